Source: an optimization exercise on an open RTL-to-GDS flow (aim: small area). Production flows keep margins and buffers that such runs may drop.
Function was checked by simulation only, so behaviour that the tests miss may differ from the original.
Runs are listed by start time; runs that overlapped did not see each other's results, and the first one shown may already differ from the original design.
The series may have gaps, and a smaller design here may also do less where the tests do not look.
No driver is modelled on the clock port, so clocking that relies on it looks cheaper here than on a real chip.
No activity file was given, so power comes from the tool's default toggle rates.

### flow/config.mk
export PLATFORM = sky130hd
export DESIGN_NAME = stopwatch
export DESIGN_NICKNAME = stopwatch
export VERILOG_FILES = /design/flow/design.v
export SDC_FILE = /design/flow/constraint.sdc
export NUM_CORES = 4
export LEC_CHECK = 0
export CAP_MARGIN = 20
export CORE_MARGIN = 2
export CORE_UTILIZATION = 40
export SLEW_MARGIN = 20
### flow/constraint.sdc
create_clock -name core_clock -period 12.0 [get_ports {clk}]
set_input_delay 2.4000 -clock core_clock [delete_from_list [all_inputs] [get_ports {clk}]]
set_output_delay 2.4000 -clock core_clock [all_outputs]
set_load 0.01 [all_outputs]
### flow/design.v
`timescale 1ns / 1ps
module clock_divider(
    input wire clk,
    input wire rst,
    output wire twohz_clk,
    output wire onehz_clk,
    output wire blink_clk,
    output wire much_faster_clk
);
reg twohz_clk_register;
reg onehz_clk_register;
reg blink_clk_register;
reg much_faster_clk_register;
reg [11:0] counter_2;
reg [12:0] counter_1;
reg [9:0] counter_blink;
reg [3:0] counter_much_faster;
localparam twohz_divisor = 2500;
localparam onehz_divisor=5000;
localparam blink_divisor = 625;
localparam faster_divisor=10;
always @(posedge clk)
begin
    if(rst) begin
        twohz_clk_register<=0;
        counter_2<=12'b0;
    end
    else if(counter_2 == twohz_divisor-1) begin
        twohz_clk_register<= ~twohz_clk_register;
        counter_2<=12'b0;
    end
    else begin
        counter_2<=counter_2+12'b1;
    end
end
always @(posedge clk)
begin
    if(rst) begin
        onehz_clk_register<=0;
        counter_1<=13'b0;
    end
    else if(counter_1 == onehz_divisor-1) begin
        onehz_clk_register<= ~onehz_clk_register;
        counter_1<=13'b0;
    end
    else begin
        counter_1<=counter_1+13'b1;
    end
end
always @(posedge clk)
begin
    if(rst) begin
        blink_clk_register<=0;
        counter_blink<=10'b0;
    end
    else if(counter_blink == blink_divisor-1) begin
        blink_clk_register<= ~blink_clk_register;
        counter_blink<=10'b0;
    end
    else begin
        counter_blink<=counter_blink+10'b1;
    end
end
always @(posedge clk)
begin
    if(rst) begin
        much_faster_clk_register<=0;
        counter_much_faster<=4'b0;
    end
    else if(counter_much_faster == faster_divisor-1) begin
        much_faster_clk_register<= ~much_faster_clk_register;
        counter_much_faster<=4'b0;
    end
    else begin
        counter_much_faster<=counter_much_faster+4'b1;
    end
end
assign twohz_clk=twohz_clk_register;
assign onehz_clk=onehz_clk_register;
assign blink_clk=blink_clk_register;
assign much_faster_clk=much_faster_clk_register;
endmodule
`timescale 1ns / 1ps
module debouncer(
    input clk_sys,
    input rst,
    input button,
    output button_output
);
localparam DIV_BITS = 5;
reg [4:0] count;
reg button_output_reg;
wire [3:0] count_sum;
reg [DIV_BITS-1:0] clk_divider;
always @(posedge clk_sys) begin
    if (rst)
        clk_divider <= 0;
    else
        clk_divider <= clk_divider+1;
end
wire clk_en = (clk_divider == {1'b0, {(DIV_BITS-1){1'b1}}});
always @(posedge clk_sys) begin
    if (rst)
        count <= 5'b00000;
    else if (clk_en) begin
        if(button==0)
            count<=(count << 1);
        else
            count<=(count<<1)|1;
    end
end
always @(posedge clk_sys) begin
    if (rst)
        button_output_reg <= 0;
    else if (clk_en) begin
        if(count_sum<=1) begin
            button_output_reg<=0;
        end else if (count_sum>=3)
        begin
            button_output_reg<=1;
        end
    end
end
    assign count_sum= count[4]+count[3]+count[2]+count[1]+count[0];
    assign button_output=button_output_reg;
endmodule
`timescale 1ns / 1ps
module stopwatch(
    input clk,
    input reset,
	 input btnd,
	 input btnr,
	 input [7:0] sw,
	 output [7:0] seg,
	 output [3:0] an
    );
wire twohz_clk;
wire onehz_clk;
wire blink_clk;
wire much_faster_clk;
wire rst;
debouncer RstDebouncer(.clk_sys(clk), .rst(reset), .button(btnd), .button_output(rst));
wire pause;
debouncer PauseDebouncer(.clk_sys(clk), .rst(reset), .button(btnr), .button_output(pause));
reg pause_prev;
reg twohz_prev;
reg faster_prev;
always @(posedge clk) begin
	if (reset) begin
		pause_prev <= 0;
		twohz_prev <= 0;
		faster_prev <= 0;
	end else begin
		pause_prev <= pause;
		twohz_prev <= twohz_clk;
		faster_prev <= much_faster_clk;
	end
end
wire pause_rise = pause & ~pause_prev;
wire twohz_rise = twohz_clk & ~twohz_prev;
wire faster_rise = much_faster_clk & ~faster_prev;
reg pause_reg;
always @(posedge clk) begin
	if (reset)
		pause_reg <= 0;
	else if (pause_rise)
		pause_reg <= ~pause_reg;
end
reg [12:0] sec_counter;
wire [6:0] minutes;
wire [5:0] seconds;
reg [7:0] sw_deb;
always @(posedge clk) begin
	if (reset)
		sw_deb <= 0;
	else if (faster_rise)
		sw_deb <= sw;
end
assign minutes = sec_counter/60;
assign seconds = sec_counter%60;
reg onehz_div;
reg [3:0] blink_which;
always @(posedge clk) begin
if (reset || rst) begin
	sec_counter <= 0;
	onehz_div <= 0;
	blink_which <= 0;
end
else if (twohz_rise) begin
if (!pause_reg && !sw_deb[0]) begin  
		sec_counter <= (sec_counter+(onehz_div))%3600;
		onehz_div <= ~onehz_div;
		blink_which <= 0;
end
else if (!pause_reg && sw_deb[0])  
begin
	if(sw[1]==0) begin
		blink_which <= 4'b1100;
		sec_counter<= (sec_counter+60) % 3600;
		end
	if(sw[1]==1)begin
		blink_which <= 4'b0011;
		if (seconds == 59)
			sec_counter <= (sec_counter - 59) % 3600;
		else
			sec_counter <= (sec_counter + 1) % 3600;
	end
end
end
end
clock_divider ClockDivider(.clk(clk), .rst(reset),
.twohz_clk(twohz_clk), .onehz_clk(onehz_clk), .blink_clk(blink_clk),
.much_faster_clk(much_faster_clk));
fourdig_7seg FourDigSevenSeg(.clk(clk), .rst(reset), .en(faster_rise), .blink_clk(blink_clk), .blink_which(blink_which),
.minutes(minutes), .seconds({1'b0, seconds}), .seg(seg), .an(an));
endmodule
module fourdig_7seg(
	input clk,
	input rst,
	input en,
	input blink_clk,
	input [3:0] blink_which,  
	input [6:0] minutes,
	input [6:0] seconds,
	output [7:0] seg,
	output [3:0] an);
reg [1:0] ctr;
reg [3:0] dig;
reg [3:0] an_fast;
assign an = an_fast | (blink_which * blink_clk);
to_7seg To_7Seg(.dig(dig), .seg(seg));
always @(posedge clk) begin
if (rst) begin
	ctr <= 0;
	dig <= 0;
	an_fast <= 4'b1111;
end else if (en) begin
ctr <= ctr+1;
if (ctr == 0) begin
	dig <= seconds % 10;
	an_fast <= 4'b1110;
end else if (ctr == 1) begin
	an_fast <= 4'b1101;
	dig <= seconds / 10;
end else if (ctr == 2) begin
	dig <= minutes % 10;
	an_fast <= 4'b1011;
end else begin
	an_fast <= 4'b0111;
	dig <= minutes / 10;
end
end
end
endmodule
module to_7seg(input [3:0] dig, output reg [7:0] seg);
always @(*) begin
if (dig == 0)
	seg = 8'b11000000;
else if (dig == 1)
	seg = 8'b11111001;  
	else if (dig == 2)
	seg = 8'b10100100;  
	else if (dig == 3)
	seg = 8'b10110000;  
	else if (dig == 4)
	seg = 8'b10011001;  
	else if (dig == 5)
	seg = 8'b10010010;  
	else if (dig == 6)
	seg = 8'b10000010;  
	else if (dig == 7)
	seg = 8'b11111000;  
	else if (dig == 8)
	seg = 8'b10000000;  
	else if (dig == 9)
	seg = 8'b10010000;  
	else
	seg = 8'b11111111;  
end
endmodule
### flow/run.sh
#!/bin/bash
# synth_recipe.tcl (not shown) runs the flow's synth.tcl, then flattens the netlist and writes it again
# the make line also repeats each setting of config.mk as NAME=value (left out here)
make -C /OpenROAD-flow-scripts/flow DESIGN_CONFIG=/design/flow/config.mk WORK_HOME=/design/flow/orfs CLKGATE_MAP_FILE= SYNTH_SCRIPT=/design/flow/synth_recipe.tcl finish
==> run notes, run 1 <==
outcome finished clean; asr flop ratio synth 0%; Syn-to-layout area delta 15.5%; max_slew headroom 46.2%; CP endpoint kind flop; largest family of logic cells by synthesized area compound AO/OA/AOI/OAI gates; initial drt markers 577; CP required 12.27 ns; max frequency 88.7 MHz; Die X-Extent 155 um; Synth area leader dfxtp_1; Crit-path slowest cell or4b_4; DRC 0; worst-skew pair later-pin latency 0.34 ns; post-DP HPWL 18.6 mm; Initial Util 40.6%; Yosys cell types 113; CTS Hold Bufs 0; Synth Area in Compound Gates 32.0%; final core utilization 46.9%; GP Congestion 0.916; share of layout cells above drive strength 1 15.4%; Synth Area in XOR/XNOR 7.81%; DRT Pass-1 Iters 5; syn_area_per_cell 7.34 um2; clock root cell clkbuf_16; first-pass GRT wire length 41.2 mm; EDFF count, synth 0; Top FF cell, synth dfxtp_1; reg-to-reg slack, setup 0.73 ns; register area share after synthesis 17.9%; core area 22,600 um2; CTS sink count 82; Slew Limit Fails 0; Layout Skew 0.00588 ns; fin crit share 93.9%; Setup CP Type reg2reg; Max FO, Critical Path 10; hold slack 0.443 ns; clock tree buffer depth 2; Rows 55; HP Start PauseDebouncer.clk_divider[0]$_SDFF_PP0_; largest register by flop count sec_counter; Synth area leaders dfxtp_1 18%, nor2_1 5.8%, ha_1 5.5%, nand2_1 5.4%, xnor2_1 4.9%; IO Count 24; maximum capacitance violations 0; Slew @ Worst Pin 0.807 ns; Synth Cell Area 9170 um2; grt total ovfl 0; DR WL/cell 15.3 um; Syn. warnings 5; antenna cell count 0; crit path launch type flop; CTS tree built; Total Routing Usage GR 19.9%; worst endpoint data arrival time 11.54 ns; CP max stage delay 0.57 ns; mux share of post-synthesis cell area 3.92%; Cells after Synth 1,249; DIE HEIGHT 155 um; Largest register FFs 13; Min-Delay Path Class reg2reg; hold path cells 1; R2R depth 46; Final Setup Violations 0; final wirelength 24.4 mm; Num CTS Buffers 9; Yosys reg bits 82; Final Hold Viols 0; Top Registers sec_counter x13, ClockDivider.counter_2 x12, ClockDivider.counter_blink x10; I/O Buffers 16; Worst R2R End sec_counter[8]$_SDFFE_PP0P_; adder-cell share of the synthesized area 6.33%; net count after synthesis 1,305; vias in the first global route 8,644; number of nets in the layout 1,365; H-Tree Depth 3; Via Count 9,424; area of the die 24,100 um2; largest net degree at the start of global routing 48; simple-gate area share of the yosys netlist 27.1%; RR Startpoint sec_counter[2]$_SDFFE_PP0P_; antenna-violating nets left 0; CTS clk-pin slew, worst paths 0.07 ns; top cell type's share of synthesized area 17.9%; Final min period 11.27 ns; via-per-instance ratio 5.89; worst min-delay path endpoint PauseDebouncer.clk_divider[0]$_SDFF_PP0_; initial antenna violation count 0
## worst max-delay path: cells and delay by family (launching register included)
kind	cells	cell delay, ns
and+or+nand+nor	19	4.15
AOI/OAI and AO/OA	17	4.26
DFF	1	0.32
muxes	3	1.14
adders and majority gates	3	0.84
buffers and inverters	4	0.50
## stage by stage
stage | cells | area [um2] | setup slack [ns] | TNS, ns
global placement | 1576 | 10000 | 0.506 | 0
CTS | 1592 | 10300 | 0.366 | 0
detailed placement | 1576 | 10000 | 0.427 | 0
finish | 1599 | 10600 | 0.727 | 0
floorplan | 1249 | 9170 | 0.729 | 0
global route | 1599 | 10600 | -0.0569 | -0.162
## metal layers
layer | track usage (%) | up-vias | share of wire (%)
met5 | 0 | - | 0
met4 | 4.59 | 0 | 0.98
met3 | 1.75 | 29 | 3.2
li1 | - | 4722 | -
met1 | 28.1 | 4472 | 49
met2 | 33.0 | 201 | 47
## kinds of logic (layout without fill, tap and decap cells)
kind of cell | count (synthesis) | count (layout)
flops | 82 | 82
other cells | 1 | 1
compound gates | 400 | 400
xor+xnor | 80 | 80
mux | 31 | 31
fa+ha+maj | 44 | 44
simple gates | 503 | 503
buf+inv | 108 | 173
## area by class of cell
class	count	area (um2)
Sequential cell	82	1640
Clock buffer	9	225
Inverter	54	205
Tap cell	285	357
Multi-Input combinational cell	1059	7270
Timing Repair Buffer	103	808
Fill cell	2310	12000
Clock inverter	7	81.3
## how the worst max path moves through the flow
stage,endpoint,startpoint,cells after the start
2_1_floorplan,sec_counter[7]$_SDFFE_PP0P_,sec_counter[2]$_SDFFE_PP0P_,49
3_3_place_gp,sec_counter[8]$_SDFFE_PP0P_,sec_counter[2]$_SDFFE_PP0P_,46
3_5_place_dp,sec_counter[8]$_SDFFE_PP0P_,sec_counter[2]$_SDFFE_PP0P_,46
4_1_cts,sec_counter[8]$_SDFFE_PP0P_,sec_counter[2]$_SDFFE_PP0P_,46
5_1_grt,sec_counter[4]$_SDFFE_PP0P_,sec_counter[2]$_SDFFE_PP0P_,52
6_report,sec_counter[8]$_SDFFE_PP0P_,sec_counter[2]$_SDFFE_PP0P_,46
## Yosys cell counts (all sizes together), types with 14 or more instances
| master | count |
|---|---|
| xnor2 | 52 |
| nor3 | 28 |
| dfxtp | 82 |
| or3 | 17 |
| nand2 | 133 |
| or2 | 14 |
| nand3 | 56 |
| a21o | 20 |
| buf | 14 |
| and2 | 17 |
| o21ai | 79 |
| inv | 52 |
| o211ai | 25 |
| nor2 | 144 |
| o21a | 15 |
| and3 | 16 |
| a21oi | 89 |
| a211oi | 22 |
| ha | 40 |
| a31oi | 28 |
| clkbuf | 40 |
| mux2i | 21 |
| xor2 | 28 |
## repair_timing
action / 4_1_cts / 5_1_grt
setup buffers: 0 / 7
endpoints found under the setup margin: 0 / 8
resized for setup: 0 / 38
## layout by cell type, fill, tap and decap left out, drive strengths merged, types with 5 or more instances in the layout
| cell type | n |
|---|---|
| a2111oi | 10 |
| a211o | 10 |
| a211oi | 22 |
| a21boi | 10 |
| a21o | 20 |
| a21oi | 89 |
| a2bb2oi | 5 |
| a31oi | 28 |
| a41o | 5 |
| and2 | 17 |
| and3 | 16 |
| buf | 88 |
| clkbuf | 9 |
| clkdlybuf4s50 | 15 |
| dfxtp | 82 |
| ha | 40 |
| inv | 57 |
| mux2 | 10 |
| mux2i | 21 |
| nand2 | 133 |
| nand2b | 13 |
| nand3 | 56 |
| nand4 | 12 |
| nor2 | 144 |
| nor2b | 13 |
| nor3 | 28 |
| nor4 | 12 |
| o2111ai | 7 |
| o211ai | 25 |
| o21a | 15 |
| o21ai | 79 |
| o22ai | 10 |
| o31a | 5 |
| o31ai | 9 |
| or2 | 14 |
| or3 | 17 |
| xnor2 | 52 |
| xor2 | 28 |
Power of run 1 is not shown: the default activity estimate is doubtful for this run.
==> run 2, diff against run 1 <==
==> flow/design.v (replaced) <==
`timescale 1ns / 1ps
module clock_divider(
    input wire clk,
    input wire rst,
    output wire tick,
    output wire scan,
    output wire sample,
    output wire blink
);
reg [4:0] k32;
reg [2:0] a;
reg [6:0] b;
wire a_wrap = (a[2]);           
always @(posedge clk) begin
    if (rst) begin
        k32 <= 5'd0;
        a <= 3'd0;
        b <= 7'd0;
    end else begin
        k32 <= k32 + 5'd1;
        a <= a_wrap ? 3'd0 : a + 3'd1;
        if (a_wrap)
            b <= (b == 7'd124) ? 7'd0 : b + 7'd1;
    end
end
wire a0 = (a == 3'd0);
assign tick   = a0 && (b == 7'd0) && (k32[2:0] == 3'd4);
assign scan   = a0 && (k32[1:0] == 2'd2);
assign sample = (k32 == 5'd15);
assign blink  = k32[0] ^ a[0] ^ b[0];
endmodule
`timescale 1ns / 1ps
module debouncer(
    input clk_sys,
    input rst,
    input en,
    input button,
    output button_output,
    output rise
);
reg [4:0] count;
reg out;
wire [4:0] c = count;
wire ge2 = (c[0] & (c[1] | c[2] | c[3] | c[4])) | (c[1] & (c[2] | c[3] | c[4]))
         | (c[2] & (c[3] | c[4])) | (c[3] & c[4]);
wire ge3 = (c[0] & c[1] & (c[2] | c[3] | c[4])) | (c[0] & c[2] & (c[3] | c[4]))
         | (c[0] & c[3] & c[4]) | (c[1] & c[2] & (c[3] | c[4])) | (c[1] & c[3] & c[4])
         | (c[2] & c[3] & c[4]);
wire hi = ge3;
wire lo = ~ge2;
always @(posedge clk_sys) begin
    if (rst) begin
        count <= 5'b0;
        out <= 1'b0;
    end else if (en) begin
        count <= {count[3:0], button};
        out <= hi | (out & ~lo);
    end
end
assign button_output = out;
assign rise = en & hi & ~out;
endmodule
`timescale 1ns / 1ps
module stopwatch(
    input clk,
    input reset,
    input btnd,
    input btnr,
    input [7:0] sw,
    output [7:0] seg,
    output [3:0] an
    );
wire tick, scan, sample, blink;
clock_divider ClockDivider(.clk(clk), .rst(reset), .tick(tick), .scan(scan),
    .sample(sample), .blink(blink));
wire clr;
wire clr_rise_unused;
debouncer RstDebouncer(.clk_sys(clk), .rst(reset), .en(sample), .button(btnd),
    .button_output(clr), .rise(clr_rise_unused));
wire pause_out_unused;
wire pause_rise;
debouncer PauseDebouncer(.clk_sys(clk), .rst(reset), .en(sample), .button(btnr),
    .button_output(pause_out_unused), .rise(pause_rise));
reg paused;
always @(posedge clk) begin
    if (reset)
        paused <= 1'b0;
    else if (pause_rise)
        paused <= ~paused;
end
reg adj;     
always @(posedge clk) begin
    if (reset)
        adj <= 1'b0;
    else if (scan)
        adj <= sw[0];
end
reg [3:0] s0;    
reg [2:0] s1;    
reg [3:0] m0;    
reg [2:0] m1;    
reg half;        
reg blink_m, blink_s;
wire run = tick & ~paused;
wire s0_9 = s0[3] & s0[0];
wire s1_5 = s1[2] & s1[0];
wire m0_9 = m0[3] & m0[0];
wire m1_5 = m1[2] & m1[0];
wire inc_s = run & (adj ? sw[1] : half);
wire inc_m = run & (adj ? ~sw[1] : (half & s0_9 & s1_5));
always @(posedge clk) begin
    if (reset || clr) begin
        s0 <= 4'd0;
        s1 <= 3'd0;
        m0 <= 4'd0;
        m1 <= 3'd0;
        half <= 1'b0;
        blink_m <= 1'b0;
        blink_s <= 1'b0;
    end else begin
        if (inc_s) begin
            s0 <= s0_9 ? 4'd0 : s0 + 4'd1;
            if (s0_9)
                s1 <= s1_5 ? 3'd0 : s1 + 3'd1;
        end
        if (inc_m) begin
            m0 <= m0_9 ? 4'd0 : m0 + 4'd1;
            if (m0_9)
                m1 <= m1_5 ? 3'd0 : m1 + 3'd1;
        end
        if (run) begin
            if (!adj)
                half <= ~half;
            blink_m <= adj & ~sw[1];
            blink_s <= adj & sw[1];
        end
    end
end
reg [1:0] pos;
reg on;
reg [3:0] dig;
always @(posedge clk) begin
    if (reset) begin
        pos <= 2'd3;
        on <= 1'b0;
        dig <= 4'd0;
    end else if (scan) begin
        pos <= pos + 2'd1;
        on <= 1'b1;
        case (pos)
            2'd3: dig <= s0;
            2'd0: dig <= {1'b0, s1};
            2'd1: dig <= m0;
            default: dig <= {1'b0, m1};
        endcase
    end
end
assign an[0] = ~(on & (pos == 2'd0)) | (blink_s & blink);
assign an[1] = ~(on & (pos == 2'd1)) | (blink_s & blink);
assign an[2] = ~(on & (pos == 2'd2)) | (blink_m & blink);
assign an[3] = ~(on & (pos == 2'd3)) | (blink_m & blink);
wire [3:0] d = dig;
wire [6:0] segs;
assign segs[0] = ~d[3] & ~d[1] & (d[2] ^ d[0]);
assign segs[1] = d[2] & (d[1] ^ d[0]);
assign segs[2] = ~d[2] & d[1] & ~d[0];
assign segs[3] = (d[2] & ~d[1] & ~d[0]) | (~d[2] & ~d[1] & d[0] & ~d[3]) | (d[2] & d[1] & d[0]);
assign segs[4] = d[0] | (d[2] & ~d[1]);
assign segs[5] = (~d[3] & ~d[2] & d[0]) | (~d[2] & d[1]) | (d[1] & d[0]);
assign segs[6] = (~d[3] & ~d[2] & ~d[1]) | (d[2] & d[1] & d[0]);
assign seg = {1'b1, segs};
endmodule
==> run notes, run 2 <==
outcome finished clean; Yosys reg bits 53 (-35%); critical-path cell list xnor2_1 > xnor2_1 > a21oi_1 > nand2_1 > clkdlybuf4s50_1; clock root cell clkbuf_8; max frequency 236 MHz (+170%); R2R depth 5 (-89%); number of nets in the layout 339 (-75%); final std cells w/o fill 389 (-76%); commonest non-fill, non-tap cells in the layout 53 x dfxtp_1, 32 x nor2_1, 24 x nand2_1; EDFF count, synth 0 (unchanged); grt total ovfl 0 (unchanged); Critical Path Most Common Cell xnor2_1; Total Routing Usage GR 14.0% (-6.0 points); core area 6680 um2 (-70%); antenna-violating nets left 0 (unchanged); top post-synthesis cells by count 53 x dfxtp_1, 32 x nor2_1, 24 x nand2_1; metal3 WL 145 um (-81%); Crit-path slowest cell clkdlybuf4s50_1; Cells after Synth 298 (-76%); wire length on met1 2.34 mm (-80%); DRT Pass-1 Iters 4 (-1); DIE HEIGHT 86.5 um (-44%); CTS tree built; vias in the first global route 1,856 (-79%); Yosys cell types 57 (-50%); largest net degree at the start of global routing 37 (-23%); maximum vdd ir drop 0.0625 mV; leakage 1.12 nW; H-Tree Depth 2 (-1); initial antenna violation count 0 (unchanged); CTS Hold Bufs 0 (unchanged); Setup CP Type reg2out; CTS clk-pin slew, worst paths 0.09 ns (+0.02 ns); DRC 0 (unchanged); hold slack 0.469 ns (+0.0258 ns); area of the die 7490 um2 (-69%); Initial Util 40.8% (+0.15 points); top cell type's share of synthesized area 39.0% (+21 points); Syn-to-layout area delta 11.5%; maximum capacitance violations 0 (unchanged); Layout Skew 0.00745 ns (+0.00157 ns); Syn. warnings 3 (-2); net count after synthesis 328 (-75%); via-per-instance ratio 5.25 (-11%); Slew @ Worst Pin 0.926 ns (+0.119 ns); postcts setup bufs 0 (unchanged); setup ws final 7.76 ns (+7.04 ns); fin crit share 35.3% (-59 points); largest register by flop count ClockDivider.b; antenna cell count 0 (unchanged); asr flop ratio synth 0% (unchanged); Synth area leaders dfxtp_1 39%, ha_1 8.3%, mux2i_1 7.0%, nor2_1 4.4%, nand2_1 3.3%; GP Congestion 0.769 (-16%); top-count cell post-synth dfxtp_1; post-DP HPWL 3.41 mm (-82%); Via Count 2,041 (-78%); RR Startpoint ClockDivider.k32[0]$_SDFF_PP0_; CP required 9.60 ns (-2.67 ns); CP endpoint kind primary output; clock tree buffer depth 2 (unchanged); Largest register FFs 7 (-6); crit path from ClockDivider.k32[0]$_SDFF_PP0_; commonest non-fill, non-tap cell in the layout dfxtp_1; I/O Buffers 16 (unchanged); Max Used Layer met4; DR WL/cell 12.4 um (-19%); Rows 30 (-45%); Fin Setup TNS 0 ns (unchanged); Final Hold Viols 0 (unchanged); worst slack, placed 7.73 ns (+7.30 ns); FILL cells 640 (-72%); crit path launch type flop; Placed Instances 382 (-76%); CP max stage delay 0.48 ns (-0.09 ns); Min-Delay Path Class reg2reg; final wirelength 4.82 mm (-80%); worst endpoint data arrival time 1.84 ns (-9.70 ns); Synth Cell Area 2720 um2 (-70%); Num CTS Buffers 5 (-4); Top FF cell, synth dfxtp_1; RSZ-0062 raised after global routing false; Power Dens Cells 106 nW/um2; Die X-Extent 86.5 um (-44%); Slew Limit Fails 0 (unchanged); share of layout cells above drive strength 1 7.44% (-8.0 points); register area share after synthesis 39.0% (+21 points); Worst R2R End paused$_SDFFE_PP0P_; Synth area leader dfxtp_1; Final min period 4.24 ns (-7.04 ns); syn_area_per_cell 9.14 um2 (+25%); IO Count 24 (unchanged); Final Setup Violations 0 (unchanged); post-cts sizing count 0 (unchanged); reg-to-reg slack, setup 9.80 ns (+9.07 ns); first-pass GRT wire length 8.47 mm (-79%); met2 WL post-DR 2.31 mm (-80%); Max FO, Critical Path 5 (-5); initial drt markers 106 (-82%); CP endpoint an[0]; CTS sink count 53 (-35%); max_slew headroom 38.0% (-8.2 points); worst-skew pair later-pin latency 0.30 ns (-0.04 ns)
==> run 2: changes by cell type in the layout (fill, tap and decap cells not counted), moves of 26 or more <==
cell     before  now
a31oi_1      26    0
dfxtp_1      82   53
xnor2_1      48    7
nor2_1      140   32
nand3_1      55    4
nand2_1     133   24
a21oi_1      86   15
o21ai_0      61   11
buf_4        87    1
inv_1        51   15
==> run 2: critical path: cells and delay by family, from the launching register on <==
kind,cells,cell delay (ns)
DFF,1,0.42
buffers and inverters,1,0.48
AOI/OAI and AO/OA,1,0.26
xor gates and xnor gates,2,0.26
and+or+nand+nor,1,0.11
==> run 2: kinds of logic (layout without fill, tap and decap cells) <==
group,after synthesis,after routing,synth area share [%]
other,1,1,0.138
buffers and inverters,28,39,4.36
adder cells (fa/ha/maj),20,20,9.00
AO/OA/AOI/OAI,53,53,13.4
multiplexers,21,21,7.81
XOR/XNOR,12,12,3.86
AND/OR/NAND/NOR,110,110,22.5
flip-flops,53,53,39.0
==> run 2: layout make-up <==
class	instances	area [um2]	share of cell area [%]
Clock inverter	2	38.8	1.28
Tap cell	80	100	3.30
Inverter	15	56.3	1.85
Multi-Input combinational cell	217	1540	50.8
Timing Repair Buffer	17	168	5.52
Clock buffer	5	68.8	2.27
Sequential cell	53	1060	34.9
==> run 2: layer usage <==
layer	global-route usage, %	vias up
met1	18.5	944
met4	3.13	0
met3	3.90	2
met2	22.7	26
met5	0	-
li1	-	1069
==> run 2: where the power goes <==
| group | total [mW] | internal (mW) | leakage, nW | switching [mW] |
|---|---|---|---|---|
| Sequential | 0.182 | 0.179 | 0.428 | 0.00296 |
| Clock | 0.118 | 0.0618 | 0.0546 | 0.0565 |
| Combinational | 0.0217 | 0.00920 | 0.642 | 0.0125 |
==> run 2: worst min path at each step <==
stage                                    start                   end  slack, ns  cells past startpoint
after floorplan           blink_s$_SDFFE_PP0P_  blink_s$_SDFFE_PP0P_       0.43                      2
after global placement    blink_s$_SDFFE_PP0P_  blink_s$_SDFFE_PP0P_       0.44                      2
after detailed placement  blink_s$_SDFFE_PP0P_  blink_s$_SDFFE_PP0P_       0.45                      2
after CTS                 blink_s$_SDFFE_PP0P_  blink_s$_SDFFE_PP0P_       0.47                      2
after global routing      blink_s$_SDFFE_PP0P_  blink_s$_SDFFE_PP0P_       0.49                      2
final                     blink_s$_SDFFE_PP0P_  blink_s$_SDFFE_PP0P_       0.47                      2
==> run 2: through the flow <==
stage	util [%]	power [mW]	cell area [um2]
6_report	45.4	0.321	3040
5_1_grt	45.4	0.338	3040
4_1_cts	45.4	0.327	3040
3_5_place_dp	43.8	0.208	2930
3_3_place_gp	43.8	0.207	2930
2_1_floorplan	-	0.202	2720
==> run 3, diff against run 2 <==
--- a/flow/design.v
+++ b/flow/design.v
@@ -8,26 +8,27 @@
     output wire blink
 );
 reg [4:0] k32;
-reg [2:0] a;
-reg [6:0] b;
-wire a_wrap = (a[2]);           
+reg [2:0] a;    
+reg [6:0] b;    
+reg bl;
+wire a_wrap = a[2] & ~a[1];
+wire a0 = ~a[2] & ~a[0];
+wire fb = b[6] ^ (b[5] | ~b[4]);
+wire b_last = (b == 7'h40);   
 always @(posedge clk) begin
     if (rst) begin
-        k32 <= 5'd0;
-        a <= 3'd0;
-        b <= 7'd0;
+        k32 <= 5'd0; a <= 3'd0; b <= 7'd0; bl <= 1'b0;
     end else begin
         k32 <= k32 + 5'd1;
-        a <= a_wrap ? 3'd0 : a + 3'd1;
-        if (a_wrap)
-            b <= (b == 7'd124) ? 7'd0 : b + 7'd1;
+        a <= {a[1:0], ~(a[1] | a[2])};
+        if (a_wrap) b <= {b[5:0], fb};
+        if (a_wrap && b_last) bl <= ~bl;
     end
 end
-wire a0 = (a == 3'd0);
 assign tick   = a0 && (b == 7'd0) && (k32[2:0] == 3'd4);
 assign scan   = a0 && (k32[1:0] == 2'd2);
 assign sample = (k32 == 5'd15);
-assign blink  = k32[0] ^ a[0] ^ b[0];
+assign blink  = bl;
 endmodule
 `timescale 1ns / 1ps
 module debouncer(
@@ -108,8 +109,17 @@
 wire m1_5 = m1[2] & m1[0];
 wire inc_s = run & (adj ? sw[1] : half);
 wire inc_m = run & (adj ? ~sw[1] : (half & s0_9 & s1_5));
+wire clear = reset | clr;
+wire [3:0] t_s0 = {inc_s & s0[0] & (s0[3] | (s0[2] & s0[1])), inc_s & s0[0] & s0[1],
+                   inc_s & s0[0] & ~s0[3], inc_s};
+wire inc_s1 = inc_s & s0_9;
+wire [2:0] t_s1 = {inc_s1 & s1[0] & (s1[1] | s1[2]), inc_s1 & s1[0] & ~s1[2], inc_s1};
+wire [3:0] t_m0 = {inc_m & m0[0] & (m0[3] | (m0[2] & m0[1])), inc_m & m0[0] & m0[1],
+                   inc_m & m0[0] & ~m0[3], inc_m};
+wire inc_m1 = inc_m & m0_9;
+wire [2:0] t_m1 = {inc_m1 & m1[0] & (m1[1] | m1[2]), inc_m1 & m1[0] & ~m1[2], inc_m1};
 always @(posedge clk) begin
-    if (reset || clr) begin
+    if (clear) begin
         s0 <= 4'd0;
         s1 <= 3'd0;
         m0 <= 4'd0;
@@ -118,16 +128,10 @@
         blink_m <= 1'b0;
         blink_s <= 1'b0;
     end else begin
-        if (inc_s) begin
-            s0 <= s0_9 ? 4'd0 : s0 + 4'd1;
-            if (s0_9)
-                s1 <= s1_5 ? 3'd0 : s1 + 3'd1;
-        end
-        if (inc_m) begin
-            m0 <= m0_9 ? 4'd0 : m0 + 4'd1;
-            if (m0_9)
-                m1 <= m1_5 ? 3'd0 : m1 + 3'd1;
-        end
+        s0 <= s0 ^ t_s0;
+        s1 <= s1 ^ t_s1;
+        m0 <= m0 ^ t_m0;
+        m1 <= m1 ^ t_m1;
         if (run) begin
             if (!adj)
                 half <= ~half;
==> flow/flow/run.sh (new file) <==
#!/bin/bash
# Own layout flow: the standard synthesis, then an area re-mapping of the
# combinational logic (flip-flops untouched), then the standard layout with
# smaller port buffers and a clock tree without dummy loads.
set -euo pipefail
W=$(pwd)
F=$W/flow
PLAT=${FLOW_PLATFORM:-sky130hd}
R=$W/orfs/results/$PLAT/stopwatch/base
YOSYS=$FLOW_HOME/../tools/install/yosys/bin/yosys
[ -x "$YOSYS" ] || YOSYS=yosys
LIB=$FLOW_HOME/platforms/$PLAT/lib/sky130_fd_sc_hd__tt_025C_1v80.lib

bash standard.sh synth > $W/log_1_synth.txt 2>&1

cp $R/1_2_yosys.v $W/standard_synth.v
python3 $F/mkmodels.py $W/standard_synth.v $LIB > $W/cell_models.v
REMAP_LIB=$LIB REMAP_MODELS=$W/cell_models.v REMAP_IN=$W/standard_synth.v \
REMAP_OUT=$W/remapped.v REMAP_STAT=$W/remap_stat.txt REMAP_ABC=$F/remap.abc \
REMAP_DONT_USE="$(cat $F/dont_use.txt)" \
  $YOSYS -c $F/remap.tcl > $W/log_2_remap.txt 2>&1

cp $W/remapped.v $R/1_2_yosys.v
rm -f $R/1_synth.odb $R/1_synth.sdc

bash standard.sh \
  "BUFFER_PORTS_ARGS=-buffer_cell sky130_fd_sc_hd__buf_1" \
  "CTS_ARGS=$(cat $F/cts_args.txt)" \
  finish > $W/log_3_layout.txt 2>&1
==> flow/flow/cts_args.txt (new file) <==
-sink_clustering_enable -repair_clock_nets -buf_list sky130_fd_sc_hd__clkbuf_8 -dont_use_dummy_load
==> flow/flow/dont_use.txt (new file) <==
sky130_fd_sc_hd__lpflow_bleeder_1 sky130_fd_sc_hd__lpflow_clkbufkapwr_1 sky130_fd_sc_hd__lpflow_clkbufkapwr_16 sky130_fd_sc_hd__lpflow_clkbufkapwr_2 sky130_fd_sc_hd__lpflow_clkbufkapwr_4 sky130_fd_sc_hd__lpflow_clkbufkapwr_8 sky130_fd_sc_hd__lpflow_clkinvkapwr_1 sky130_fd_sc_hd__lpflow_clkinvkapwr_16 sky130_fd_sc_hd__lpflow_clkinvkapwr_2 sky130_fd_sc_hd__lpflow_clkinvkapwr_4 sky130_fd_sc_hd__lpflow_clkinvkapwr_8 sky130_fd_sc_hd__lpflow_decapkapwr_12 sky130_fd_sc_hd__lpflow_decapkapwr_3 sky130_fd_sc_hd__lpflow_decapkapwr_4 sky130_fd_sc_hd__lpflow_decapkapwr_6 sky130_fd_sc_hd__lpflow_decapkapwr_8 sky130_fd_sc_hd__lpflow_inputiso0n_1 sky130_fd_sc_hd__lpflow_inputiso0p_1 sky130_fd_sc_hd__lpflow_inputiso1n_1 sky130_fd_sc_hd__lpflow_inputiso1p_1 sky130_fd_sc_hd__lpflow_inputisolatch_1 sky130_fd_sc_hd__lpflow_isobufsrc_1 sky130_fd_sc_hd__lpflow_isobufsrc_16 sky130_fd_sc_hd__lpflow_isobufsrc_2 sky130_fd_sc_hd__lpflow_isobufsrc_4 sky130_fd_sc_hd__lpflow_isobufsrc_8 sky130_fd_sc_hd__lpflow_isobufsrckapwr_16 sky130_fd_sc_hd__lpflow_lsbuf_lh_hl_isowell_tap_1 sky130_fd_sc_hd__lpflow_lsbuf_lh_hl_isowell_tap_2 sky130_fd_sc_hd__lpflow_lsbuf_lh_hl_isowell_tap_4 sky130_fd_sc_hd__lpflow_lsbuf_lh_isowell_4 sky130_fd_sc_hd__lpflow_lsbuf_lh_isowell_tap_1 sky130_fd_sc_hd__lpflow_lsbuf_lh_isowell_tap_2 sky130_fd_sc_hd__lpflow_lsbuf_lh_isowell_tap_4 sky130_fd_sc_hd__probe_p_8 sky130_fd_sc_hd__probec_p_8 
==> flow/flow/mkmodels.py (new file) <==
# Writes Verilog models of the combinational standard cells a netlist uses,
# from the functions in the Liberty file: mkmodels.py NETLIST LIBERTY
import re,sys
lib=open(sys.argv[2]).read()
used=set(re.findall(r'(sky130_fd_sc_hd__\w+)\s',open(sys.argv[1]).read()))
out=[]
for m in re.finditer(r'\n\s*cell\s*\(\s*"?(\w+)"?\s*\)\s*\{',lib):
    name=m.group(1)
    if name not in used: continue
    # find block end
    i=m.end(); depth=1
    while depth:
        c=lib[i]
        if c=='{': depth+=1
        elif c=='}': depth-=1
        i+=1
    body=lib[m.end():i]
    if re.search(r'\bff\s*\(|\blatch\s*\(',body): continue
    pins=re.findall(r'\n\s*pin\s*\(\s*"?(\w+)"?\s*\)\s*\{(.*?)\n\s*\}',body,re.S)
    ins=[];outs=[]
    for p,pb in pins:
        d=re.search(r'direction\s*:\s*"?(\w+)',pb)
        if not d: continue
        if d.group(1)=='input': ins.append(p)
        elif d.group(1)=='output':
            f=re.search(r'function\s*:\s*"([^"]*)"',pb)
            outs.append((p,f.group(1) if f else None))
    if any(f is None for _,f in outs): continue
    def conv(f):
        f=f.replace('!','~').replace('*','&').replace('+','|')
        f=re.sub(r'(\w+)\s+(?=[\w(~])',r'\1 & ',f)  # implicit AND by space
        return f
    ports=ins+[o for o,_ in outs]
    out.append(f"module {name}({', '.join(ports)});")
    for p in ins: out.append(f"  input {p};")
    for o,f in outs: out.append(f"  output {o};\n  assign {o} = {conv(f)};")
    out.append("endmodule")
print('\n'.join(out))
==> flow/flow/remap.abc (new file) <==
strash
&get -n
&deepsyn -T 60
&put
dch -f
map -a
topo
==> flow/flow/remap.tcl (new file) <==
# Re-maps the combinational logic of the standard synthesis netlist for area.
# The flip-flops stay as they are (same instances, names and cells); every
# combinational cell is replaced by its function and mapped again by ABC.
yosys -import
set lib $::env(REMAP_LIB)
read_verilog $::env(REMAP_MODELS)
read_liberty -lib -ignore_redef $lib
read_verilog $::env(REMAP_IN)
hierarchy -top $::env(FLOW_TOP)
flatten
hierarchy -top $::env(FLOW_TOP)
read_liberty -lib -ignore_redef $lib
techmap
opt -purge
set dont_use {}
foreach c $::env(REMAP_DONT_USE) { lappend dont_use -dont_use $c }
abc -script $::env(REMAP_ABC) -liberty $lib {*}$dont_use
setundef -zero
splitnets
opt_clean -purge
hilomap -singleton -hicell sky130_fd_sc_hd__conb_1 HI -locell sky130_fd_sc_hd__conb_1 LO
insbuf -buf sky130_fd_sc_hd__buf_4 A X
opt_clean -purge
tee -o $::env(REMAP_STAT) stat -liberty $lib
check -assert
write_verilog -noattr -nohex -nodec $::env(REMAP_OUT)
==> flow/standard.sh (new file) <==
#!/bin/bash
# synth_recipe.tcl (not shown) runs the flow's synth.tcl, then flattens the netlist and writes it again
# the make line also repeats each setting of config.mk as NAME=value (left out here)
make -C /OpenROAD-flow-scripts/flow DESIGN_CONFIG=/design/flow/config.mk WORK_HOME=/design/flow/orfs CLKGATE_MAP_FILE= SYNTH_SCRIPT=/design/flow/synth_recipe.tcl "${@:-finish}"
removed: flow/run.sh
==> run notes, run 3 <==
maximum vdd ir drop 0.0550 mV (-12%); worst endpoint data arrival time 1.90 ns (+0.06 ns); Via Count 1,846 (-9.6%); final std cells w/o fill 374 (-3.9%); grt total ovfl 0 (unchanged); Largest delay share family, worst path compound AO/OA/AOI/OAI gates; Synth Cell Area 2240 um2 (-18%); clock tree buffer depth 2 (unchanged); Fin Setup TNS 0 ns (unchanged); Final Setup Violations 0 (unchanged); Final min period 4.30 ns (+0.0625 ns); GP Congestion 0.778 (+1.2%); DR WL/cell 11.2 um (-9.9%); commonest non-fill, non-tap cell in the layout dfxtp_1; Gate power share 3.6% (-3.1 points); P_int 0.222 mW (-11%); DRC 0 (unchanged); CTS clk-pin slew, worst paths 0.11 ns (+0.02 ns); hold slack 0.426 ns (-0.0437 ns); leakage 0.791 nW (-30%); CP max stage delay 0.39 ns (-0.09 ns); initial antenna violation count 0 (unchanged); switching share of power 21.8% (-0.58 points); crit path launch type flop; hold path cells 1 (-1); antenna cell count 0 (unchanged); H-Tree Depth 2 (unchanged); IO Count 24 (unchanged); Total Routing Usage GR 14.3% (+0.36 points); core area 5440 um2 (-19%); syn_area_per_cell 7.64 um2 (-16%); maximum capacitance violations 0 (unchanged); Num CTS Buffers 5 (unchanged); first-pass GRT wire length 7.05 mm (-17%); Die X-Extent 78.8 um (-8.9%); power share of the clock group 31.8% (-5.0 points); CP required 9.60 ns (about the same); reg-to-reg slack, setup 9.19 ns (-0.61 ns); Slew @ Worst Pin 0.543 ns (-0.383 ns); Initial Util 41.2% (+0.39 points); Seq pwr share 64.6% (+8.1 points); Power Total 0.284 mW (-12%); post-DP HPWL 3.11 mm (-8.9%); vias in the first global route 1,646 (-11%); clock root cell clkbuf_8; largest register by flop count ClockDivider.b; Crit path buffers/inverters 3 (+2); Rows 27 (-10%); postcts setup bufs 0 (unchanged); critical-path cell list clkinv_1 > o21ai_0 > nand2_1 > a21oi_1 > clkinv_1 > a21oi_1 > buf_1; cell count along the critical path 7 (+2); RR Startpoint ClockDivider.b[5]$_SDFFE_PP0P_; CTS sink count 54 (+1.9%); outcome finished clean; area of the die 6210 um2 (-17%); Cells after Synth 293 (-1.7%); share of layout cells above drive strength 1 2.98% (-4.5 points); post-cts sizing count 0 (unchanged); Worst R2R End s1[2]$_SDFF_PP0_; CP endpoint kind primary output; max_slew headroom 63.8% (+26 points); HP Start ClockDivider.a[1]$_SDFF_PP0_; Min-Delay Path Class reg2reg; CTS tree built; net count after synthesis 305 (-7.0%); final core utilization 43.5% (-1.9 points); Largest register FFs 7 (unchanged); Placed Instances 369 (-3.4%); commonest non-fill, non-tap cells in the layout 54 x dfxtp_1, 53 x clkinv_1, 42 x nor2_1; Crit-path slowest cell dfxtp_1; initial drt markers 52 (-51%); DIE HEIGHT 78.8 um (-8.9%); via-per-instance ratio 4.94 (-5.9%); CTS Hold Bufs 0 (unchanged); Layout Skew 0.0325 ns (+0.0251 ns); R2R depth 15 (+10); DRT Pass-1 Iters 4 (unchanged); Slew Limit Fails 0 (unchanged); final wirelength 4.17 mm (-13%); Syn-to-layout area delta 5.76%; Net Sw Power 0.0619 mW (-14%); antenna-violating nets left 0 (unchanged); number of nets in the layout 316 (-6.8%); largest net degree at the start of global routing 19 (-49%); Max FO, Critical Path 4 (-1); Final Hold Viols 0 (unchanged); max frequency 233 MHz (-1.5%); RSZ-0062 raised after global routing false; fin crit share 35.8% (+0.52 points); Setup CP Type reg2out; worst-skew pair later-pin latency 0.31 ns (about the same); Syn. warnings 3 (unchanged); worst min-delay path endpoint ClockDivider.a[0]$_SDFF_PP0_; Power Dens Cells 120 nW/um2 (+13%); I/O Buffers 16 (unchanged)
run 3: final cells by class:
class | count | area (um2)
clock buffer | 5 | 68.8
tap | 72 | 90.1
fill | 565 | 3070
inverter | 53 | 199
sequential | 54 | 1080
multi-input combinational | 174 | 868
timing repair buffer | 16 | 60.1
run 3: layer usage:
metal  global-route usage (%)  wire (um)
met2                     22.3       1780
met4                     6.84         53
met5                        0          0
met3                     3.75        164
met1                     18.4       2180
run 3: how the worst max path moves through the flow:
stage	from	end	slack, ns
6_report	dig[2]$_SDFFE_PP0P_	seg[6]	7.70
2_1_floorplan	sw[1]	s1[2]$_SDFF_PP0_	8.16
3_5_place_dp	sw[1]	s1[2]$_SDFF_PP0_	7.80
3_3_place_gp	sw[1]	s1[2]$_SDFF_PP0_	7.81
4_1_cts	dig[2]$_SDFFE_PP0P_	seg[6]	7.74
5_1_grt	dig[2]$_SDFFE_PP0P_	seg[5]	7.57
run 3: power groups by stage:
stage / Combinational, mW / Clock [mW] / Sequential [mW]
after floorplan: 0.00768 / 0 / 0.187
after global placement: 0.0103 / 0 / 0.188
after detailed placement: 0.0104 / 0 / 0.188
after CTS: 0.0104 / 0.0951 / 0.183
after global routing: 0.0118 / 0.0993 / 0.184
final: 0.0102 / 0.0904 / 0.183
run 3: per-stage QoR:
step / setup WS (ns) / area, um2
finish: 7.70 / 2370
floorplan: 8.16 / 2240
detailed placement: 7.80 / 2300
global route: 7.57 / 2370
CTS: 7.74 / 2370
global placement: 7.81 / 2300
==> run 4, diff against run 3 <==
--- a/flow/design.v
+++ b/flow/design.v
@@ -91,9 +91,7 @@
 end
 reg adj;     
 always @(posedge clk) begin
-    if (reset)
-        adj <= 1'b0;
-    else if (scan)
+    if (scan)
         adj <= sw[0];
 end
 reg [3:0] s0;    
@@ -102,14 +100,37 @@
 reg [2:0] m1;    
 reg half;        
 reg blink_m, blink_s;
+reg P;
+wire clear = reset | clr;
 wire run = tick & ~paused;
+always @(posedge clk) begin
+    if (clear) begin
+        half <= 1'b0;
+        blink_m <= 1'b0;
+        blink_s <= 1'b0;
+    end else if (run) begin
+        if (!adj)
+            half <= ~half;
+        blink_m <= adj & ~sw[1];
+        blink_s <= adj & sw[1];
+    end
+end
+always @(posedge clk) begin
+    if (reset) begin
+        P <= 1'b0;
+    end else begin
+        if (scan)
+            P <= 1'b0;
+        else if (run & ~clr)
+            P <= 1'b1;
+    end
+end
 wire s0_9 = s0[3] & s0[0];
 wire s1_5 = s1[2] & s1[0];
 wire m0_9 = m0[3] & m0[0];
 wire m1_5 = m1[2] & m1[0];
-wire inc_s = run & (adj ? sw[1] : half);
-wire inc_m = run & (adj ? ~sw[1] : (half & s0_9 & s1_5));
-wire clear = reset | clr;
+wire inc_s = P & (adj ? blink_s : ~half);
+wire inc_m = P & (adj ? blink_m : (~half & s0_9 & s1_5));
 wire [3:0] t_s0 = {inc_s & s0[0] & (s0[3] | (s0[2] & s0[1])), inc_s & s0[0] & s0[1],
                    inc_s & s0[0] & ~s0[3], inc_s};
 wire inc_s1 = inc_s & s0_9;
@@ -119,45 +140,37 @@
 wire inc_m1 = inc_m & m0_9;
 wire [2:0] t_m1 = {inc_m1 & m1[0] & (m1[1] | m1[2]), inc_m1 & m1[0] & ~m1[2], inc_m1};
 always @(posedge clk) begin
-    if (clear) begin
+    if (reset || (scan && clr)) begin
         s0 <= 4'd0;
         s1 <= 3'd0;
         m0 <= 4'd0;
         m1 <= 3'd0;
-        half <= 1'b0;
-        blink_m <= 1'b0;
-        blink_s <= 1'b0;
-    end else begin
+    end else if (scan) begin
         s0 <= s0 ^ t_s0;
         s1 <= s1 ^ t_s1;
         m0 <= m0 ^ t_m0;
         m1 <= m1 ^ t_m1;
-        if (run) begin
-            if (!adj)
-                half <= ~half;
-            blink_m <= adj & ~sw[1];
-            blink_s <= adj & sw[1];
-        end
     end
 end
 reg [1:0] pos;
 reg on;
-reg [3:0] dig;
 always @(posedge clk) begin
     if (reset) begin
         pos <= 2'd3;
         on <= 1'b0;
-        dig <= 4'd0;
     end else if (scan) begin
-        pos <= pos + 2'd1;
+        pos <= {pos[1] ^ pos[0], ~pos[0]};
         on <= 1'b1;
-        case (pos)
-            2'd3: dig <= s0;
-            2'd0: dig <= {1'b0, s1};
-            2'd1: dig <= m0;
-            default: dig <= {1'b0, m1};
-        endcase
     end
+end
+reg [3:0] dig;
+always @(*) begin
+    case (pos)
+        2'd0: dig = s0;
+        2'd1: dig = {1'b0, s1};
+        2'd2: dig = m0;
+        default: dig = {1'b0, m1};
+    endcase
 end
 assign an[0] = ~(on & (pos == 2'd0)) | (blink_s & blink);
 assign an[1] = ~(on & (pos == 2'd1)) | (blink_s & blink);
==> flow/flow/run.sh (replaced) <==
#!/bin/bash
# Own layout flow: the standard synthesis, then an area re-mapping of the
# combinational logic (flip-flops untouched: same instances, names and cells),
# then the standard layout with smaller port buffers and a clock tree
# without dummy loads. Each tool writes its full output to a log_* file here.
set -euo pipefail
W=$(pwd)
F=$W/flow
PLAT=${FLOW_PLATFORM:-sky130hd}
R=$W/orfs/results/$PLAT/stopwatch/base
YOSYS=$FLOW_HOME/../tools/install/yosys/bin/yosys
[ -x "$YOSYS" ] || YOSYS=yosys
LIB=$FLOW_HOME/platforms/$PLAT/lib/sky130_fd_sc_hd__tt_025C_1v80.lib

bash standard.sh synth > $W/log_1_synth.txt 2>&1

cp $R/1_2_yosys.v $W/standard_synth.v
python3 $F/mkmodels.py $W/standard_synth.v $LIB > $W/cell_models.v

# map with ABC under several random seeds, four at a time, and keep the smallest
SEEDS="1 2 3 4 5 6 7 8"
for S in $SEEDS; do
  sed "s/@SEED@/$S/" $F/remap.abc > $W/remap_$S.abc
  REMAP_LIB=$LIB REMAP_MODELS=$W/cell_models.v REMAP_IN=$W/standard_synth.v \
  REMAP_OUT=$W/remapped_$S.v REMAP_STAT=$W/remap_stat_$S.txt REMAP_ABC=$W/remap_$S.abc \
  REMAP_DONT_USE="$(cat $F/dont_use.txt)" \
    $YOSYS -c $F/remap.tcl > $W/log_2_remap_$S.txt 2>&1 &
  if [ $((S % 4)) -eq 0 ]; then wait; fi
done
wait
best=""; bestarea=""
for S in $SEEDS; do
  a=$(grep "Chip area" $W/remap_stat_$S.txt | awk '{print $NF}') || continue
  [ -n "$a" ] || continue
  if [ -z "$best" ] || awk "BEGIN{exit !($a < $bestarea)}"; then best=$S; bestarea=$a; fi
done
echo "remap: chose $best with area $bestarea" > $W/log_2_remap_choice.txt
cp $W/remapped_$best.v $R/1_2_yosys.v
rm -f $R/1_synth.odb $R/1_synth.sdc

bash standard.sh \
  "BUFFER_PORTS_ARGS=-buffer_cell sky130_fd_sc_hd__buf_1" \
  "CTS_ARGS=$(cat $F/cts_args.txt)" \
  finish > $W/log_3_layout.txt 2>&1
==> flow/flow/remap.abc (replaced) <==
strash
&get -n
&deepsyn -S @SEED@ -T 20
&dch -f
&nf -R 1000
&put
topo
--- a/flow/flow/remap.tcl
+++ b/flow/flow/remap.tcl
@@ -8,6 +8,10 @@
 read_verilog $::env(REMAP_IN)
 hierarchy -top $::env(FLOW_TOP)
 flatten
+# hide the wires flattening made from the cells' pins, so that ABC's outputs
+# drive the ports directly
+opt_clean -purge
+yosys rename -hide w:_*_.*
 hierarchy -top $::env(FLOW_TOP)
 read_liberty -lib -ignore_redef $lib
 techmap
@@ -19,6 +23,7 @@
 splitnets
 opt_clean -purge
 hilomap -singleton -hicell sky130_fd_sc_hd__conb_1 HI -locell sky130_fd_sc_hd__conb_1 LO
+opt_clean -purge
 insbuf -buf sky130_fd_sc_hd__buf_4 A X
 opt_clean -purge
 tee -o $::env(REMAP_STAT) stat -liberty $lib
==> run notes, run 4 <==
Syn. warnings 3 (unchanged); reg-to-reg slack, setup 9.75 ns (+0.56 ns); antenna-violating nets left 0 (unchanged); GP Congestion 0.790 (+1.6%); Synth Cell Area 2010 um2 (-10%); Power Total 0.274 mW (-3.7%); share of layout cells above drive strength 1 3.72% (+0.74 points); Critical Path Most Common Cell a21oi_1; Min-Delay Path Class reg2reg; Crit-path slowest cell dfxtp_1; CTS clk-pin slew, worst paths 0.09 ns (-0.02 ns); critical-path cell list nor2b_1 > a22oi_1 > nand3_1 > a221o_1 > a21oi_1 > nand2_1 > a21oi_1 > buf_1; grt total ovfl 0 (unchanged); CP endpoint kind primary output; final wirelength 3.77 mm (-9.6%); hold slack 0.447 ns (+0.0211 ns); largest net degree at the start of global routing 24 (+5); Power Dens Cells 122 nW/um2 (+1.5%); Max FO, Critical Path 9 (+5); Syn-to-layout area delta 11.6%; worst slack, placed 7.74 ns (-0.0560 ns); R2R depth 7 (-8); Net Sw Power 0.0593 mW (-4.1%); DR WL/cell 12.2 um (+9.4%); DRC 0 (unchanged); Setup CP Type reg2out; net count after synthesis 231 (-24%); fin crit share 38.3% (+2.4 points); Num CTS Buffers 5 (unchanged); clock tree buffer depth 2 (unchanged); DIE HEIGHT 74.9 um (-4.9%); Rows 25 (-7.4%); clock root cell clkbuf_8; antenna cell count 0 (unchanged); max frequency 218 MHz (-6.4%); Final Hold Viols 0 (unchanged); hold path cells 1 (unchanged); Seq pwr share 63.9% (-0.7 points); Worst R2R End blink_m$_SDFFE_PP0P_; CTS tree built; switching share of power 21.7% (-0.092 points); initial drt markers 71 (+37%); Total Routing Usage GR 15.4% (+1.1 points); crit path launch type flop; area of the die 5620 um2 (-9.6%); Final Setup Violations 0 (unchanged); CTS Hold Bufs 0 (unchanged); Largest register FFs 7 (unchanged); worst endpoint data arrival time 2.19 ns (+0.29 ns); leakage 0.852 nW (+7.7%); CP max stage delay 0.49 ns (+0.10 ns); outcome finished clean; IO Count 24 (unchanged); CTS sink count 51 (-5.6%); RR Startpoint ClockDivider.b[1]$_SDFFE_PP0P_; DRT Pass-1 Iters 5 (+1); Gate power share 4.2% (+0.6 points); first-pass GRT wire length 6.60 mm (-6.5%); Layout Skew 0.0116 ns (-0.0209 ns); H-Tree Depth 2 (unchanged); power share of the clock group 31.9% (about the same); Fin Setup TNS 0 ns (unchanged); core area 4790 um2 (-12%); largest register by flop count ClockDivider.b; post-cts sizing count 0 (unchanged); P_int 0.214 mW (-3.6%); Slew Limit Fails 0 (unchanged); worst min-delay path endpoint ClockDivider.a[0]$_SDFF_PP0_; worst-skew pair later-pin latency 0.30 ns (about the same); max_slew headroom 54.0% (-9.7 points); maximum vdd ir drop 0.0675 mV (+23%); CP required 9.60 ns (about the same); postcts setup bufs 0 (unchanged); maximum capacitance violations 0 (unchanged); FILL cells 478 (-15%); vias in the first global route 1,486 (-9.7%); Cells after Synth 219 (-25%); Slew @ Worst Pin 0.690 ns (+0.146 ns); initial antenna violation count 0 (unchanged); Initial Util 42.1% (+0.91 points); number of nets in the layout 256 (-19%); post-DP HPWL 2.70 mm (-13%); Die X-Extent 74.9 um (-4.9%); Via Count 1,666 (-9.8%); setup ws final 7.41 ns (-0.292 ns); I/O Buffers 16 (unchanged); syn_area_per_cell 9.19 um2 (+20%); commonest non-fill, non-tap cells in the layout 50 x dfxtp_1, 24 x a21oi_1, 23 x nor2_1; commonest non-fill, non-tap cell in the layout dfxtp_1; HP Start ClockDivider.a[1]$_SDFF_PP0_; RSZ-0062 raised after global routing false; Final min period 4.59 ns (+0.292 ns); via-per-instance ratio 5.39 (+9.2%); final core utilization 46.9% (+3.4 points)
## run 4: changes by cell type in the layout (fill, tap and decap cells not counted), sizes merged, moves of 5 or more
cell / delta
a22o: +15
nor2: -19
o22ai: -17
a21o: +5
nor3: -7
clkinv: -51
nand2: -7
nor2b: +7
## run 4: cell type report
| cell class | count | area [um2] | share of cell area (%) |
|---|---|---|---|
| clock buffers | 5 | 68.8 | 3.06 |
| inverters | 2 | 7.51 | 0.334 |
| multi-input cells | 166 | 980 | 43.6 |
| flip-flops and latches | 51 | 1030 | 45.9 |
| well taps | 67 | 83.8 | 3.73 |
| repair buffers | 18 | 75.1 | 3.34 |
## run 4: metrics by stage
stage	cells	instance area [um2]
2_1_floorplan	219	2010
3_3_place_gp	304	2170
3_5_place_dp	304	2170
4_1_cts	309	2240
5_1_grt	309	2250
6_report	309	2250
## run 4: how the worst max path moves through the flow
| stage | startpoint | end | slack, ns | depth (start not counted) |
|---|---|---|---|---|
| finish | pos[1]$_SDFFE_PP1P_ | seg[0] | 7.41 | 8 |
| global route | pos[0]$_SDFFE_PP1P_ | seg[0] | 7.15 | 8 |
| CTS | pos[0]$_SDFFE_PP1P_ | seg[0] | 7.40 | 8 |
| detailed placement | pos[1]$_SDFFE_PP1P_ | seg[0] | 7.74 | 6 |
| global placement | pos[0]$_SDFFE_PP1P_ | seg[0] | 7.74 | 8 |
| floorplan | pos[0]$_SDFFE_PP1P_ | seg[0] | 7.83 | 7 |
## run 4: power by group through the flow
stage,clock network [mW],registers (mW),logic (mW)
2_1_floorplan,0,0.178,0.00737
3_3_place_gp,0,0.179,0.0114
3_5_place_dp,0,0.179,0.0114
4_1_cts,0.0907,0.175,0.0115
5_1_grt,0.0986,0.176,0.0129
6_report,0.0872,0.175,0.0114
## run 4: critical path, delay by kind of cell (launching register included)
| kind | cells | cell delay, ns |
|---|---|---|
| AO/OA/AOI/OAI | 4 | 0.84 |
| buffers and inverters | 1 | 0.16 |
| flip-flops | 1 | 0.49 |
| AND/OR/NAND/NOR | 3 | 0.41 |
## run 4: routing by layer
metal / up-vias / track usage [%] / wire length, um
met1: 772 / 20.3 / 1860
met4: 0 / 4.96 / 46
met2: 26 / 24.1 / 1710
li1: 864 / - / -
met5: - / 0 / 0
met3: 4 / 4.95 / 150
==> run 5, diff against run 4 <==
--- a/flow/config.mk
+++ b/flow/config.mk
@@ -8,4 +8,5 @@
 export CAP_MARGIN = 20
 export CORE_MARGIN = 2
 export CORE_UTILIZATION = 40
+export GPL_TIMING_DRIVEN = 0
 export SLEW_MARGIN = 20
==> run notes, run 5 <==
fin area 2240 um2 (-0.39%); Total Routing Usage GR 15.7% (+0.28 points); R2R depth 7 (unchanged); net count after synthesis 231 (unchanged); DIE HEIGHT 74.9 um (unchanged); Largest register FFs 7 (unchanged); FILL cells 496 (+3.8%); syn_area_per_cell 9.19 um2 (unchanged); CTS tree built; vias in the first global route 1,478 (-0.54%); Worst R2R End blink_m$_SDFFE_PP0P_; crit path from pos[1]$_SDFFE_PP1P_; maximum capacitance violations 0 (unchanged); Power Total 0.274 mW (+0.17%); maximum vdd ir drop 0.0708 mV (+4.9%); Slew Limit Fails 0 (unchanged); CTS Hold Bufs 0 (unchanged); Setup CP Type reg2out; hold slack 0.462 ns (+0.0158 ns); commonest non-fill, non-tap cells in the layout 50 x dfxtp_1, 24 x a21oi_1, 23 x nor2_1; area of the die 5620 um2 (unchanged); Syn. warnings 3 (unchanged); largest register by flop count ClockDivider.b; I/O Buffers 16 (unchanged); Power Dens Cells 122 nW/um2 (+0.56%); postcts setup bufs 0 (unchanged); largest net degree at the start of global routing 24 (unchanged); Synth Cell Area 2010 um2 (unchanged); Die X-Extent 74.9 um (unchanged); CP endpoint kind primary output; CP required 9.60 ns (about the same); share of layout cells above drive strength 1 3.33% (-0.39 points); CTS sink count 51 (unchanged); antenna cell count 0 (unchanged); crit path launch type flop; clock tree buffer depth 2 (unchanged); Area after DPL 2160 um2 (-0.40%); RSZ-0062 raised after global routing false; IO Count 24 (unchanged); Syn-to-layout area delta 11.1%; initial antenna violation count 0 (unchanged); Layout Skew 0.0241 ns (+0.0125 ns); Slew @ Worst Pin 0.987 ns (+0.297 ns); reg-to-reg slack, setup 9.76 ns (about the same); Rows 25 (unchanged); Min-Delay Path Class reg2reg; DRT Pass-1 Iters 4 (-1); initial drt markers 90 (+27%); Via Count 1,666 (unchanged); antenna-violating nets left 0 (unchanged); worst slack, placed 7.73 ns (-0.00636 ns); grt total ovfl 0 (unchanged); max_slew headroom 34.2% (-20 points); leakage 0.844 nW (-1.0%); core area 4790 um2 (unchanged); final wirelength 3.83 mm (+1.5%); commonest non-fill, non-tap cell in the layout dfxtp_1; outcome finished clean; worst-skew pair later-pin latency 0.31 ns (about the same); clock root cell clkbuf_8; Final Hold Viols 0 (unchanged); Final Setup Violations 0 (unchanged); Final min period 4.59 ns (+0.00250 ns); via-per-instance ratio 5.43 (+0.65%); DRC 0 (unchanged); GP Congestion 0.813 (+3.0%); Fin Setup TNS 0 ns (unchanged); DR WL/cell 12.5 um (+2.1%); number of nets in the layout 254 (-0.78%); post-cts sizing count 0 (unchanged); H-Tree Depth 2 (unchanged); CTS clk-pin slew, worst paths 0.10 ns (about the same); fin crit share 38.3% (about the same); worst endpoint data arrival time 2.19 ns (about the same); Cells after Synth 219 (unchanged); RR Startpoint ClockDivider.b[1]$_SDFFE_PP0P_; Num CTS Buffers 5 (unchanged); CP endpoint seg[0]; Initial Util 42.1% (unchanged); first-pass GRT wire length 6.70 mm (+1.6%); setup ws final 7.41 ns (-0.00250 ns); Max FO, Critical Path 9 (unchanged); post-DP HPWL 2.73 mm (+1.1%); max frequency 218 MHz (about the same)
## run 5: area by class of cell
class	instances	area (um2)	area share [%]
repair buffers	16	60.1	2.68
clock buffers	5	68.8	3.08
inverters	2	7.51	0.336
well taps	67	83.8	3.75
multi-input cells	166	986	44.1
flip-flops and latches	51	1030	46.1
## run 5: power breakdown
part | total [mW] | switching [mW] | internal [mW]
clock network | 0.0879 | 0.0502 | 0.0377
registers | 0.175 | 0.00290 | 0.172
logic | 0.0110 | 0.00694 | 0.00403
total | 0.274 | 0.0600 | 0.214
## run 5: how the worst min path moves through the flow
stage / endpoint / start / cells after the start / slack, ns
6_report: ClockDivider.a[0]$_SDFF_PP0_ / ClockDivider.a[1]$_SDFF_PP0_ / 1 / 0.46
5_1_grt: ClockDivider.a[0]$_SDFF_PP0_ / ClockDivider.a[1]$_SDFF_PP0_ / 1 / 0.49
4_1_cts: ClockDivider.a[0]$_SDFF_PP0_ / ClockDivider.a[1]$_SDFF_PP0_ / 1 / 0.46
3_5_place_dp: P$_SDFFE_PP0P_ / P$_SDFFE_PP0P_ / 1 / 0.44
3_3_place_gp: P$_SDFFE_PP0P_ / P$_SDFFE_PP0P_ / 1 / 0.44
2_1_floorplan: ClockDivider.a[0]$_SDFF_PP0_ / ClockDivider.a[1]$_SDFF_PP0_ / 1 / 0.41
## run 5: critical path: stages, from the launching register on
cell,delay (ns)
dfxtp_1,0.50
nor2b_1,0.32
a222oi_1,0.10
and2_0,0.24
or3_1,0.42
a21oi_1,0.15
buf_1,0.16
## run 5: metrics by stage
stage / instances / util [%]
2_1_floorplan: 219 / -
3_3_place_gp: 302 / 45.1
3_5_place_dp: 302 / 45.2
4_1_cts: 307 / 46.6
5_1_grt: 307 / 46.7
6_report: 307 / 46.7
## run 5: routing by layer
metal  vias to the layer above  wire (um)  global-route usage [%]
li1                        864          -                       -
met1                       769       1960                    21.2
met2                        25       1650                    23.6
met3                         8        146                    4.42
met4                         0         70                    6.55
met5                         -          0                       0
==> run 6, diff against run 5 <==
--- a/flow/flow/run.sh
+++ b/flow/flow/run.sh
@@ -1,8 +1,8 @@
 #!/bin/bash
 # Own layout flow: the standard synthesis, then an area re-mapping of the
 # combinational logic (flip-flops untouched: same instances, names and cells),
-# then the standard layout with smaller port buffers and a clock tree
-# without dummy loads. Each tool writes its full output to a log_* file here.
+# then the standard layout with smaller port buffers and a hand-made
+# two-buffer clock tree (manual_cts.tcl). Each tool writes its full output to a log_* file here.
 set -euo pipefail
 W=$(pwd)
 F=$W/flow
@@ -41,4 +41,5 @@
 bash standard.sh \
   "BUFFER_PORTS_ARGS=-buffer_cell sky130_fd_sc_hd__buf_1" \
   "CTS_ARGS=$(cat $F/cts_args.txt)" \
+  "PRE_CTS_TCL=$F/manual_cts.tcl" \
   finish > $W/log_3_layout.txt 2>&1
==> flow/flow/cts_args.txt (replaced) <==
-sink_clustering_enable -repair_clock_nets -buf_list sky130_fd_sc_hd__clkbuf_16 -dont_use_dummy_load
==> flow/flow/manual_cts.tcl (new file) <==
# Sourced before clock_tree_synthesis (PRE_CTS_TCL). The design is small, so
# the clock tree is built by hand: the flip-flops are split into two halves by
# x position, and each half is driven by one clock buffer placed at the centre
# of its flip-flops, fed from the clock port. Both halves see the same
# buffer type and a similar load, so the clock arrives alike at all of them.
# clock_tree_synthesis then finds the clock net already buffered and leaves it.
proc manual_clock_tree {ng bufcell clknet} {
  set block [ord::get_db_block]
  set ffs {}
  foreach i [$block getInsts] {
    foreach it [$i getITerms] {
      set net [$it getNet]
      if {[[$it getMTerm] getName] eq "CLK" && $net ne "NULL" && [$net getName] eq $clknet} {
        set loc [$i getLocation]
        lappend ffs [list [lindex $loc 0] [lindex $loc 1] [$i getName]]
      }
    }
  }
  set ffs [lsort -integer -index 0 $ffs]
  set n [llength $ffs]
  set dbu [$block getDbUnitsPerMicron]
  for {set g 0} {$g < $ng} {incr g} {
    set grp [lrange $ffs [expr {$g * $n / $ng}] [expr {($g + 1) * $n / $ng - 1}]]
    set xs 0
    set ys 0
    set pins {}
    foreach f $grp {
      set xs [expr {$xs + [lindex $f 0]}]
      set ys [expr {$ys + [lindex $f 1]}]
      lappend pins [get_pins -of_objects [get_cells [lindex $f 2]] -filter "name==CLK"]
    }
    set cx [expr {$xs / [llength $grp] / double($dbu)}]
    set cy [expr {$ys / [llength $grp] / double($dbu)}]
    insert_buffer -buffer_cell $bufcell -net $clknet -load_pins $pins \
      -location [list $cx $cy] -buffer_name clkbuf_man_$g -net_name clknet_man_$g
    puts "manual clock tree: buffer clkbuf_man_$g drives [llength $grp] flip-flops"
  }
}
manual_clock_tree 2 sky130_fd_sc_hd__clkbuf_16 clk
==> run notes, run 6 <==
reg-to-reg slack, setup 9.75 ns (about the same); critical-path cell list nor2b_1 > a222oi_1 > and2_0 > or3_1 > a21oi_1 > buf_1; Syn-to-layout area delta 10.2%; Setup CP Type reg2out; CTS clk-pin slew, worst paths 0.10 ns (about the same); Slew Limit Fails 0 (unchanged); Crit-path slowest cell dfxtp_1; DRC 0 (unchanged); CP max stage delay 0.49 ns (about the same); Power Dens Cells 116 nW/um2 (-5.2%); RR Startpoint ClockDivider.b[1]$_SDFFE_PP0P_; post-cts sizing count 0 (unchanged); setup ws final 7.57 ns (+0.168 ns); first-pass GRT wire length 6.63 mm (-1.0%); antenna-violating nets left 0 (unchanged); grt total ovfl 0 (unchanged); Crit path buffers/inverters 1 (unchanged); worst endpoint data arrival time 2.03 ns (-0.16 ns); Layout Skew 0.00977 ns (-0.0144 ns); DR WL/cell 12.2 um (-1.8%); Die X-Extent 74.9 um (unchanged); DRT Pass-1 Iters 4 (unchanged); worst min-delay path endpoint ClockDivider.a[0]$_SDFF_PP0_; outcome finished clean; Synth Cell Area 2010 um2 (unchanged); RSZ-0062 raised after global routing false; core area 4790 um2 (unchanged); Final Setup Violations 0 (unchanged); wire length on met1 1.94 mm (-0.97%); Max Used Layer met4; net count after synthesis 231 (unchanged); number of nets in the layout 251 (-1.2%); Initial Util 42.1% (unchanged); Via Count 1,609 (-3.4%); initial drt markers 69 (-23%); Reg area 1030 um2 (unchanged); Final Hold Viols 0 (unchanged); area of the die 5620 um2 (unchanged); Final min period 4.43 ns (-0.168 ns); Worst R2R End blink_m$_SDFFE_PP0P_; Rows 25 (unchanged); DIE HEIGHT 74.9 um (unchanged); I/O Buffers 16 (unchanged); metal3 WL 90 um (-38%); Syn. warnings 3 (unchanged); largest net degree at the start of global routing 27 (+13%); R2R depth 7 (unchanged); initial antenna violation count 0 (unchanged); postcts setup bufs 0 (unchanged); share of layout cells above drive strength 1 2.11% (-1.2 points); FILL cells 496 (unchanged); maximum vdd ir drop 0.103 mV (+45%); Slew @ Worst Pin 0.983 ns (-0.00320 ns); crit path launch type flop; commonest non-fill, non-tap cell in the layout dfxtp_1; hold path cells 1 (unchanged); Total Routing Usage GR 14.2% (-1.4 points); CTS Hold Bufs 0 (unchanged); Min-Delay Path Class reg2reg; max_slew headroom 34.4% (+0.21 points); Largest delay share family, worst path simple AND/OR/NAND/NOR gates; max frequency 226 MHz (+3.8%); post-DP HPWL 2.73 mm (unchanged); GP Congestion 0.813 (unchanged); Fin Setup TNS 0 ns (unchanged); antenna cell count 0 (unchanged); final wirelength 3.72 mm (-2.8%); vias in the first global route 1,468 (-0.68%); HP Start ClockDivider.a[1]$_SDFF_PP0_; Max FO, Critical Path 9 (unchanged); fin crit share 36.9% (-1.4 points); Largest register FFs 7 (unchanged); worst slack, placed 7.73 ns (unchanged); CP endpoint kind primary output; via-per-instance ratio 5.29 (-2.5%); syn_area_per_cell 9.19 um2 (unchanged); largest register by flop count ClockDivider.b; met2 WL post-DR 1.66 mm (+0.48%); leakage 0.832 nW (-1.3%); Cells after Synth 219 (unchanged); maximum capacitance violations 0 (unchanged); worst-skew pair later-pin latency 0.16 ns (-0.15 ns); area of the multi-input gates 986 um2 (unchanged); commonest non-fill, non-tap cells in the layout 50 x dfxtp_1, 24 x a21oi_1, 23 x nor2_1; CP required 9.60 ns (about the same); IO Count 24 (unchanged)
-- run 6: changes by cell type in the layout (fill, tap and decap cells not counted) --
cell / before / now
clkbuf_16: 0 / 2
clkbuf_8: 5 / 0
-- run 6: how the worst max path moves through the flow --
| stage | start | endpoint | cells past startpoint |
|---|---|---|---|
| after floorplan | pos[0]$_SDFFE_PP1P_ | seg[0] | 7 |
| after global routing | pos[0]$_SDFFE_PP1P_ | seg[0] | 8 |
| after global placement | pos[0]$_SDFFE_PP1P_ | seg[0] | 8 |
| after CTS | pos[1]$_SDFFE_PP1P_ | seg[0] | 8 |
| final | pos[1]$_SDFFE_PP1P_ | seg[0] | 6 |
| after detailed placement | pos[1]$_SDFFE_PP1P_ | seg[0] | 8 |
-- run 6: layout make-up, without the clock buffers --
class                      count  area share (%)
tap                           67            3.78
inverter                       2           0.338
timing repair buffer          16            2.71
sequential                    51            46.5
multi-input combinational    166            44.4
-- run 6: report_power, final --
group	leakage [nW]	switching, mW	internal, mW
Sequential	0.414	0.00287	0.172
Clock	0.0246	0.0408	0.0306
Combinational	0.394	0.00695	0.00403
-- run 6: metal layers --
layer  up-vias  GRT usage [%]
met5         -              0
met4         0           1.19
met3         2           1.07
met2        12           24.0
met1       740           20.9
li1        855              -
-- run 6: stage by stage --
stage | util, % | instance area (um2) | instances | power, mW | hold slack [ns]
CTS | 46.2 | 2210 | 304 | 0.246 | 0.446
finish | 46.4 | 2220 | 304 | 0.258 | 0.463
floorplan | - | 2010 | 219 | 0.186 | 0.408
global route | 46.4 | 2220 | 304 | 0.270 | 0.501
global placement | 45.1 | 2160 | 302 | 0.190 | 0.437
detailed placement | 45.2 | 2160 | 302 | 0.190 | 0.445
==> run 7, diff against run 6 <==
--- a/flow/design.v
+++ b/flow/design.v
@@ -14,18 +14,18 @@
 wire a_wrap = a[2] & ~a[1];
 wire a0 = ~a[2] & ~a[0];
 wire fb = b[6] ^ (b[5] | ~b[4]);
-wire b_last = (b == 7'h40);   
+wire b0 = (b == 7'd0);
 always @(posedge clk) begin
     if (rst) begin
         k32 <= 5'd0; a <= 3'd0; b <= 7'd0; bl <= 1'b0;
     end else begin
         k32 <= k32 + 5'd1;
         a <= {a[1:0], ~(a[1] | a[2])};
-        if (a_wrap) b <= {b[5:0], fb};
-        if (a_wrap && b_last) bl <= ~bl;
+        if (a0) b <= {b[5:0], fb};
+        if (a_wrap && b0) bl <= ~bl;
     end
 end
-assign tick   = a0 && (b == 7'd0) && (k32[2:0] == 3'd4);
+assign tick   = a0 && b0 && (k32[2:0] == 3'd4);
 assign scan   = a0 && (k32[1:0] == 2'd2);
 assign sample = (k32 == 5'd15);
 assign blink  = bl;
--- a/flow/flow/run.sh
+++ b/flow/flow/run.sh
@@ -2,7 +2,7 @@
 # Own layout flow: the standard synthesis, then an area re-mapping of the
 # combinational logic (flip-flops untouched: same instances, names and cells),
 # then the standard layout with smaller port buffers and a hand-made
-# two-buffer clock tree (manual_cts.tcl). Each tool writes its full output to a log_* file here.
+# three-buffer clock tree (manual_cts.tcl). Each tool writes its full output to a log_* file here.
 set -euo pipefail
 W=$(pwd)
 F=$W/flow
==> flow/flow/cts_args.txt (replaced) <==
-sink_clustering_enable -repair_clock_nets -buf_list sky130_fd_sc_hd__clkbuf_8 -dont_use_dummy_load
--- a/flow/flow/manual_cts.tcl
+++ b/flow/flow/manual_cts.tcl
@@ -1,7 +1,7 @@
 # Sourced before clock_tree_synthesis (PRE_CTS_TCL). The design is small, so
-# the clock tree is built by hand: the flip-flops are split into two halves by
-# x position, and each half is driven by one clock buffer placed at the centre
-# of its flip-flops, fed from the clock port. Both halves see the same
+# the clock tree is built by hand: the flip-flops are split into three groups
+# by x position, and each group is driven by one clock buffer placed at the
+# centre of its flip-flops, fed from the clock port. All groups see the same
 # buffer type and a similar load, so the clock arrives alike at all of them.
 # clock_tree_synthesis then finds the clock net already buffered and leaves it.
 proc manual_clock_tree {ng bufcell clknet} {
@@ -36,4 +36,4 @@
     puts "manual clock tree: buffer clkbuf_man_$g drives [llength $grp] flip-flops"
   }
 }
-manual_clock_tree 2 sky130_fd_sc_hd__clkbuf_16 clk
+manual_clock_tree 3 sky130_fd_sc_hd__clkbuf_8 clk
==> run notes, run 7 <==
core area 4790 um2 (unchanged); GP Congestion 0.798 (-1.9%); Synth Cell Area 2010 um2 (unchanged); Power Total 0.254 mW (-1.5%); Syn. warnings 3 (unchanged); final wirelength 3.75 mm (+0.70%); Syn-to-layout area delta 9.20%; CTS clk-pin slew, worst paths 0.10 ns (about the same); IO Count 24 (unchanged); max_slew headroom 47.7% (+13 points); Final min period 4.70 ns (+0.278 ns); I/O Buffers 16 (unchanged); worst endpoint data arrival time 2.30 ns (+0.27 ns); R2R depth 10 (+3); syn_area_per_cell 8.83 um2 (-3.9%); Setup CP Type reg2out; maximum vdd ir drop 0.116 mV (+13%); hold path cells 1 (unchanged); Die X-Extent 74.9 um (unchanged); vias in the first global route 1,415 (-3.6%); Rows 25 (unchanged); maximum capacitance violations 0 (unchanged); DRC 0 (unchanged); share of layout cells above drive strength 1 1.21% (-0.90 points); antenna-violating nets left 0 (unchanged); Largest register FFs 7 (unchanged); DIE HEIGHT 74.9 um (unchanged); hold slack 0.429 ns (-0.0344 ns); first-pass GRT wire length 6.40 mm (-3.4%); post-cts sizing count 0 (unchanged); Initial Util 42.1% (unchanged); Final Hold Viols 0 (unchanged); commonest non-fill, non-tap cell in the layout dfxtp_1; antenna cell count 0 (unchanged); Final Setup Violations 0 (unchanged); crit path from pos[0]$_SDFFE_PP1P_; grt total ovfl 0 (unchanged); largest register by flop count ClockDivider.b; initial antenna violation count 0 (unchanged); Total Routing Usage GR 13.7% (-0.56 points); Fin Setup TNS 0 ns (unchanged); fin crit share 39.2% (+2.3 points); Power Dens Cells 115 nW/um2 (-0.60%); DRT Pass-1 Iters 4 (unchanged); via-per-instance ratio 5.19 (-2.0%); critical-path cell list nor2b_1 > a221o_1 > a21oi_1 > nand2_1 > a21boi_0 > o21ai_0 > o21ai_0 > buf_1; Critical Path Most Common Cell o21ai_0; number of nets in the layout 261 (+4.0%); net count after synthesis 240 (+3.9%); Slew @ Worst Pin 0.781 ns (-0.202 ns); area of the die 5620 um2 (unchanged); CP required 9.60 ns (about the same); Min-Delay Path Class reg2reg; max frequency 213 MHz (-5.9%); initial drt markers 96 (+39%); CTS Hold Bufs 0 (unchanged); outcome finished clean; leakage 0.863 nW (+3.7%); Max FO, Critical Path 9 (unchanged); Slew Limit Fails 0 (unchanged); crit path launch type flop; CP endpoint kind primary output; CP max stage delay 0.51 ns (+0.02 ns); Crit-path slowest cell dfxtp_1; worst-skew pair later-pin latency 0.16 ns (about the same); Cells after Synth 228 (+4.1%); post-DP HPWL 2.70 mm (-1.3%); postcts setup bufs 0 (unchanged); final core utilization 45.9% (-0.42 points); RSZ-0062 raised after global routing false; RR Startpoint ClockDivider.a[2]$_SDFF_PP0_; HP Start ClockDivider.a[1]$_SDFF_PP0_; largest net degree at the start of global routing 18 (-33%); Via Count 1,629 (+1.2%); Layout Skew 0.0128 ns (+0.00301 ns); commonest non-fill, non-tap cells in the layout 50 x dfxtp_1, 30 x nand2_1, 25 x nor2_1; DR WL/cell 11.9 um (-2.5%)
-- run 7: changes by cell type in the layout (fill, tap and decap cells not counted), moves of 3 or more --
cell | previous run | this run
o21ai_0 | 11 | 15
o21a_1 | 4 | 1
a21oi_1 | 24 | 19
clkbuf_8 | 0 | 3
nand2_1 | 20 | 30
-- run 7: power by group --
part,total (mW),internal (mW),switching (mW)
clock,0.0641,0.0232,0.0409
combinational,0.0132,0.00472,0.00848
sequential,0.176,0.173,0.00331
-- run 7: final cells by class, without the clock buffers --
| class | count | area [um2] |
|---|---|---|
| multi-input cells | 173 | 967 |
| flip-flops and latches | 51 | 1030 |
| fillers | 481 | 2590 |
| well taps | 67 | 83.8 |
| inverters | 4 | 15.0 |
| repair buffers | 16 | 60.1 |
-- run 7: path summary, 6_finish.rpt --
check | slack [ns] | end
setup / recovery | 7.30 | seg[5]
hold / removal | 0.43 | ClockDivider.a[0]$_SDFF_PP0_
setup reg to reg | 9.66 | m1[1]$_SDFFE_PP0P_
hold reg to reg | 0.43 | ClockDivider.a[0]$_SDFF_PP0_
-- run 7: critical path, delay by kind of cell (launching register included) --
family | cells | cell delay [ns]
AOI/OAI and AO/OA | 5 | 1.19
buffers and inverters | 1 | 0.16
DFF | 1 | 0.51
and+or+nand+nor | 2 | 0.27
-- run 7: stage by stage --
stage / std cells / worst slack [ns] / instance area, um2
2_1_floorplan: 228 / 7.56 / 2010
3_3_place_gp: 311 / 7.54 / 2160
3_5_place_dp: 311 / 7.52 / 2160
4_1_cts: 314 / 7.52 / 2200
5_1_grt: 314 / 7.01 / 2200
6_report: 314 / 7.30 / 2200
-- run 7: per-layer routing --
layer	routed length, um	up-vias	GRT usage (%)
met3	147	2	0.937
met2	1670	28	23.7
met1	1900	721	19.7
met4	29	0	0.794
li1	-	878	-
met5	0	-	0
==> run 8, diff against run 7 <==
--- a/flow/design.v
+++ b/flow/design.v
@@ -129,8 +129,9 @@
 wire s1_5 = s1[2] & s1[0];
 wire m0_9 = m0[3] & m0[0];
 wire m1_5 = m1[2] & m1[0];
-wire inc_s = P & (adj ? blink_s : ~half);
-wire inc_m = P & (adj ? blink_m : (~half & s0_9 & s1_5));
+wire step = scan & P;
+wire inc_s = step & (adj ? blink_s : ~half);
+wire inc_m = step & (adj ? blink_m : (~half & s0_9 & s1_5));
 wire [3:0] t_s0 = {inc_s & s0[0] & (s0[3] | (s0[2] & s0[1])), inc_s & s0[0] & s0[1],
                    inc_s & s0[0] & ~s0[3], inc_s};
 wire inc_s1 = inc_s & s0_9;
@@ -145,7 +146,7 @@
         s1 <= 3'd0;
         m0 <= 4'd0;
         m1 <= 3'd0;
-    end else if (scan) begin
+    end else begin
         s0 <= s0 ^ t_s0;
         s1 <= s1 ^ t_s1;
         m0 <= m0 ^ t_m0;
==> run notes, run 8 <==
outcome finished clean; Die X-Extent 74.9 um (-0.12%); number of nets in the layout 258 (-1.1%); share of layout cells above drive strength 1 1.64% (+0.42 points); worst-skew pair later-pin latency 0.16 ns (about the same); FILL cells 483 (+0.42%); final std cells w/o fill 311 (-0.96%); postcts setup bufs 0 (unchanged); Total Routing Usage GR 13.7% (-0.023 points); largest net degree at the start of global routing 20 (+2); grt total ovfl 0 (unchanged); DRT Pass-1 Iters 4 (unchanged); DR WL/cell 12.0 um (+0.37%); largest register by flop count ClockDivider.b; Via Count 1,652 (+1.4%); antenna cell count 0 (unchanged); Syn-to-layout area delta 9.47%; RSZ-0062 raised after global routing false; maximum vdd ir drop 0.0883 mV (-24%); CTS Hold Bufs 0 (unchanged); initial antenna violation count 0 (unchanged); Fin Setup TNS 0 ns (unchanged); final core utilization 45.9% (unchanged); max frequency 220 MHz (+3.4%); post-cts sizing count 0 (unchanged); Final Setup Violations 0 (unchanged); DRC 0 (unchanged); Final min period 4.55 ns (-0.155 ns); Final Hold Viols 0 (unchanged); Power Dens Cells 116 nW/um2 (+0.92%); CP endpoint kind primary output; max_slew headroom 43.6% (-4.1 points); syn_area_per_cell 8.93 um2 (+1.1%); GP Congestion 0.763 (-4.3%); area of the die 5600 um2 (-0.24%); Slew @ Worst Pin 0.846 ns (+0.0642 ns); Layout Skew 0.00756 ns (-0.00521 ns); Crit-path slowest cell dfxtp_1; core area 4790 um2 (unchanged); reg-to-reg slack, setup 9.66 ns (about the same); net count after synthesis 237 (-1.3%); first-pass GRT wire length 6.37 mm (-0.55%); crit path launch type flop; fin crit share 37.9% (-1.3 points); Setup CP Type reg2out; worst endpoint data arrival time 2.15 ns (-0.15 ns); initial drt markers 37 (-61%); Cells after Synth 225 (-1.3%); critical-path cell list nor2_1 > a22oi_1 > nand3_1 > a221o_1 > clkinv_1 > o21ai_0 > nor3_1 > buf_1; IO Count 24 (unchanged); antenna-violating nets left 0 (unchanged); area of the multi-input gates 967 um2 (unchanged); Slew Limit Fails 0 (unchanged); Min-Delay Path Class reg2reg; vias in the first global route 1,470 (+3.9%); Placed Instances 308 (-0.96%); commonest non-fill, non-tap cell in the layout dfxtp_1; I/O Buffers 16 (unchanged); maximum capacitance violations 0 (unchanged); via-per-instance ratio 5.31 (+2.4%); Syn. warnings 3 (unchanged); commonest non-fill, non-tap cells in the layout 50 x dfxtp_1, 26 x nor2_1, 23 x a21oi_1; Synth Cell Area 2010 um2 (-0.25%); CP max stage delay 0.51 ns (about the same); Initial Util 42.0% (-0.10 points); Largest register FFs 7 (unchanged); final wirelength 3.72 mm (-0.59%); CTS clk-pin slew, worst paths 0.10 ns (about the same); DIE HEIGHT 74.9 um (-0.12%); Rows 25 (unchanged); Reg area 1030 um2 (unchanged); Max FO, Critical Path 9 (unchanged); CP required 9.60 ns (about the same); post-DP HPWL 2.65 mm (-1.9%); leakage 0.820 nW (-5.1%); Power Total 0.256 mW (+0.92%)
==> run 8: area by class of cell, without the clock buffers <==
type | instances | share of cell area [%]
Multi-Input combinational cell | 170 | 44.0
Sequential cell | 51 | 46.9
Timing Repair Buffer | 16 | 2.73
Tap cell | 67 | 3.81
Inverter | 4 | 0.683
==> run 8: worst max-delay path: cells and delay by family (launching register included) <==
family                 cells  cell delay, ns
AND/OR/NAND/NOR            3            0.53
flip-flops                 1            0.51
AO/OA/AOI/OAI              3            0.72
buffers and inverters      2            0.23
==> run 8: through the flow <==
step,setup slack (ns),hold slack [ns],instance area [um2]
final,7.45,0.431,2200
after detailed placement,7.67,0.416,2160
after floorplan,7.96,0.405,2010
after global placement,7.70,0.415,2150
after global routing,7.22,0.450,2200
after CTS,7.66,0.416,2200
==> run 8: per-layer routing <==
metal | global-route usage (%) | up-vias | wire (um)
li1 | - | 876 | -
met1 | 18.2 | 750 | 1880
met2 | 25.0 | 21 | 1710
met3 | 1.07 | 5 | 101
met4 | 1.19 | 0 | 30
met5 | 0 | - | 0
==> run 8: path summary, 6_finish.rpt <==
kind                                  endpoint                    startpoint  cells after the start
setup reg to reg              m1[1]$_SDFF_PP0_  ClockDivider.a[0]$_SDFF_PP0_                     10
setup / recovery                        seg[0]           pos[0]$_SDFFE_PP1N_                      8
hold / removal    ClockDivider.a[0]$_SDFF_PP0_  ClockDivider.a[1]$_SDFF_PP0_                      1
hold reg to reg   ClockDivider.a[0]$_SDFF_PP0_  ClockDivider.a[1]$_SDFF_PP0_                      1
==> run 8: where the power goes <==
| group | total (mW) | internal (mW) | switching, mW |
|---|---|---|---|
| combinational | 0.0129 | 0.00466 | 0.00827 |
| clock | 0.0666 | 0.0233 | 0.0433 |
| sequential | 0.176 | 0.173 | 0.00343 |
| total | 0.256 | 0.201 | 0.0550 |
==> run 9, diff against run 8 <==
--- a/flow/design.v
+++ b/flow/design.v
@@ -153,30 +153,23 @@
         m1 <= m1 ^ t_m1;
     end
 end
-reg [1:0] pos;
-reg on;
+reg [2:0] ds;
 always @(posedge clk) begin
-    if (reset) begin
-        pos <= 2'd3;
-        on <= 1'b0;
-    end else if (scan) begin
-        pos <= {pos[1] ^ pos[0], ~pos[0]};
-        on <= 1'b1;
-    end
+    if (reset)
+        ds <= 3'b000;
+    else if (scan)
+        ds <= {ds[1] & ds[0], ds[0], ~(ds[2] & ds[0])};
 end
-reg [3:0] dig;
-always @(*) begin
-    case (pos)
-        2'd0: dig = s0;
-        2'd1: dig = {1'b0, s1};
-        2'd2: dig = m0;
-        default: dig = {1'b0, m1};
-    endcase
-end
-assign an[0] = ~(on & (pos == 2'd0)) | (blink_s & blink);
-assign an[1] = ~(on & (pos == 2'd1)) | (blink_s & blink);
-assign an[2] = ~(on & (pos == 2'd2)) | (blink_m & blink);
-assign an[3] = ~(on & (pos == 2'd3)) | (blink_m & blink);
+wire d_s0 = ds[0] & ~ds[1];
+wire d_s1 = ds[1] & ~ds[2];
+wire d_m0 = ds[2] & ds[0];
+wire d_m1 = ds[2] & ~ds[0];
+wire [3:0] dig = ({4{d_s0}} & s0) | ({4{d_s1}} & {1'b0, s1})
+               | ({4{d_m0}} & m0) | ({4{d_m1}} & {1'b0, m1});
+assign an[0] = ~d_s0 | (blink_s & blink);
+assign an[1] = ~d_s1 | (blink_s & blink);
+assign an[2] = ~d_m0 | (blink_m & blink);
+assign an[3] = ~d_m1 | (blink_m & blink);
 wire [3:0] d = dig;
 wire [6:0] segs;
 assign segs[0] = ~d[3] & ~d[1] & (d[2] ^ d[0]);
==> run notes, run 9 <==
outcome finished clean; Layout Skew 0.00465 ns (-0.00291 ns); Power Dens Cells 115 nW/um2 (-1.3%); initial antenna violation count 0 (unchanged); worst slack, placed 7.57 ns (-0.104 ns); IO Count 24 (unchanged); net count after synthesis 235 (-0.84%); area of the die 5590 um2 (-0.24%); GP Congestion 0.766 (+0.38%); Slew Limit Fails 0 (unchanged); initial drt markers 83 (+120%); Fin Setup TNS 0 ns (unchanged); Via Count 1,648 (-0.24%); Final Hold Viols 0 (unchanged); Syn. warnings 3 (unchanged); Net Sw Power 0.0518 mW (-5.8%); Die X-Extent 74.8 um (-0.12%); Final min period 4.61 ns (+0.0663 ns); RR Startpoint ClockDivider.k32[0]$_SDFF_PP0_; number of nets in the layout 256 (-0.78%); I/O Buffers 16 (unchanged); Cells after Synth 223 (-0.89%); CP endpoint kind primary output; R2R depth 8 (-2); switching share of power 20.6% (-0.88 points); CTS clk-pin slew, worst paths 0.10 ns (about the same); max_slew headroom 47.7% (+4.1 points); max frequency 217 MHz (-1.4%); Worst R2R End paused$_SDFFE_PP0P_; CP required 9.60 ns (about the same); reg-to-reg slack, setup 9.82 ns (+0.16 ns); hold path cells 2 (+1); Final Setup Violations 0 (unchanged); FILL cells 467 (-3.3%); grt total ovfl 0 (unchanged); Initial Util 41.9% (-0.10 points); worst-skew pair later-pin latency 0.16 ns (about the same); maximum capacitance violations 0 (unchanged); post-cts sizing count 0 (unchanged); share of layout cells above drive strength 1 1.24% (-0.40 points); Max FO, Critical Path 6 (-3); crit path launch type flop; core area 4790 um2 (unchanged); leakage 0.859 nW (+4.8%); via-per-instance ratio 5.33 (+0.40%); HP Start ClockDivider.a[1]$_SDFF_PP0_; largest net degree at the start of global routing 18 (-10%); Slew @ Worst Pin 0.781 ns (-0.0644 ns); fin crit share 38.5% (+0.55 points); Gate power share 4.5% (-0.6 points); RSZ-0062 raised after global routing false; Min-Delay Path Class reg2reg; worst endpoint data arrival time 2.21 ns (+0.06 ns); syn_area_per_cell 8.98 um2 (+0.65%); CTS Hold Bufs 0 (unchanged); largest register by flop count ClockDivider.b; Largest register FFs 7 (unchanged); Rows 25 (unchanged); maximum vdd ir drop 0.0900 mV (+1.9%); Setup CP Type reg2out; Total Routing Usage GR 13.2% (-0.43 points); DR WL/cell 12.0 um (+0.13%); Seq pwr share 69.7% (+0.8 points); final core utilization 45.7% (-0.21 points); P_int 0.200 mW (-0.66%); Syn-to-layout area delta 9.24%; Synth Cell Area 2000 um2 (-0.25%); antenna-violating nets left 0 (unchanged); first-pass GRT wire length 6.09 mm (-4.3%); postcts setup bufs 0 (unchanged); commonest non-fill, non-tap cell in the layout dfxtp_1; final wirelength 3.70 mm (-0.51%); post-DP HPWL 2.80 mm (+5.6%); DRC 0 (unchanged); worst min-delay path endpoint ClockDivider.a[2]$_SDFF_PP0_; DRT Pass-1 Iters 4 (unchanged); vias in the first global route 1,329 (-9.6%); commonest non-fill, non-tap cells in the layout 50 x dfxtp_1, 31 x nand2_1, 22 x nor2_1; power share of the clock group 25.8% (-0.2 points); setup ws final 7.39 ns (-0.0663 ns); Power Total 0.251 mW (-1.8%); DIE HEIGHT 74.8 um (-0.12%); antenna cell count 0 (unchanged); hold slack 0.429 ns (-0.00200 ns)
==> run 9: layer usage <==
layer  track usage, %  vias up  share of wire, %
met2             23.4       21                46
met4            0.794        0              0.70
met1             18.7      756                50
met3            0.937        2               3.2
met5                0        -                 0
li1                 -      869                 -
==> run 9: how the worst max path moves through the flow <==
| stage | slack [ns] | startpoint | end | depth (start not counted) |
|---|---|---|---|---|
| floorplan | 7.82 | ds[2]$_SDFFE_PP0N_ | seg[0] | 7 |
| global placement | 7.58 | ds[0]$_SDFFE_PP0N_ | seg[0] | 8 |
| detailed placement | 7.57 | ds[0]$_SDFFE_PP0N_ | seg[0] | 8 |
| CTS | 7.56 | ds[0]$_SDFFE_PP0N_ | seg[0] | 8 |
| global route | 7.11 | ds[0]$_SDFFE_PP0N_ | seg[0] | 8 |
| finish | 7.39 | ds[0]$_SDFFE_PP0N_ | seg[0] | 8 |
==> run 9: worst max-delay path, cell delays in order, from the launching register on <==
cell	delay, ns
dfxtp_1	0.35
and2_0	0.24
a222oi_1	0.39
nand2_1	0.18
a221oi_1	0.38
nand3_1	0.15
nand2_1	0.11
and2_0	0.12
buf_1	0.14
==> run 9: per-stage QoR <==
| stage | cell area [um2] | cells |
|---|---|---|
| after floorplan | 2000 | 223 |
| after global placement | 2150 | 306 |
| after detailed placement | 2150 | 306 |
| after CTS | 2190 | 309 |
| after global routing | 2190 | 309 |
| final | 2190 | 309 |
==> run 9: power groups by stage <==
stage	logic (mW)	registers, mW	clock network [mW]
floorplan	0.00781	0.179	0
global placement	0.0112	0.179	0
detailed placement	0.0114	0.179	0
CTS	0.0114	0.179	0.0486
global route	0.0128	0.176	0.0727
finish	0.0113	0.175	0.0650
==> run 9: area by class of cell, without the clock buffers <==
type	count	area (um2)	share of cell area (%)
sequential	51	1030	47.1
multi-input combinational	170	965	44.1
tap	67	83.8	3.83
timing repair buffer	16	60.1	2.74
inverter	2	7.51	0.343
==> run 10, diff against run 9 <==
--- a/flow/flow/run.sh
+++ b/flow/flow/run.sh
@@ -18,7 +18,7 @@
 python3 $F/mkmodels.py $W/standard_synth.v $LIB > $W/cell_models.v
 
 # map with ABC under several random seeds, four at a time, and keep the smallest
-SEEDS="1 2 3 4 5 6 7 8"
+SEEDS="1 2 3 4 5 6 7 8 9 10 11 12 13 14 15 16"
 for S in $SEEDS; do
   sed "s/@SEED@/$S/" $F/remap.abc > $W/remap_$S.abc
   REMAP_LIB=$LIB REMAP_MODELS=$W/cell_models.v REMAP_IN=$W/standard_synth.v \
==> run notes, run 10 <==
outcome finished clean; commonest non-fill, non-tap cell in the layout dfxtp_1; Slew Limit Fails 0 (unchanged); Final Setup Violations 0 (unchanged); worst endpoint data arrival time 2.57 ns (+0.36 ns); CP required 9.60 ns (about the same); area of the die 5560 um2 (-0.53%); Min-Delay Path Class reg2reg; GP Congestion 0.784 (+2.4%); post-DP HPWL 2.65 mm (-5.2%); crit path launch type flop; initial drt markers 54 (-35%); DRC 0 (unchanged); largest net degree at the start of global routing 20 (+2); Power Dens Cells 115 nW/um2 (+0.12%); core area 4750 um2 (-0.65%); Syn-to-layout area delta 9.55%; RSZ-0062 raised after global routing false; vias in the first global route 1,405 (+5.7%); HP Start ClockDivider.a[1]$_SDFF_PP0_; final wirelength 3.63 mm (-2.0%); Max FO, Critical Path 6 (unchanged); Net Sw Power 0.0512 mW (-1.1%); P_int 0.200 mW (about the same); Crit path buffers/inverters 2 (+1); DIE HEIGHT 74.6 um (-0.27%); power share of the clock group 25.8% (about the same); Initial Util 41.9% (about the same); first-pass GRT wire length 6.39 mm (+4.9%); Die X-Extent 74.6 um (-0.27%); IO Count 24 (unchanged); post-cts sizing count 0 (unchanged); Final min period 4.97 ns (+0.360 ns); R2R depth 9 (+1); commonest non-fill, non-tap cells in the layout 50 x dfxtp_1, 26 x nand2_1, 26 x nor2_1; reg-to-reg slack, setup 9.77 ns (-0.05 ns); largest register by flop count ClockDivider.b; fin crit share 41.5% (+3.0 points); critical-path cell list nor2b_1 > a222oi_1 > a21boi_0 > nand2_1 > nand2_1 > nor2_1 > o21ai_0 > clkinv_1 > and3_1 > buf_1; Crit-path slowest cell a21boi_0; syn_area_per_cell 8.93 um2 (-0.56%); Total Routing Usage GR 13.7% (+0.44 points); Gate power share 4.4% (about the same); CTS Hold Bufs 0 (unchanged); Largest register FFs 7 (unchanged); antenna cell count 0 (unchanged); Synth Cell Area 1990 um2 (-0.56%); hold path cells 1 (-1); grt total ovfl 0 (unchanged); number of nets in the layout 256 (unchanged); leakage 0.838 nW (-2.4%); Cells after Synth 223 (unchanged); max frequency 201 MHz (-7.2%); Seq pwr share 69.8% (about the same); Worst R2R End m1[1]$_SDFF_PP0_; Setup CP Type reg2out; share of layout cells above drive strength 1 1.65% (+0.41 points); initial antenna violation count 0 (unchanged); postcts setup bufs 0 (unchanged); Syn. warnings 3 (unchanged); DR WL/cell 11.7 um (-2.0%); antenna-violating nets left 0 (unchanged); maximum capacitance violations 0 (unchanged); Layout Skew 0.00686 ns (+0.00222 ns); net count after synthesis 235 (unchanged); CP endpoint kind primary output; Slew @ Worst Pin 0.801 ns (+0.0204 ns); switching share of power 20.4% (-0.19 points); Final Hold Viols 0 (unchanged); DRT Pass-1 Iters 4 (unchanged); worst-skew pair later-pin latency 0.16 ns (about the same); Critical Path Most Common Cell nand2_1; via-per-instance ratio 5.21 (-2.4%); Power Total 0.251 mW (-0.17%); CP max stage delay 0.55 ns (+0.16 ns); maximum vdd ir drop 0.0754 mV (-16%); worst min-delay path endpoint ClockDivider.a[0]$_SDFF_PP0_; max_slew headroom 46.6% (-1.2 points); CTS clk-pin slew, worst paths 0.10 ns (about the same); I/O Buffers 16 (unchanged); Fin Setup TNS 0 ns (unchanged); Rows 25 (unchanged); RR Startpoint ClockDivider.k32[0]$_SDFF_PP0_; Via Count 1,609 (-2.4%); Largest delay share family, worst path compound AO/OA/AOI/OAI gates
run 10: metrics by stage:
| step | hold slack, ns | utilization [%] | area [um2] | cells | setup WS (ns) |
|---|---|---|---|---|---|
| finish | 0.426 | 45.9 | 2180 | 309 | 7.03 |
| global route | 0.450 | 45.9 | 2180 | 309 | 6.73 |
| CTS | 0.416 | 45.9 | 2180 | 309 | 7.23 |
| detailed placement | 0.415 | 45.0 | 2140 | 306 | 7.24 |
| global placement | 0.416 | 44.9 | 2140 | 306 | 7.28 |
| floorplan | 0.405 | - | 1990 | 223 | 7.48 |
run 10: how the worst max path moves through the flow:
stage | start | endpoint | slack, ns | cells past startpoint
floorplan | ds[0]$_SDFFE_PP0N_ | seg[0] | 7.48 | 9
global placement | ds[0]$_SDFFE_PP0N_ | seg[0] | 7.28 | 10
detailed placement | ds[0]$_SDFFE_PP0N_ | seg[0] | 7.24 | 10
CTS | ds[0]$_SDFFE_PP0N_ | seg[0] | 7.23 | 10
global route | ds[0]$_SDFFE_PP0N_ | seg[0] | 6.73 | 10
finish | ds[0]$_SDFFE_PP0N_ | seg[0] | 7.03 | 10
run 10: per-layer routing:
layer	global-route usage [%]	part of all wire (%)	vias to the layer above
met3	0.949	3.1	4
li1	-	-	855
met2	22.4	43	19
met1	20.6	53	731
met5	0	0	-
met4	1.19	0.94	0
run 10: power by group through the flow:
stage / Combinational, mW / Clock (mW) / Sequential, mW
floorplan: 0.00773 / 0 / 0.179
global placement: 0.0111 / 0 / 0.179
detailed placement: 0.0111 / 0 / 0.179
CTS: 0.0112 / 0.0486 / 0.179
global route: 0.0129 / 0.0727 / 0.176
finish: 0.0111 / 0.0647 / 0.175
run 10: cell type report, without the clock buffers:
cell class | instances | area (um2)
Multi-Input combinational cell | 169 | 955
Fill cell | 488 | 2570
Tap cell | 67 | 83.8
Timing Repair Buffer | 16 | 60.1
Inverter | 3 | 11.3
Sequential cell | 51 | 1030

[afterwards: timing with drivers on the ports]
How much do the figures lean on ideal ports? The routed layouts below were timed once more, with nothing changed but the port constraints.
Step 1 (the two cells are an assumption about what drives the block):
set clk [get_ports {clk}]
set_driving_cell -lib_cell sky130_fd_sc_hd__clkbuf_16 $clk
set_driving_cell -lib_cell sky130_fd_sc_hd__buf_2 [delete_from_list [all_inputs] $clk]
Step 2 also shifts input and output timing later by t, the mid clock arrival at the registers, as if the neighbouring blocks saw the same clock.
Three values: ideal ports, drivers, drivers and shift; two values: the first two.
run | shift t [ns] | setup WS [ns] | hold WS [ns] | worst setup path after step 2 | cell pins on the clock port's net
run 1 | 0.369 | 0.727 / 0.727 / 0.727 | 0.443 / 0.443 / 0.443 | register to register | 1
run 2 | 0.323 | 7.763 / 7.736 / 7.712 | 0.469 / 0.469 / 0.469 | input to register | 1
run 3 | 0.328 | 7.700 / 7.671 / 7.780 | 0.426 / 0.426 / 0.426 | input to register | 1
run 4 | 0.317 | 7.409 / 7.383 / 7.700 | 0.447 / 0.447 / 0.447 | register to output | 1
run 5 | 0.324 | 7.406 / 7.378 / 7.702 | 0.462 / 0.462 / 0.462 | register to output | 1
run 6 | 0.198 | 7.574 / 7.529 / 7.727 | 0.463 / 0.463 / 0.463 | register to output | 2
run 7 | 0.196 | 7.297 / 7.255 / 7.451 | 0.429 / 0.429 / 0.429 | register to output | 3
run 8 | 0.201 | 7.451 / 7.409 / 7.610 | 0.431 / 0.431 / 0.431 | register to output | 3
run 9 | 0.198 | 7.385 / 7.343 / 7.541 | 0.429 / 0.429 / 0.429 | register to output | 3
run 10 | 0.202 | 7.025 / 6.980 / 7.181 | 0.426 / 0.426 / 0.426 | register to output | 3
After both steps every run listed still meets setup and hold. For run 2, which loses most, drivers alone change the setup slack by -0.027 ns; drivers and shift together by -0.051 ns.
